This design comes from an exercise in tuning for small area on the open sky130 flow, not from production work.
Where RTL was checked, it was by simulation tests only, not by an equivalence proof against the original.
The runs stand in the order in which they began. Some may have run side by side, so a run need not build on the results above it, and the first need not be the original design.
The series may have gaps, and a smaller design here may also do less where the tests do not look.
Only the layout flow was run in runs 1, 4 and 5; the RTL was not checked for function there.

### flow/design.v
module compare_and_exchange(
    input [31:0] i1,
    input [31:0] i2,
    input dir,
    input clk,
    input reset,
    input enable,
    output [31:0] o1,
    output  [31:0] o2
    );
    reg [31:0]r1;
    reg [31:0]r2;
   always @(posedge clk)
   begin
   if(reset==0)
   begin
           if(enable==1)
            begin
                 if(dir==1)
                     begin
                        if (i1<i2)
                            begin
                                 r1 <= i1;
                                 r2 <= i2;
                            end
                        else
                             begin
                                 r1 <= i2;
                                 r2 <= i1;
                             end
                       end
                 else if(dir==0)  
                     begin
                        if (i1>i2)
                            begin
                             r1 <= i1;
                             r2 <= i2;
                            end
                        else
                             begin
                                 r1 <= i2;
                                 r2 <= i1;
                              end
                      end
            end
    else if (reset==1)
    begin
    r1<=32'b0;
    r2<=32'b0;
    end
    end
    end
    assign o2=r2; 
  assign o1=r1;
endmodule
module BM4_CAE(
    input [31:0] i1,
    input [31:0] i2,
    input [31:0] i3,
    input [31:0] i4,
    input dir1,
    input dir2,
    input dir3,
    input clk,
    input reset,
    input enable,
    output [31:0] o1,
    output [31:0] o2,
    output [31:0] o3,
    output [31:0] o4
    );
    wire [31:0]r1,r2,r3,r4,r5,r6,r7,r8,r9,r10,r11,r12,r13,r14;
           compare_and_exchange cae1(i1[31:0],i2[31:0],dir1,clk,reset,enable,r1,r2);
           compare_and_exchange cae2(i3[31:0],i4[31:0],dir1,clk,reset,enable,r3,r4);
           compare_and_exchange cae3(r1[31:0],r4[31:0],dir2,clk,reset,enable,r5,r8);
           compare_and_exchange cae4(r2[31:0],r3[31:0],dir2,clk,reset,enable,r6,r7);
           compare_and_exchange cae5(r5[31:0],r6[31:0],dir3,clk,reset,enable,r11,r13);
           compare_and_exchange cae6(r7[31:0],r8[31:0],dir3,clk,reset,enable,r12,r14); 
           assign o1=r11;
           assign o2=r12;
           assign o3=r13;
           assign o4=r14;
    endmodule
module BM8_CAE(
        input [31:0] i1,
        input [31:0] i2,
        input [31:0] i3,
        input [31:0] i4,
        input [31:0] i5,
        input [31:0] i6,
        input [31:0] i7,
        input [31:0] i8,
        input dir1,
        input dir2,
        input dir3,
        input clk,
        input reset,
        input enable,
        output [31:0] o1,
        output [31:0] o2,
        output [31:0] o3,
        output [31:0] o4,
        output [31:0] o5,
        output [31:0] o6,
        output [31:0] o7,
        output [31:0] o8
        );
      wire [31:0] r1,r2 ,r3,r4,r5,r6,r7,r8,r9,r10,r11,r12,r13,r14,r15,r16,r17,r18,r19,r20,r21,r22,r23,r24;   
         compare_and_exchange cae1(i1[31:0],i8[31:0],dir1,clk,reset,enable,r1,r8);
         compare_and_exchange cae2(i2[31:0],i7[31:0],dir1,clk,reset,enable,r2,r7);
         compare_and_exchange cae3(i3[31:0],i6[31:0],dir1,clk,reset,enable,r3,r6);
         compare_and_exchange cae4(i4[31:0],i5[31:0],dir1,clk,reset,enable,r4,r5);
         compare_and_exchange cae6(r1[31:0],r2[31:0],dir2,clk,reset,enable,r9,r10); 
         compare_and_exchange cae7(r3[31:0],r4[31:0],dir2,clk,reset,enable,r11,r12); 
         compare_and_exchange cae8(r5[31:0],r6[31:0],dir2,clk,reset,enable,r13,r14);
         compare_and_exchange cae9(r7[31:0],r8[31:0],dir2,clk,reset,enable,r15,r16);
         compare_and_exchange cae10(r9[31:0],r11[31:0],dir3,clk,reset,enable,r17,r18); 
         compare_and_exchange cae11(r10[31:0],r12[31:0],dir3,clk,reset,enable,r19,r20);
         compare_and_exchange cae12(r13[31:0],r15[31:0],dir3,clk,reset,enable,r21,r22); 
         compare_and_exchange cae13(r14[31:0],r16[31:0],dir3,clk,reset,enable,r23,r24);  
        assign o1=r17;
        assign o2=r18;
        assign o3=r19;
        assign o4=r20;
        assign o5=r21;
        assign o6=r22;
        assign o7=r23;
        assign o8=r24;
      endmodule
module full_CAE(
input [31:0] i1,
input [31:0] i2,
input [31:0] i3,
input [31:0] i4,
input [31:0] i5,
input [31:0] i6,
input [31:0] i7,
input [31:0] i8,
input dir,
input clk,
input reset,
input enable,
output [31:0] o1,
output [31:0] o2,
output [31:0] o3,
output [31:0] o4,
output [31:0] o5,
output [31:0] o6,
output [31:0] o7,
output [31:0] o8
);
wire [31:0] r1,r2 ,r3,r4,r5,r6,r7,r8,r9,r10,r11,r12,r13,r14,r15,r16,r17,r18,r19,r20,r21,r22,r23,r24;
reg [6:1] dq;
always @(posedge clk)
begin
    if (reset==0 && enable==1)
        dq <= {dq[5:1], dir};
end
compare_and_exchange cae1(i1[31:0],i2[31:0],dir,clk,reset,enable,r1,r2);
compare_and_exchange cae2(i3[31:0],i4[31:0],dir,clk,reset,enable,r3,r4);
compare_and_exchange cae3(i5[31:0],i6[31:0],dir,clk,reset,enable,r5,r6);
compare_and_exchange cae4(i7[31:0],i8[31:0],dir,clk,reset,enable,r7,r8);
BM4_CAE a1(r1,r2,r3,r4,dq[1],dq[2],dq[3],clk,reset,enable,r9,r10,r11,r12);
BM4_CAE a2(r5,r6,r7,r8,dq[1],dq[2],dq[3],clk,reset,enable,r13,r14,r15,r16);
BM8_CAE a3(r9,r10,r11,r12,r13,r14,r15,r16,dq[4],dq[5],dq[6],clk,reset,enable,r17,r18,r19,r20,r21,r22,r23,r24);
assign o1=r17;
assign o2=r18;
assign o3=r19;
assign o4=r20;
assign o5=r21;
assign o6=r22;
assign o7=r23;
assign o8=r24;
endmodule
### flow/run.sh
#!/bin/bash
# synth_recipe.tcl (not shown) runs the flow's synth.tcl, then flattens the netlist and writes it again
# the make line also repeats each setting of config.mk as NAME=value (left out here)
make -C /OpenROAD-flow-scripts/flow DESIGN_CONFIG=/design/flow/config.mk WORK_HOME=/design/flow/orfs CLKGATE_MAP_FILE= SYNTH_SCRIPT=/design/flow/synth_recipe.tcl finish
### flow/config.mk
export PLATFORM = sky130hd
export DESIGN_NAME = full_CAE
export DESIGN_NICKNAME = full_CAE
export VERILOG_FILES = /design/flow/design.v
export SDC_FILE = /design/flow/constraint.sdc
export NUM_CORES = 4
export LEC_CHECK = 0
export CAP_MARGIN = 20
export CORE_MARGIN = 2
export CORE_UTILIZATION = 45
export SLEW_MARGIN = 20
### flow/constraint.sdc
create_clock -name core_clock -period 4.5 [get_ports {clk}]
set_input_delay 0.9000 -clock core_clock [delete_from_list [all_inputs] [get_ports {clk}]]
set_output_delay 0.9000 -clock core_clock [all_outputs]
set_load 0.01 [all_outputs]
==> results of run 1 <==
[per-stage QoR]
stage	TNS [ns]	setup WS [ns]	cells	cell area, µm²	util [%]
after detailed placement	-25.55	-0.270	10700	109000	49.7
after CTS	0	0.555	11000	116000	52.7
after global routing	0	0.305	11000	116000	52.7
final	0	0.498	11000	116000	52.7
after global placement	-20.79	-0.216	10700	109000	49.7
after floorplan	-	-23.64	7236	99800	-
[cells by family (layout without fill, tap and decap cells)]
group | Yosys count | after routing
compound gates | 1014 | 1014
xor+xnor | 2 | 2
simple gates | 736 | 736
buf+inv | 1133 | 1967
fa+ha+maj | 896 | 896
other cells | 0 | 5
flops | 1798 | 1798
mux | 1657 | 1657
[cells in the mapped netlist, drive strengths merged, types with 26 or more instances]
cell / number
o21ai: 180
a21o: 166
a211oi: 30
o211ai: 39
nand3: 48
a21oi: 296
inv: 907
mux2: 1635
edfxtp: 1798
a2111oi: 26
nor2b: 35
nor2: 132
nand4: 173
a221oi: 56
buf: 187
nand2: 238
nor4: 39
clkbuf: 38
a221o: 64
a22oi: 69
ha: 896
nor3: 29
[per-layer routing]
layer / GRT usage [%] / vias up
met1: 36.1 / 30600
met2: 36.6 / 1734
met3: 3.14 / 390
met4: 7.66 / 8
met5: 0 / -
li1: - / 28800
[final cells by class]
type	count	area, µm²	area share, %
well taps	2958	3700	3.19
flip-flops and latches	1798	54000	46.6
clock buffers	221	5080	4.38
repair buffers	696	7260	6.26
clock inverters	142	1590	1.37
multi-input cells	4305	40900	35.3
inverters	908	3410	2.94
diodes	5	12.5	0.0108
[worst max-delay path by stage]
stage,end,slack (ns)
finish,a2.cae5.r1[6]$_DFFE_PP_,0.50
floorplan,a1.cae1.r1[0]$_DFFE_PP_,-23.64
global placement,cae1.r1[6]$_DFFE_PP_,-0.22
detailed placement,cae1.r2[11]$_DFFE_PP_,-0.27
global route,a2.cae5.r2[6]$_DFFE_PP_,0.30
CTS,a2.cae3.r2[0]$_DFFE_PP_,0.56
[worst max-delay path: stages, from the launching register on]
cell and delay (ns):
edfxtp_1 0.48, ha_1 0.34, a21o_1 0.16, nand3_1 0.08
a21oi_1 0.06, a2111oi_0 0.60, o21ai_0 0.45, a211oi_2 0.41
mux2i_4 0.31, buf_12 0.35, mux2_2 0.44
==> notes.md, run 1 <==
R2R Path End a2.cae5.r1[6]$_DFFE_PP_; critical path required time between 5 and 6 ns; fin. max-slew vios 0; worst reg2reg path depth 10; Avg Cell Area, Syn 13.8 µm²; HPWL after detailed placement about 220000 µm; Num CTS Buffers 196; Initial Util 45.4%; post-cts sizing count 0; Final GP Congestion 0.951; Critical Path AT around 4.6 ns; syn nets approximately 8400; Remaining DRCs 0; period utilisation layout about nine tenths; layout cell share with drive strength beyond 1 26.5%; final setup fails 0; synthesis-stage register bit count around 1800; Metal-1 WL between 100000 and 150000 µm; worst hold stages 1; first-pass GRT wire length 403000 µm; xor-xnor portion of the synthesized cell area 0.0176%; warnings from Yosys 2; max_cap viols 0; Syn Inst Count just over 7000; largest family of logic cells by synthesized area multiplexers; Reg2Reg Setup Slack between 0.4 and 0.5 ns; min-delay src a2.cae6.r2[7]$_DFFE_PP_; crit path from a2.cae3.r1[5]$_DFFE_PP_; post-CTS setup buffer count 0; die width around 470 µm; post-synthesis compound-gate area fraction under 10%; synth unique cells 64; CP max FO 64; GRT Residual Overflow 0; synthesis-to-layout area growth 16.2%; Synth top area share between 50 and 60%; clk buf depth 3; die height 475 µm; Worst-Skew Late Latency approximately 0.86 ns; Num Clock Sinks around 1800; Worst-path clk slew roughly 0.06 ns; WL final 275000 µm; Simple-Gate Fraction of Synth Area under 10%; Most used DFF post-synth edfxtp_1; Post-DRT Antenna Nets 0; Filler cells approximately 18000; Post-Synth Adder-Cell Area roughly 11%; sequential-to-total area share from yosys stat 54.1%; crit path capture type flip-flop; slew margin rel. ~25%; slew at the pin closest to its max-slew limit 1.13 ns; # nets final around 9100; CTS tree built; status timing/DRC/antenna clean; uppermost layer routed met5; worst hold slack 0.598 ns; pin count of the biggest net entering global routing 84; Synth area leaders edfxtp_1, mux2_2, ha_1; worst r2r src a2.cae3.r1[5]$_DFFE_PP_; total core area ~220000 µm²; Core Rows 172; Worst Setup Start Kind flip-flop; first-pass detailed-route iteration total 6; Crit Path Class reg -> reg; Post-CTS Hold Buffers 0; initial antenna violation count 10; CTS root buf clkbuf_16; post-synth top area cell edfxtp_1; fin crit period around 4.0 ns; met3 WL ~13000 µm; commonest non-fill, non-tap cell in the layout edfxtp_1; H-tree level count 4; Via Count around 62000; worst hold path type reg -> reg; Total GRT Usage between 20% and 30%; Post-synth EDFFs roughly 1800; synthesized area between 90000 and 100000 µm²; asr flop ratio synth 0%; Worst Skew between 0.03 and 0.04 ns; fmax 250 MHz; I/O pins 516; met2 wire length about 120000 µm; vias in the first global route roughly 60000; commonest cells after routing, fill and taps aside edfxtp_1, mux2_2, inv_1; WL per Instance ~25 µm; RSZ-0062 raised after global routing false; Hold Fails Final Rpt 0; post-synthesis mux area share between 10% and 20%; vias per cell about 5.6; Initial DRC Count between 5000 and 6000; I/O Buffers just over 500; hold endpoint a3.cae1.r1[7]$_DFFE_PP_; Die ar. around 230000 µm²
Power of run 1 is not shown: the default activity estimate is doubtful for this run.
==> inputs of run 2 (changes only) <==
==> flow/design.v (replaced) <==
module cae_reg(
    input             clk,
    input             e,
    input             d,
    input      [31:0] x,
    input      [31:0] y,
    output reg [31:0] lo,
    output reg [31:0] hi
    );
    function lt32;
        input [31:0] a, b;
        integer i;
        reg c;
        begin
            c = 1'b0;
            for (i = 0; i < 32; i = i + 1)
                c = (~a[i] & b[i]) | (~a[i] & c) | (b[i] & c);
            lt32 = c;
        end
    endfunction
    wire sw = lt32(x, y) ^ d;
    wire ls = e & sw;
    wire lk = e & ~sw;
    wire h  = ~e;
    always @(posedge clk) begin
        lo <= ({32{ls}} & y) | ({32{lk}} & x) | ({32{h}} & lo);
        hi <= ({32{ls}} & x) | ({32{lk}} & y) | ({32{h}} & hi);
    end
endmodule
module pass_reg(
    input             clk,
    input             e,
    input      [31:0] x,
    output reg [31:0] q
    );
    always @(posedge clk)
        if (e)
            q <= x;
endmodule
module full_CAE(
input [31:0] i1,
input [31:0] i2,
input [31:0] i3,
input [31:0] i4,
input [31:0] i5,
input [31:0] i6,
input [31:0] i7,
input [31:0] i8,
input dir,
input clk,
input reset,
input enable,
output [31:0] o1,
output [31:0] o2,
output [31:0] o3,
output [31:0] o4,
output [31:0] o5,
output [31:0] o6,
output [31:0] o7,
output [31:0] o8
);
wire e = enable & ~reset;
reg [6:1] dq;
always @(posedge clk)
    if (e)
        dq <= {dq[5:1], dir};
wire [31:0] a0, a1, a2, a3, a4, a5, a6, a7;    
wire [31:0] b0, b1, b2, b3, b4, b5, b6, b7;    
wire [31:0] c0, c1, c2, c3, c4, c5, c6, c7;    
wire [31:0] f0, f1, f2, f3, f4, f5, f6, f7;    
wire [31:0] g0, g1, g2, g3, g4, g5, g6, g7;    
wire [31:0] k0, k1, k2, k3, k4, k5, k6, k7;    
wire [31:0] m0, m1, m2, m3, m4, m5, m6, m7;    
pass_reg p10(clk, e, i1, a0);
pass_reg p11(clk, e, i2, a1);
pass_reg p12(clk, e, i3, a2);
pass_reg p13(clk, e, i4, a3);
pass_reg p14(clk, e, i5, a4);
pass_reg p15(clk, e, i6, a5);
pass_reg p16(clk, e, i7, a6);
pass_reg p17(clk, e, i8, a7);
cae_reg x20(clk, e, dq[1], a0, a2, b0, b2);
cae_reg x21(clk, e, dq[1], a1, a3, b1, b3);
cae_reg x22(clk, e, dq[1], a4, a6, b4, b6);
cae_reg x23(clk, e, dq[1], a5, a7, b5, b7);
cae_reg x30(clk, e, dq[2], b0, b4, c0, c4);
cae_reg x31(clk, e, dq[2], b1, b5, c1, c5);
cae_reg x32(clk, e, dq[2], b2, b6, c2, c6);
cae_reg x33(clk, e, dq[2], b3, b7, c3, c7);
cae_reg x40(clk, e, dq[3], c0, c1, f0, f1);
cae_reg x41(clk, e, dq[3], c2, c3, f2, f3);
cae_reg x42(clk, e, dq[3], c4, c5, f4, f5);
cae_reg x43(clk, e, dq[3], c6, c7, f6, f7);
cae_reg x50(clk, e, dq[4], f2, f4, g2, g4);
cae_reg x51(clk, e, dq[4], f3, f5, g3, g5);
pass_reg p50(clk, e, f0, g0);
pass_reg p51(clk, e, f1, g1);
pass_reg p56(clk, e, f6, g6);
pass_reg p57(clk, e, f7, g7);
cae_reg x60(clk, e, dq[5], g1, g4, k1, k4);
cae_reg x61(clk, e, dq[5], g3, g6, k3, k6);
pass_reg p60(clk, e, g0, k0);
pass_reg p62(clk, e, g2, k2);
pass_reg p65(clk, e, g5, k5);
pass_reg p67(clk, e, g7, k7);
cae_reg x70(clk, e, dq[6], k1, k2, m1, m2);
cae_reg x71(clk, e, dq[6], k3, k4, m3, m4);
cae_reg x72(clk, e, dq[6], k5, k6, m5, m6);
pass_reg p70(clk, e, k0, m0);
pass_reg p77(clk, e, k7, m7);
assign o1 = m0;
assign o2 = m1;
assign o3 = m2;
assign o4 = m3;
assign o5 = m4;
assign o6 = m5;
assign o7 = m6;
assign o8 = m7;
endmodule
==> run 2 against run 1 <==
The layout now fails its checks (negative setup slack); global-route usage increased by 8.3 points; final cell count decreased by 0.27%; synthesized area decreased by 20%; fmax decreased by 12%; hold slack got worse by 0.19 ns; first-iteration DRC count increased by 10%; count of clock-buffer cells in the layout increased by 44; clock skew increased by 0.012 ns; sequential cell count unchanged; synthesized cell count increased by 11%; die area decreased by 20%; cell area decreased by 19%; critical endpoint is now x43.hi[20]$_DFF_P_; highest routed layer unchanged.
==> notes.md, run 2 <==
status complete, but fails checks (was timing/DRC/antenna clean); layout check failures negative setup slack; Slowest cell on crit path nor4_1 (was a2111oi_0); CTS tree built (unchanged); Synth top area share 30.6% (was 54.1%); Post-DRT Antenna Nets 0 (unchanged); first-pass GRT wire length 425000 µm (was 403000 µm); post-synth top area cell dfxtp_1 (was edfxtp_1); critical path required time 5.27 ns (was 5.07 ns); Post-synth EDFFs 582 (was 1798); Avg Cell Area, Syn 9.93 µm² (was 13.8 µm²); total core area 176000 µm² (was 220000 µm²); HPWL after detailed placement 235000 µm (was 220000 µm); final setup fails 1 (was 0); Initial Util 45.2% (was 45.4%); Synth area leaders dfxtp_1, edfxtp_1, mux2i_1 (was edfxtp_1, mux2_2, ha_1); vias in the first global route 59500 (was 60500); Initial DRC Count 6464 (was 5874); RSZ-0062 raised after global routing false (unchanged); max_cap viols 0 (unchanged); Hold Fails Final Rpt 0 (unchanged); Filler cells 16000 (was 18400); Die ar. 180000 µm² (was 225000 µm²); Num Clock Sinks 1798 (unchanged); Most used DFF post-synth dfxtp_1 (was edfxtp_1); slew at the pin closest to its max-slew limit 1.29 ns (was 1.13 ns); register area 41800 µm² (was 54000 µm²); Total GRT Usage 32.5% (was 24.2%); fin. max-slew vios 0 (unchanged); Remaining DRCs 0 (unchanged); fmax 220 MHz (was 250 MHz); Core Rows 154 (was 172); Design Area, Final 94400 µm² (was 116000 µm²); synthesized area 79700 µm² (was 99800 µm²); Post-DP Area 87900 µm² (was 109000 µm²); first-pass detailed-route iteration total 9 (was 6); GRT Residual Overflow 0 (unchanged); Worst-Skew Late Latency 0.91 ns (was 0.86 ns); Syn Inst Count 8024 (was 7236); final setup margin -0.0543 ns (was 0.498 ns); most used cell along the critical path buf_12; period utilisation layout 101% (was 88.9%); CTS root buf clkbuf_16 (unchanged); synthesis-stage register bit count 1798 (unchanged); synth unique cells 53 (was 64); Final GP Congestion 1.10 (was 0.951); die width 425 µm (was 475 µm); initial antenna violation count 20 (was 10); clk buf depth 3 (unchanged); Multi-input gate area 33700 µm² (was 40900 µm²); fin crit period 4.55 ns (was 4.00 ns); I/O pins 516 (unchanged); synthesis-to-layout area growth 18.5% (was 16.2%); I/O Buffers 515 (unchanged); most common cell in the netlist nand2_1 (was edfxtp_1); CP Cell Sequence o22ai_1 > or4_1 > nor4_1 > o221ai_1 > a2111oi_4 > buf_12 > buf_12 > mux2i_1 > o21ai_1 (was ha_1 > a21o_1 > nand3_1 > a21oi_1 > a2111oi_0 > o21ai_0 > a211oi_2 > mux2i_4 > buf_12 > mux2_2); sequential-to-total area share from yosys stat 52.5% (was 54.1%); H-tree level count 4 (unchanged); vias per cell 5.78 (was 5.58); syn nets 8284 (was 8392); commonest cells after routing, fill and taps aside nand2_1, dfxtp_1, mux2i_1 (was edfxtp_1, mux2_2, inv_1); asr flop ratio synth 0% (unchanged); crit path capture type flip-flop (unchanged); Crit Path Class reg -> reg (unchanged); WL final 301000 µm (was 275000 µm); commonest non-fill, non-tap cell in the layout nand2_1 (was edfxtp_1); Num CTS Buffers 188 (was 196); Critical Path AT 5.32 ns (was 4.58 ns); WL per Instance 27.3 µm (was 24.9 µm); pin count of the biggest net entering global routing 223 (was 84); # nets final 8752 (was 9061); warnings from Yosys 3 (was 2); worst hold path type reg -> reg (unchanged); Worst-path clk slew 0.06 ns (about the same); die height 425 µm (was 475 µm); Via Count 63600 (was 61500); CP max stage delay 0.99 ns (was 0.60 ns); Worst Setup Start Kind flip-flop (unchanged); slew margin rel. 13.0% (was 24.6%); CP max FO 40 (was 64); layout cell share with drive strength beyond 1 6.91% (was 26.5%); most instantiated cells after synthesis nand2_1, dfxtp_1, mux2i_1 (was edfxtp_1, mux2_2, inv_1); Worst Skew 0.0442 ns (was 0.0326 ns)
==> run 2: cell types whose count changed in the layout (fill, tap and decap cells not counted), sizes merged, moves of 361 or more <==
cell,previous run,this run
inv,916,456
o21ai,180,1012
ha,896,0
mux2,1635,0
nand2,238,1258
dfxtp,0,1216
o221ai,5,366
edfxtp,1798,582
mux2i,22,844
==> run 2: worst paths after layout <==
check | startpoint | to | slack, ns | depth (start not counted)
setup reg to reg | x33.hi[11]$_DFF_P_ | x43.hi[20]$_DFF_P_ | -0.05 | 9
hold reg to reg | p50.q[2]$_DFFE_PP_ | p60.q[2]$_DFFE_PP_ | 0.41 | 0
hold / removal | p50.q[2]$_DFFE_PP_ | p60.q[2]$_DFFE_PP_ | 0.41 | 0
setup / recovery | x33.hi[11]$_DFF_P_ | x43.hi[20]$_DFF_P_ | -0.05 | 9
==> run 2: critical path: cells and delay by family, from the launching register on <==
family / cells / cell delay (ns)
AO/OA/AOI/OAI: 4 / 1.15
buffers and inverters: 2 / 0.58
flip-flops: 1 / 0.48
multiplexers: 1 / 0.58
AND/OR/NAND/NOR: 2 / 1.60
==> run 2: cell type report <==
class                      count  share of cell area [%]
sequential                  1798                    44.3
multi-input combinational   5276                    35.7
timing repair buffer         777                    8.22
clock buffer                 265                    5.57
tap                         2340                    3.10
inverter                     451                    1.80
clock inverter                87                    1.32
antenna                        9                  0.0239
==> run 2: logic make-up (layout without fill, tap and decap cells) <==
family / after synthesis / in the layout / synth area share, %
adder cells (fa/ha/maj): 113 / 113 / 1.44
AND/OR/NAND/NOR: 2508 / 2508 / 15.0
multiplexers: 844 / 844 / 10.6
AO/OA/AOI/OAI: 1811 / 1811 / 15.0
flip-flops: 1798 / 1798 / 52.5
buffers and inverters: 950 / 1580 / 5.49
other: 0 / 9 / 0
==> run 2: metrics by stage <==
stage | setup WS, ns | utilization [%] | cells | TNS, ns | hold slack [ns]
floorplan | 0.470 | - | 8024 | 0 | 0.400
global placement | 0.161 | 49.9 | 10600 | 0 | 0.402
detailed placement | 0.133 | 49.9 | 10600 | 0 | 0.405
CTS | 0.159 | 53.6 | 11000 | 0 | 0.392
global route | 0.0771 | 53.6 | 11000 | 0 | 0.420
finish | -0.0543 | 53.6 | 11000 | -0.0543 | 0.408
==> run 2: timing repair <==
item,CTS,global route
hold endpoints to repair,0,0
hold buffers,0,0
endpoints found under the setup margin,0,1
resized for setup,0,1
setup buffers,0,0
==> run 2: per-layer routing <==
metal	global-route usage (%)	part of all wire [%]	up-vias
li1	-	-	29900
met1	41.7	41	30500
met2	50.5	44	2509
met3	6.04	7.0	632
met4	20.9	7.3	8
met5	0	0.015	-
Power of run 2 is not shown: the default activity estimate is doubtful for this run.
==> inputs of run 3 (changes only) <==
--- a/flow/design.v
+++ b/flow/design.v
@@ -8,16 +8,5 @@
     output reg [31:0] hi
     );
-    function lt32;
-        input [31:0] a, b;
-        integer i;
-        reg c;
-        begin
-            c = 1'b0;
-            for (i = 0; i < 32; i = i + 1)
-                c = (~a[i] & b[i]) | (~a[i] & c) | (b[i] & c);
-            lt32 = c;
-        end
-    endfunction
-    wire sw = lt32(x, y) ^ d;
+    wire sw = (x < y) ^ d;
     wire ls = e & sw;
     wire lk = e & ~sw;
==> flow/flow/run.sh (new file) <==
#!/bin/bash
# Own layout flow: the standard ORFS flow with these changes:
#  - synthesis is the standard flow's synthesis script, except that ABC maps the logic for
#    area (flow/amap.script) and Yosys does not extract half/full adders;
#    registers are inferred and mapped exactly as in the standard synthesis;
#  - ports get the smallest buffer, and CTS inserts no dummy loads.
# Every tool's output is kept: make.log here, ORFS's per-step logs in orfs/logs.
set -euo pipefail
W=$(pwd)
F=$W/flow

cat > $W/my_synth.tcl <<EOT
proc abc {args} {
  set i [lsearch -exact \$args -script]
  if { \$i >= 0 } {
    set args [lreplace \$args [expr {\$i + 1}] [expr {\$i + 1}] $F/amap.script]
  }
  puts "own flow: abc \$args"
  yosys abc {*}\$args
}
proc extract_fa {args} {
  puts "own flow: no extract_fa"
}
source $W/synth_recipe.tcl
EOT

make -C "$FLOW_HOME" DESIGN_CONFIG=$W/config.mk WORK_HOME=$W/orfs CLKGATE_MAP_FILE= \
  SYNTH_SCRIPT=$W/my_synth.tcl \
  BUFFER_PORTS_ARGS="-buffer_cell sky130_fd_sc_hd__buf_1" \
  CTS_ARGS="-sink_clustering_enable -repair_clock_nets -dont_use_dummy_load" \
  finish > $W/make.log 2>&1

R=$W/orfs/results/$FLOW_PLATFORM/full_CAE/base
: # left out here: write the final layout as DEF
==> flow/flow/amap.script (new file) <==
strash
dch
amap
topo
stime -c
==> flow/standard.sh (new file) <==
#!/bin/bash
# synth_recipe.tcl (not shown) runs the flow's synth.tcl, then flattens the netlist and writes it again
# the make line also repeats each setting of config.mk as NAME=value (left out here)
make -C /OpenROAD-flow-scripts/flow DESIGN_CONFIG=/design/flow/config.mk WORK_HOME=/design/flow/orfs CLKGATE_MAP_FILE= SYNTH_SCRIPT=/design/flow/synth_recipe.tcl "${@:-finish}"
removed: flow/run.sh
==> run 3 against run 2 <==
The run now finishes clean; fmax rose by 7.1%; register-to-register slack improved by 0.30 ns; sequential cell count did not move; worst setup slack improved by 0.30 ns; sequential share of layout area rose by 7.6 points; routed wire length fell by 21%; critical path depth rose by 4; synthesized area fell by 12%; critical path type unchanged.
==> notes.md, run 3 <==
critical path required time 5.17 ns (was 5.27 ns); Synth area leaders dfxtp_1, edfxtp_1, a22oi_1 (was dfxtp_1, edfxtp_1, mux2i_1); most instantiated cells after synthesis dfxtp_1, clkinv_1, a22oi_1 (was nand2_1, dfxtp_1, mux2i_1); Multi-input gate area 24900 µm² (was 33700 µm²); slew at the pin closest to its max-slew limit 1.00 ns (was 1.29 ns); CTS root buf clkbuf_16 (unchanged); fin crit period 4.25 ns (was 4.55 ns); final setup fails 0 (was 1); asr flop ratio synth 0% (unchanged); H-tree level count 4 (unchanged); sequential-to-total area share from yosys stat 59.9% (was 52.5%); I/O pins 516 (unchanged); GRT Residual Overflow 0 (unchanged); Remaining DRCs 0 (unchanged); Final GP Congestion 0.945 (was 1.10); layout cell share with drive strength beyond 1 4.99% (was 6.91%); synthesized area 69800 µm² (was 79700 µm²); first-pass GRT wire length 347000 µm (was 425000 µm); fin. max-slew vios 0 (unchanged); most common cell in the netlist dfxtp_1 (was nand2_1); Post-DRT Antenna Nets 0 (unchanged); Slowest cell on crit path clkinv_1 (was nor4_1); Die ar. 158000 µm² (was 180000 µm²); Worst Setup Start Kind flip-flop (unchanged); Synth top area share 34.9% (was 30.6%); Syn Inst Count 6718 (was 8024); Core Util, Final 52.3% (was 53.6%); clk buf depth 3 (unchanged); Post-Synth Adder-Cell Area 0% (was 1.44%); worst r2r src p13.q[30]$_DFFE_PP_ (was x33.hi[11]$_DFF_P_); register area 41800 µm² (unchanged); cell family with most CP delay simple AND/OR/NAND/NOR gates (unchanged); CP max stage delay 0.68 ns (was 0.99 ns); die height 398 µm (was 425 µm); post-synthesis mux area share 0% (was 10.6%); slew margin rel. 33.3% (was 13.0%); Initial DRC Count 6849 (was 6464); R2R Path End x21.hi[12]$_DFF_P_ (was x43.hi[20]$_DFF_P_); max_cap viols 0 (unchanged); Num CTS Buffers 188 (unchanged); Worst-path clk slew 0.06 ns (about the same); worst hold path type in -> reg (was reg -> reg); min-delay src i7[13] (was p50.q[2]$_DFFE_PP_); Most used DFF post-synth dfxtp_1 (unchanged); CP max FO 21 (was 40); I/O Buffers 515 (unchanged); vias per cell 6.15 (was 5.78); WL final 238000 µm (was 301000 µm); first-pass detailed-route iteration total 9 (unchanged); Hold Fails Final Rpt 0 (unchanged); period utilisation layout 94.5% (was 101%); initial antenna violation count 18 (was 20); total core area 154000 µm² (was 176000 µm²); Avg Cell Area, Syn 10.4 µm² (was 9.93 µm²); vias in the first global route 52800 (was 59500); crit path capture type flip-flop (unchanged); worst hold stages 1 (was 0); CP Cell Sequence clkinv_1 > nand2_1 > o21ai_0 > a2111oi_0 > nand2_1 > or4b_1 > or4_1 > o221a_1 > nand2_1 > o21ai_0 > nor2_4 > clkinv_1 > o221ai_1 (was o22ai_1 > or4_1 > nor4_1 > o221ai_1 > a2111oi_4 > buf_12 > buf_12 > mux2i_1 > o21ai_1); Critical Path AT 4.92 ns (was 5.32 ns); warnings from Yosys 3 (unchanged); worst reg2reg path depth 13 (was 9); Filler cells 13800 (was 16000); synth unique cells 44 (was 53); fmax 235 MHz (was 220 MHz); Reg2Reg Setup Slack 0.25 ns (was -0.05 ns); syn nets 6978 (was 8284); HPWL after detailed placement 179000 µm (was 235000 µm); post-synth top area cell dfxtp_1 (unchanged); Core Rows 144 (was 154); Worst-Skew Late Latency 0.82 ns (was 0.91 ns); Num Clock Sinks 1798 (unchanged); commonest cells after routing, fill and taps aside dfxtp_1, clkinv_1, a22oi_1 (was nand2_1, dfxtp_1, mux2i_1); commonest non-fill, non-tap cell in the layout dfxtp_1 (was nand2_1); WL per Instance 24.8 µm (was 27.3 µm); synthesis-to-layout area growth 15.4% (was 18.5%); Post-synth EDFFs 582 (unchanged); Worst Skew 0.0608 ns (was 0.0442 ns); post-synthesis compound-gate area fraction 27.2% (was 15.0%); xor-xnor portion of the synthesized cell area 0% (unchanged); Total GRT Usage 29.2% (was 32.5%); worst path bufs/invs 2 (unchanged); worst hold slack 0.255 ns (was 0.408 ns); CTS tree built (unchanged); largest family of logic cells by synthesized area compound AO/OA/AOI/OAI gates (was simple AND/OR/NAND/NOR gates); hold endpoint p16.q[13]$_DFFE_PP_ (was p60.q[2]$_DFFE_PP_); Via Count 59100 (was 63600); Initial Util 45.3% (was 45.2%); pin count of the biggest net entering global routing 182 (was 223); # nets final 7812 (was 8752); synthesis-stage register bit count 1798 (unchanged); status timing/DRC/antenna clean (was complete, but fails checks); Post-CTS Hold Buffers 0 (unchanged); Simple-Gate Fraction of Synth Area 7.96% (was 15.0%); most used cell along the critical path nand2_1 (was buf_12); Crit Path Class reg -> reg (unchanged); RSZ-0062 raised after global routing false (unchanged); die width 398 µm (was 425 µm)
==> run 3: changes by cell type in the layout (fill, tap and decap cells not counted), sizes merged, moves of 169 or more <==
cell / previous run / this run
inv: 456 / 1
buf: 262 / 644
clkinv: 58 / 915
nand2b: 172 / 3
nor2b: 339 / 32
mux2i: 844 / 0
clkdlybuf4s50: 515 / 0
a22oi: 37 / 789
nand2: 1258 / 560
nand3: 375 / 7
a221o: 0 / 180
o21ai: 1012 / 762
nor2: 72 / 622
==> run 3: layout make-up <==
type                       instances  share of cell area, %
timing repair buffer             644                   3.85
clock buffer                     188                   5.84
sequential                      1798                   51.9
antenna                            4                 0.0124
multi-input combinational       4003                   30.9
inverter                         917                   4.30
tap                             2044                   3.18
==> run 3: cells by family (layout without fill, tap and decap cells) <==
kind of cell	count (synthesis)	after routing
AO/OA/AOI/OAI	2655	2655
flip-flops	1798	1798
AND/OR/NAND/NOR	1348	1348
buffers and inverters	917	1749
other	0	4
==> run 3: worst max-delay path by stage <==
| stage | startpoint | endpoint | slack (ns) | depth (start not counted) |
|---|---|---|---|---|
| after floorplan | enable | x60.hi[29]$_DFF_P_ | -32.84 | 5 |
| after global placement | p12.q[30]$_DFFE_PP_ | x20.lo[28]$_DFF_P_ | -0.24 | 12 |
| after detailed placement | x23.lo[15]$_DFF_P_ | x31.hi[5]$_DFF_P_ | 0.34 | 15 |
| after CTS | p51.q[7]$_DFFE_PP_ | x60.lo[16]$_DFF_P_ | 0.33 | 15 |
| after global routing | x21.lo[15]$_DFF_P_ | x31.hi[5]$_DFF_P_ | 0.02 | 15 |
| final | p13.q[30]$_DFFE_PP_ | x21.hi[12]$_DFF_P_ | 0.25 | 13 |
==> run 3: per-stage QoR <==
stage	std cells	setup WS [ns]	setup TNS, ns	cell area [µm²]
after floorplan	6718	-32.84	-	70000
after global placement	9404	-0.236	-2.48	75700
after detailed placement	9405	0.345	0	75800
after CTS	9593	0.327	0	80500
after global routing	9594	0.0161	0	80500
final	9598	0.246	0	80500
==> run 3: repair_timing <==
action / in CTS / in global routing
hold endpoints to repair: 0 / 0
resized for setup: 0 / 1
setup endpoints to repair: 0 / 4
setup buffers: 0 / 0
==> run 3: routing by layer <==
metal / GRT usage [%] / routed length, µm / vias to the layer above
li1: - / - / 27500
met1: 44.3 / 109000 / 28600
met2: 42.2 / 101000 / 2655
met3: 4.82 / 19800 / 330
met4: 9.44 / 7810 / 0
met5: 0 / 0 / -
Power of run 3 is not shown: the default activity estimate is doubtful for this run.
==> inputs of run 4 (changes only) <==
--- a/flow/design.v
+++ b/flow/design.v
@@ -1,2 +1,44 @@
+module lt32(
+    input  [31:0] a,
+    input  [31:0] b,
+    output        lt
+    );
+    function f;
+        input [31:0] a, b;
+        integer i, j, n;
+        reg [1:0] l, p;
+        reg c, q;
+        begin
+            for (j = 0; j < 2; j = j + 1) begin
+                c = 1'b0;
+                q = 1'b1;
+                for (i = 16 * j; i < 16 * j + 16; i = i + 1) begin
+                    c = (~a[i] & b[i]) | (~a[i] & c) | (b[i] & c);
+                    q = q & (~a[i] | b[i]);
+                end
+                l[j] = c;
+                p[j] = q;
+            end
+            for (n = 1; n >= 1; n = n / 2)
+                for (i = 0; i < n; i = i + 1) begin
+                    l[i] = l[2*i+1] | (p[2*i+1] & l[2*i]);
+                    p[i] = p[2*i+1] & p[2*i];
+                end
+            f = l[0];
+        end
+    endfunction
+    assign lt = f(a, b);
+endmodule
+module sel3(
+    input  s1,
+    input  s0,
+    input  h,
+    input  v1,
+    input  v0,
+    input  q,
+    output d
+    );
+    assign d = (s1 & v1) | (s0 & v0) | (h & q);
+endmodule
 module cae_reg(
     input             clk,
@@ -8,11 +50,21 @@
     output reg [31:0] hi
     );
-    wire sw = (x < y) ^ d;
+    wire lt;
+    lt32 c(x, y, lt);
+    wire sw = lt ^ d;
     wire ls = e & sw;
     wire lk = e & ~sw;
     wire h  = ~e;
+    wire [31:0] dlo, dhi;
+    genvar i;
+    generate
+        for (i = 0; i < 32; i = i + 1) begin : b
+            sel3 slo(ls, lk, h, y[i], x[i], lo[i], dlo[i]);
+            sel3 shi(ls, lk, h, x[i], y[i], hi[i], dhi[i]);
+        end
+    endgenerate
     always @(posedge clk) begin
-        lo <= ({32{ls}} & y) | ({32{lk}} & x) | ({32{h}} & lo);
-        hi <= ({32{ls}} & x) | ({32{lk}} & y) | ({32{h}} & hi);
+        lo <= dlo;
+        hi <= dhi;
     end
 endmodule
==> flow/flow/run.sh (replaced) <==
#!/bin/bash
# Own layout flow: the standard ORFS flow with these changes:
#  - synthesis is the standard flow's synthesis script, except that Yosys does not extract
#    half/full adders, modules lt32 (comparator) and sel3 (one register input
#    bit) are mapped on their own before the design is flattened, and ABC maps
#    for area: lt32 with flow/mapa.script, the rest with flow/amap.script.
#    Registers are inferred and mapped exactly as in the standard synthesis.
#  - ports get the smallest buffer, and CTS inserts no dummy loads.
# Every tool's output is kept: make.log here, ORFS's per-step logs in orfs/logs.
set -euo pipefail
# clock tree: no dummy loads; the buffers CTS may use
CTS_ARGS="-sink_clustering_enable -repair_clock_nets -dont_use_dummy_load -buf_list sky130_fd_sc_hd__clkbuf_4"
W=$(pwd)
F=$W/flow

cat > $W/my_synth.tcl <<EOT
proc abc {args} {
  set i [lsearch -exact \$args -script]
  set a2 [lreplace \$args [expr {\$i + 1}] [expr {\$i + 1}] $F/mapa.script]
  puts "own flow: abc \$a2 lt32"
  yosys abc {*}\$a2 lt32
  set a1 [lreplace \$args [expr {\$i + 1}] [expr {\$i + 1}] $F/amap.script]
  puts "own flow: abc \$a1"
  yosys abc {*}\$a1
}
proc extract_fa {args} {
  puts "own flow: no extract_fa"
}
source $W/synth_recipe.tcl
EOT

make -C "$FLOW_HOME" DESIGN_CONFIG=$W/config.mk WORK_HOME=$W/orfs CLKGATE_MAP_FILE= \
  SYNTH_SCRIPT=$W/my_synth.tcl \
  SYNTH_KEEP_MODULES="lt32 sel3" \
  BUFFER_PORTS_ARGS="-buffer_cell sky130_fd_sc_hd__buf_1" \
  CTS_ARGS="$CTS_ARGS" \
  finish > $W/make.log 2>&1

R=$W/orfs/results/$FLOW_PLATFORM/full_CAE/base
: # left out here: write the final layout as DEF
==> flow/flow/mapa.script (new file) <==
strash
dch
map -a
topo
stime -c
==> run 4 against run 3 <==
Critical path type unchanged; count of clock-buffer cells in the layout up 283; register-to-register slack about the same; clock skew up 0.083 ns; fmax down 0.17%; sequential share of layout area up 0.50 points; synthesized area down 2.9%; global-route usage down 0.77 points; synthesized cell count down 11%; critical endpoint is now x43.lo[12]$_DFF_P_.
==> notes.md, run 4 <==
Core Rows 142 (was 144); Synth area leaders dfxtp_1, edfxtp_1, a222oi_1 (was dfxtp_1, edfxtp_1, a22oi_1); vias in the first global route 54100 (was 52800); H-tree level count 5 (was 4); largest family of logic cells by synthesized area compound AO/OA/AOI/OAI gates (unchanged); slew at the pin closest to its max-slew limit 1.24 ns (was 1.00 ns); Avg Cell Area, Syn 11.3 µm² (was 10.4 µm²); Hold Fails Final Rpt 0 (unchanged); initial antenna violation count 10 (was 18); vias per cell 6.18 (was 6.15); commonest cells after routing, fill and taps aside clkinv_1, a222oi_1, dfxtp_1 (was dfxtp_1, clkinv_1, a22oi_1); sequential-to-total area share from yosys stat 61.7% (was 59.9%); Via Count 57900 (was 59100); pre-CTS setup slack 0.171 ns (was 0.345 ns); Num CTS Buffers 471 (was 188); synthesis-to-layout area growth 17.6% (was 15.4%); pin count of the biggest net entering global routing 163 (was 182); Reg2Reg Setup Slack 0.24 ns (was 0.25 ns); I/O pins 516 (unchanged); HPWL after detailed placement 165000 µm (was 179000 µm); setup TNS 0 ns (unchanged); fmax 235 MHz (about the same); most used cell along the critical path o221ai_1 (was nand2_1); Syn Inst Count 5999 (was 6718); synth unique cells 22 (was 44); Worst-Skew Late Latency 1.41 ns (was 0.82 ns); fin crit period 4.26 ns (was 4.25 ns); max_cap viols 0 (unchanged); warnings from Yosys 4 (was 3); Filler cells 13300 (was 13800); die height 392 µm (was 398 µm); synthesized area 67800 µm² (was 69800 µm²); Worst Skew 0.144 ns (was 0.0608 ns); asr flop ratio synth 0% (unchanged); worst hold slack 0.212 ns (was 0.255 ns); Initial Util 45.3% (about the same); CTS root buf clkbuf_4 (was clkbuf_16); synthesis-stage register bit count 1798 (unchanged); Num Clock Sinks 1798 (unchanged); CP max stage delay 1.05 ns (was 0.68 ns); first-pass GRT wire length 331000 µm (was 347000 µm); # nets final 7614 (was 7812); post-synthesis mux area share 0% (unchanged); Final GP Congestion 0.919 (was 0.945); first-pass detailed-route iteration total 15 (was 9); Post-Synth Adder-Cell Area 0% (unchanged); most instantiated cells after synthesis clkinv_1, a222oi_1, dfxtp_1 (was dfxtp_1, clkinv_1, a22oi_1); Total GRT Usage 28.4% (was 29.2%); xor-xnor portion of the synthesized cell area 0% (unchanged); Simple-Gate Fraction of Synth Area 3.24% (was 7.96%); WL final 227000 µm (was 238000 µm); period utilisation layout 94.7% (was 94.5%); Synth top area share 35.9% (was 34.9%); Post-synth EDFFs 582 (unchanged); cell family with most CP delay compound AO/OA/AOI/OAI gates (was simple AND/OR/NAND/NOR gates); CP Cell Sequence clkinv_1 > nand2_1 > o21ai_0 > nand2_1 > o221ai_1 > nand3_1 > o221ai_1 > a31o_2 > nand3_1 > o221ai_1 > a31oi_1 > and2b_2 > o211ai_1 > o221ai_1 > a32o_1 > a21oi_1 > nor2b_2 > a222oi_1 > clkinv_1 (was clkinv_1 > nand2_1 > o21ai_0 > a2111oi_0 > nand2_1 > or4b_1 > or4_1 > o221a_1 > nand2_1 > o21ai_0 > nor2_4 > clkinv_1 > o221ai_1); CP max FO 22 (was 21); total core area 150000 µm² (was 154000 µm²); Critical Path AT 5.52 ns (was 4.92 ns); Initial DRC Count 10400 (was 6849); fin. max-slew vios 0 (unchanged); final setup fails 0 (unchanged); slew margin rel. 17.2% (was 33.3%); Slowest cell on crit path nor2b_2 (was clkinv_1); commonest non-fill, non-tap cell in the layout clkinv_1 (was dfxtp_1); worst hold path type in -> reg (unchanged); critical path required time 5.76 ns (was 5.17 ns); final setup margin 0.239 ns (was 0.246 ns); Post-DRT Antenna Nets 0 (unchanged); Remaining DRCs 0 (unchanged); die width 392 µm (was 398 µm); crit path capture type flip-flop (unchanged); Die ar. 154000 µm² (was 158000 µm²); worst path bufs/invs 2 (unchanged); WL per Instance 24.2 µm (was 24.8 µm); Crit Path Class reg -> reg (unchanged); most common cell in the netlist clkinv_1 (was dfxtp_1); Worst-path clk slew 0.08 ns (was 0.06 ns); post-synthesis compound-gate area fraction 25.0% (was 27.2%); status timing/DRC/antenna clean (unchanged); post-synth top area cell dfxtp_1 (unchanged); Most used DFF post-synth dfxtp_1 (unchanged); Worst Setup Start Kind flip-flop (unchanged); CTS tree built (unchanged); I/O Buffers 515 (unchanged); syn nets 6259 (was 6978); layout cell share with drive strength beyond 1 8.99% (was 4.99%); GRT Residual Overflow 0 (unchanged); clk buf depth 4 (was 3)
## run 4: cell families (layout without fill, tap and decap cells)
group | Yosys count | in the layout
buf+inv | 1825 | 3170
compound gates | 1881 | 1881
simple gates | 495 | 503
flops | 1798 | 1798
other cells | 0 | 9
## run 4: worst paths after layout
kind                  startpoint                  end  cells past startpoint
max           x32.hi[16]$_DFF_P_   x43.lo[12]$_DFF_P_                     19
min                       i4[31]  p13.q[31]$_DFFE_PP_                      2
max reg2reg   x32.hi[16]$_DFF_P_   x43.lo[12]$_DFF_P_                     19
min reg2reg  p67.q[11]$_DFFE_PP_  p77.q[11]$_DFFE_PP_                      0
## run 4: metal layers
metal  global-route usage [%]  share of wire (%)  vias to the layer above
li1                         -                  -                    26500
met5                        0             0.0053                        -
met1                     41.5                 44                    28000
met3                     5.69                 10                      334
met4                     10.6                3.1                        2
met2                     41.5                 43                     3098
## run 4: final cells by class
type	count	area [µm²]	share of cell area [%]
diodes	9	22.5	0.0282
clock buffers	471	3540	4.43
inverters	1825	6860	8.60
multi-input cells	2384	19500	24.4
flip-flops and latches	1798	41800	52.4
well taps	2016	2520	3.16
repair buffers	874	5500	6.90
## run 4: worst reg2reg max path, delay by kind of cell, from the launching register on
| kind | cells | cell delay, ns |
|---|---|---|
| DFF | 1 | 0.34 |
| buffers and inverters | 2 | 0.18 |
| AOI/OAI and AO/OA | 11 | 1.98 |
| and+or+nand+nor | 6 | 1.66 |
## run 4: modules after synthesis (local to each module, per instance)
module	flip-flops and latches	times used
lt32	0	19
full_CAE	1798	1
sel3	0	1216
## run 4: per-stage QoR
step | std cells | area [µm²] | util, %
6_report | 9377 | 79700 | 53.2
5_1_grt | 9372 | 79700 | 53.2
4_1_cts | 9357 | 79600 | 53.2
3_5_place_dp | 8629 | 73500 | 49.1
3_3_place_gp | 8628 | 73500 | 49.1
2_1_floorplan | 5999 | 67800 | -
## run 4: repair_timing
item                                   in CTS  in global routing
setup endpoints to repair                   0                117
hold buffers                              257                  0
resized for setup                           0                  4
endpoints found under the hold margin     257                  0
setup buffers                               0                  3
Power of run 4 is not shown: the default activity estimate is doubtful for this run.
==> inputs of run 5 (changes only) <==
--- a/flow/flow/run.sh
+++ b/flow/flow/run.sh
@@ -10,5 +10,5 @@
 set -euo pipefail
 # clock tree: no dummy loads; the buffers CTS may use
-CTS_ARGS="-sink_clustering_enable -repair_clock_nets -dont_use_dummy_load -buf_list sky130_fd_sc_hd__clkbuf_4"
+CTS_ARGS="-sink_clustering_enable -repair_clock_nets -dont_use_dummy_load"
 W=$(pwd)
 F=$W/flow
==> run 5 against run 4 <==
Critical path depth is 2 higher; final cell count is 5.8% lower; fmax hardly changed; first-iteration DRC count is 2.6% lower; register-to-register slack hardly changed.
==> notes.md, run 5 <==
status timing/DRC/antenna clean (unchanged); worst path bufs/invs 3 (was 2); slew at the pin closest to its max-slew limit 1.23 ns (was 1.24 ns); Hold Fails Final Rpt 0 (unchanged); min-delay src i4[27] (was i4[31]); pin count of the biggest net entering global routing 163 (unchanged); asr flop ratio synth 0% (unchanged); CTS tree built (unchanged); clk buf depth 3 (was 4); die height 392 µm (unchanged); post-synth top area cell dfxtp_1 (unchanged); Crit Path Class reg -> reg (unchanged); vias per cell 6.29 (was 6.18); Remaining DRCs 0 (unchanged); Via Count 55500 (was 57900); Initial DRC Count 10100 (was 10400); final setup fails 0 (unchanged); # nets final 7074 (was 7614); cell family with most CP delay compound AO/OA/AOI/OAI gates (unchanged); Worst Setup Start Kind flip-flop (unchanged); crit path capture type flip-flop (unchanged); WL final 221000 µm (was 227000 µm); warnings from Yosys 4 (unchanged); I/O pins 516 (unchanged); Core Rows 142 (unchanged); most used cell along the critical path o221ai_1 (unchanged); synthesis-to-layout area growth 15.5% (was 17.6%); synthesized area 67800 µm² (unchanged); Post-DRT Antenna Nets 0 (unchanged); RSZ-0062 raised after global routing false; CP Cell Sequence clkinv_1 > nand2_1 > o21ai_0 > nand2_1 > o221ai_1 > nand3_1 > o221ai_1 > a31o_2 > nand3_1 > o221ai_1 > a31oi_1 > and2b_2 > o211ai_1 > o221ai_1 > a32o_1 > nor2_1 > a21oi_1 > nor2_4 > buf_4 > a222oi_1 > clkinv_1 (was clkinv_1 > nand2_1 > o21ai_0 > nand2_1 > o221ai_1 > nand3_1 > o221ai_1 > a31o_2 > nand3_1 > o221ai_1 > a31oi_1 > and2b_2 > o211ai_1 > o221ai_1 > a32o_1 > a21oi_1 > nor2b_2 > a222oi_1 > clkinv_1); Synth top area share 35.9% (unchanged); commonest non-fill, non-tap cell in the layout clkinv_1 (unchanged); max_cap viols 0 (unchanged); CP max stage delay 0.80 ns (was 1.05 ns); DP Cell Count 8629 (unchanged); Reg2Reg Setup Slack 0.24 ns (about the same); worst hold path type in -> reg (unchanged); setup TNS 0 ns (unchanged); most common cell in the netlist clkinv_1 (unchanged); first-pass detailed-route iteration total 12 (was 15); CTS root buf clkbuf_16 (was clkbuf_4); fmax 235 MHz (about the same); GRT Residual Overflow 0 (unchanged); Critical Path AT 5.01 ns (was 5.52 ns); Num Clock Sinks 1798 (unchanged); first-pass GRT wire length 319000 µm (was 331000 µm); Worst Skew 0.0726 ns (was 0.144 ns); Total GRT Usage 27.6% (was 28.4%); initial antenna violation count 6 (was 10); Post-synth EDFFs 582 (unchanged); Post-Layout Cell Count 8829 (was 9377); Worst-Skew Late Latency 0.82 ns (was 1.41 ns); Num CTS Buffers 187 (was 471); synthesis-stage register bit count 1798 (unchanged); Die ar. 154000 µm² (unchanged); Avg Cell Area, Syn 11.3 µm² (unchanged); Syn Inst Count 5999 (unchanged); commonest cells after routing, fill and taps aside clkinv_1, a222oi_1, dfxtp_1 (unchanged); sequential-to-total area share from yosys stat 61.7% (unchanged); fin crit period 4.26 ns (about the same); worst reg2reg path depth 21 (was 19); most instantiated cells after synthesis clkinv_1, a222oi_1, dfxtp_1 (unchanged); vias in the first global route 50400 (was 54100); worst r2r src x21.hi[16]$_DFF_P_ (was x32.hi[16]$_DFF_P_); Final GP Congestion 0.919 (unchanged); WL per Instance 25.0 µm (was 24.2 µm); Most used DFF post-synth dfxtp_1 (unchanged); Synth area leaders dfxtp_1, edfxtp_1, a222oi_1 (unchanged); die width 392 µm (unchanged); worst hold stages 1 (was 2); period utilisation layout 94.8% (was 94.7%); synth unique cells 22 (unchanged); I/O Buffers 515 (unchanged); critical path required time 5.25 ns (was 5.76 ns); H-tree level count 4 (was 5); syn nets 6259 (unchanged); Worst-path clk slew 0.06 ns (was 0.08 ns); fin. max-slew vios 0 (unchanged); hold endpoint p13.q[27]$_DFFE_PP_ (was p13.q[31]$_DFFE_PP_); Post-CTS Hold Buffers 0 (was 257); slew margin rel. 17.9% (was 17.2%); CP max FO 37 (was 22); Initial Util 45.3% (unchanged); total core area 150000 µm² (unchanged); HPWL after detailed placement 165000 µm (unchanged); Slowest cell on crit path nor2_4 (was nor2b_2); layout cell share with drive strength beyond 1 5.56% (was 8.99%); R2R Path End x33.lo[1]$_DFF_P_ (was x43.lo[12]$_DFF_P_)
[run 5: per-module statistics from Yosys (local to each module, per instance)]
module | flip-flops and latches | cells inside | area (µm²) | times used
full_CAE | 1798 | 1876 | 42200 | 1
lt32 | 0 | 89 | 467 | 19
sel3 | 0 | 2 | 13.8 | 1216
[run 5: worst max-delay path by stage]
stage	from	to	slack, ns	cells past startpoint
final	x21.hi[16]$_DFF_P_	x33.lo[1]$_DFF_P_	0.24	21
after global routing	x23.hi[2]$_DFF_P_	x33.lo[9]$_DFF_P_	0.004	19
after detailed placement	p17.q[2]$_DFFE_PP_	x23.lo[27]$_DFF_P_	0.17	19
after floorplan	enable	x21.lo[3]$_DFF_P_	-33.09	5
after CTS	p17.q[2]$_DFFE_PP_	x23.lo[27]$_DFF_P_	0.13	19
after global placement	p65.q[16]$_DFFE_PP_	x72.hi[19]$_DFF_P_	0.16	21
[run 5: cell families (layout without fill, tap and decap cells)]
kind of cell	after synthesis	count (layout)	share of synthesized area [%]
AO/OA/AOI/OAI	1881	1881	25.0
AND/OR/NAND/NOR	495	502	3.24
flip-flops	1798	1798	61.7
other	0	1	0
buffers and inverters	1825	2631	10.1
[run 5: cell type report]
cell class              instances  area [µm²]
repair buffers                619        2940
multi-input cells            2383       19500
well taps                    2016        2520
clock buffers                 187        4680
fillers                     13300       71500
flip-flops and latches       1798       41800
diodes                          1        2.50
inverters                    1825        6860
[run 5: repair_timing]
action | CTS | global route
setup buffers | 0 | 5
endpoints found under the setup margin | 0 | 114
endpoints found under the hold margin | 0 | 0
gates resized for setup | 0 | 4
[run 5: metrics by stage]
stage               cell area, µm²  setup slack (ns)  hold WS [ns]  util [%]
global placement             73500             0.164         0.403      49.1
global route                 78300           0.00445         0.206      52.3
detailed placement           73500             0.171         0.405      49.1
CTS                          78200             0.133         0.184      52.2
finish                       78300             0.236         0.239      52.3
floorplan                    67800            -33.09         0.400         -
[run 5: metal layers]
metal	wire (µm)	global-route usage [%]	vias to the layer above
met4	7590	9.69	2
met1	97700	41.5	27100
met2	93600	39.8	2790
met3	21700	4.59	353
li1	-	-	25300
met5	13	0	-
Power of run 5 is not shown: the default activity estimate is doubtful for this run.
==> inputs of run 6 (changes only) <==
==> flow/design.v (replaced) <==
module lt32(
    input  [31:0] xn,
    input  [31:0] y,
    output        lt
    );
    function f;
        input [31:0] xn, y;
        integer i, j, n;
        reg [1:0] l, p;
        reg c, q;
        begin
            for (j = 0; j < 2; j = j + 1) begin
                c = 1'b0;
                q = 1'b1;
                for (i = 16 * j; i < 16 * j + 16; i = i + 1) begin
                    c = (xn[i] & y[i]) | (xn[i] & c) | (y[i] & c);
                    q = q & (xn[i] | y[i]);
                end
                l[j] = c;
                p[j] = q;
            end
            for (n = 1; n >= 1; n = n / 2)
                for (i = 0; i < n; i = i + 1) begin
                    l[i] = l[2*i+1] | (p[2*i+1] & l[2*i]);
                    p[i] = p[2*i+1] & p[2*i];
                end
            f = l[0];
        end
    endfunction
    assign lt = f(xn, y);
endmodule
module sel3n(
    input  s1,
    input  s0,
    input  h,
    input  v1,
    input  v0,
    input  q,
    output d
    );
    assign d = ~((s1 & v1) | (s0 & v0) | (h & q));
endmodule
module cae_reg(
    input             clk,
    input             e,
    input             d,
    input             ltv,
    input      [31:0] x,
    input      [31:0] y,
    output reg [31:0] lo,
    output reg [31:0] hi,
    output     [31:0] loc,
    output     [31:0] hic
    );
    wire sw = ltv ^ d;
    wire ls = e & sw;
    wire lk = e & ~sw;
    wire h  = ~e;
    wire [31:0] dlo, dhi;
    assign loc = ~lo;
    assign hic = ~hi;
    genvar i;
    generate
        for (i = 0; i < 32; i = i + 1) begin : b
            sel3n slo(ls, lk, h, y[i], x[i], loc[i], dlo[i]);
            sel3n shi(ls, lk, h, x[i], y[i], hic[i], dhi[i]);
        end
    endgenerate
    always @(posedge clk) begin
        lo <= dlo;
        hi <= dhi;
    end
endmodule
module pass_reg(
    input             clk,
    input             e,
    input      [31:0] x,
    output reg [31:0] q
    );
    always @(posedge clk)
        if (e)
            q <= x;
endmodule
module full_CAE(
input [31:0] i1,
input [31:0] i2,
input [31:0] i3,
input [31:0] i4,
input [31:0] i5,
input [31:0] i6,
input [31:0] i7,
input [31:0] i8,
input dir,
input clk,
input reset,
input enable,
output [31:0] o1,
output [31:0] o2,
output [31:0] o3,
output [31:0] o4,
output [31:0] o5,
output [31:0] o6,
output [31:0] o7,
output [31:0] o8
);
wire e = enable & ~reset;
reg [6:1] dq;
always @(posedge clk)
    if (e)
        dq <= {dq[5:1], dir};
wire [31:0] a0, a1, a2, a3, a4, a5, a6, a7;    
wire [31:0] b0_n, b0_c, b1_n, b1_c, b2_n, b2_c, b3_n, b3_c, b4_n, b4_c, b5_n, b5_c, b6_n, b6_c, b7_n, b7_c;    
wire [31:0] c0_n, c0_c, c1_n, c1_c, c2_n, c2_c, c3_n, c3_c, c4_n, c4_c, c5_n, c5_c, c6_n, c6_c, c7_n, c7_c;    
wire [31:0] f0_n, f0_c, f1_n, f1_c, f2_n, f2_c, f3_n, f3_c, f4_n, f4_c, f5_n, f5_c, f6_n, f6_c, f7_n, f7_c;    
wire [31:0] g0, g1, g2_n, g2_c, g3_n, g3_c, g4_n, g4_c, g5_n, g5_c, g6, g7;    
wire [31:0] k0, k1_n, k1_c, k2, k3_n, k3_c, k4_n, k4_c, k5, k6_n, k6_c, k7;    
wire [31:0] m0, m1_n, m1_c, m2_n, m2_c, m3_n, m3_c, m4_n, m4_c, m5_n, m5_c, m6_n, m6_c, m7;    
pass_reg p10(clk, e, i1, a0);
pass_reg p11(clk, e, i2, a1);
pass_reg p12(clk, e, i3, a2);
pass_reg p13(clk, e, i4, a3);
pass_reg p14(clk, e, i5, a4);
pass_reg p15(clk, e, i6, a5);
pass_reg p16(clk, e, i7, a6);
pass_reg p17(clk, e, i8, a7);
wire lt_20;
lt32 c20((~a0), a2, lt_20);
cae_reg x20(clk, e, dq[1], lt_20, a0, a2, b0_n, b2_n, b0_c, b2_c);
wire lt_21;
lt32 c21((~a1), a3, lt_21);
cae_reg x21(clk, e, dq[1], lt_21, a1, a3, b1_n, b3_n, b1_c, b3_c);
wire lt_22;
lt32 c22((~a4), a6, lt_22);
cae_reg x22(clk, e, dq[1], lt_22, a4, a6, b4_n, b6_n, b4_c, b6_c);
wire lt_23;
lt32 c23((~a5), a7, lt_23);
cae_reg x23(clk, e, dq[1], lt_23, a5, a7, b5_n, b7_n, b5_c, b7_c);
wire lt_30;
lt32 c30(b0_n, b4_c, lt_30);
cae_reg x30(clk, e, dq[2], lt_30, b0_c, b4_c, c0_n, c4_n, c0_c, c4_c);
wire lt_31;
lt32 c31(b1_n, b5_c, lt_31);
cae_reg x31(clk, e, dq[2], lt_31, b1_c, b5_c, c1_n, c5_n, c1_c, c5_c);
wire lt_32;
lt32 c32(b2_n, b6_c, lt_32);
cae_reg x32(clk, e, dq[2], lt_32, b2_c, b6_c, c2_n, c6_n, c2_c, c6_c);
wire lt_33;
lt32 c33(b3_n, b7_c, lt_33);
cae_reg x33(clk, e, dq[2], lt_33, b3_c, b7_c, c3_n, c7_n, c3_c, c7_c);
wire lt_40;
lt32 c40(c0_n, c1_c, lt_40);
cae_reg x40(clk, e, dq[3], lt_40, c0_c, c1_c, f0_n, f1_n, f0_c, f1_c);
wire lt_41;
lt32 c41(c2_n, c3_c, lt_41);
cae_reg x41(clk, e, dq[3], lt_41, c2_c, c3_c, f2_n, f3_n, f2_c, f3_c);
wire lt_42;
lt32 c42(c4_n, c5_c, lt_42);
cae_reg x42(clk, e, dq[3], lt_42, c4_c, c5_c, f4_n, f5_n, f4_c, f5_c);
wire lt_43;
lt32 c43(c6_n, c7_c, lt_43);
cae_reg x43(clk, e, dq[3], lt_43, c6_c, c7_c, f6_n, f7_n, f6_c, f7_c);
wire lt_50;
lt32 c50(f2_n, f4_c, lt_50);
cae_reg x50(clk, e, dq[4], lt_50, f2_c, f4_c, g2_n, g4_n, g2_c, g4_c);
wire lt_51;
lt32 c51(f3_n, f5_c, lt_51);
cae_reg x51(clk, e, dq[4], lt_51, f3_c, f5_c, g3_n, g5_n, g3_c, g5_c);
pass_reg p50(clk, e, f0_c, g0);
pass_reg p51(clk, e, f1_c, g1);
pass_reg p56(clk, e, f6_c, g6);
pass_reg p57(clk, e, f7_c, g7);
wire gt_60;
wire lt_60 = ~gt_60;
lt32 c60(g4_n, g1, gt_60);
cae_reg x60(clk, e, dq[5], lt_60, g1, g4_c, k1_n, k4_n, k1_c, k4_c);
wire lt_61;
lt32 c61(g3_n, g6, lt_61);
cae_reg x61(clk, e, dq[5], lt_61, g3_c, g6, k3_n, k6_n, k3_c, k6_c);
pass_reg p60(clk, e, g0, k0);
pass_reg p62(clk, e, g2_c, k2);
pass_reg p65(clk, e, g5_c, k5);
pass_reg p67(clk, e, g7, k7);
wire lt_70;
lt32 c70(k1_n, k2, lt_70);
cae_reg x70(clk, e, dq[6], lt_70, k1_c, k2, m1_n, m2_n, m1_c, m2_c);
wire lt_71;
lt32 c71(k3_n, k4_c, lt_71);
cae_reg x71(clk, e, dq[6], lt_71, k3_c, k4_c, m3_n, m4_n, m3_c, m4_c);
wire gt_72;
wire lt_72 = ~gt_72;
lt32 c72(k6_n, k5, gt_72);
cae_reg x72(clk, e, dq[6], lt_72, k5, k6_c, m5_n, m6_n, m5_c, m6_c);
pass_reg p70(clk, e, k0, m0);
pass_reg p77(clk, e, k7, m7);
assign o1 = m0;
assign o2 = m1_c;
assign o3 = m2_c;
assign o4 = m3_c;
assign o5 = m4_c;
assign o6 = m5_c;
assign o7 = m6_c;
assign o8 = m7;
endmodule
--- a/flow/flow/run.sh
+++ b/flow/flow/run.sh
@@ -2,5 +2,5 @@
 # Own layout flow: the standard ORFS flow with these changes:
 #  - synthesis is the standard flow's synthesis script, except that Yosys does not extract
-#    half/full adders, modules lt32 (comparator) and sel3 (one register input
+#    half/full adders, modules lt32 (comparator) and sel3n (one register input
 #    bit) are mapped on their own before the design is flattened, and ABC maps
 #    for area: lt32 with flow/mapa.script, the rest with flow/amap.script.
@@ -10,5 +10,5 @@
 set -euo pipefail
 # clock tree: no dummy loads; the buffers CTS may use
-CTS_ARGS="-sink_clustering_enable -repair_clock_nets -dont_use_dummy_load"
+CTS_ARGS="-sink_clustering_enable -repair_clock_nets -dont_use_dummy_load -sink_clustering_size 24 -sink_clustering_max_diameter 60"
 W=$(pwd)
 F=$W/flow
@@ -32,5 +32,5 @@
 make -C "$FLOW_HOME" DESIGN_CONFIG=$W/config.mk WORK_HOME=$W/orfs CLKGATE_MAP_FILE= \
   SYNTH_SCRIPT=$W/my_synth.tcl \
-  SYNTH_KEEP_MODULES="lt32 sel3" \
+  SYNTH_KEEP_MODULES="lt32 sel3n" \
   BUFFER_PORTS_ARGS="-buffer_cell sky130_fd_sc_hd__buf_1" \
   CTS_ARGS="$CTS_ARGS" \
==> run 6 against run 5 <==
Still clean; non-clock buffer count is 3 higher; first-iteration DRC count is 13% higher; die area is 3.3% lower; critical path depth is 2 lower; worst setup slack better by 0.012 ns; register-to-register slack hardly changed; synthesized area is 3.3% lower; count of clock-buffer cells in the layout is 49 lower; hold slack better by 0.033 ns; sequential share of layout area is 2.3 points higher; routed wire length is 1.8% higher; critical path type unchanged.
==> notes.md, run 6 <==
vias in the first global route 48100 (was 50400); pin count of the biggest net entering global routing 214 (was 163); slew at the pin closest to its max-slew limit 1.24 ns (was 1.23 ns); Worst-Skew Late Latency 0.80 ns (was 0.82 ns); syn nets 5646 (was 6259); worst path bufs/invs 1 (was 3); Hold Fails Final Rpt 0 (unchanged); met1 Use GR 37.1% (was 41.5%); final setup fails 0 (unchanged); Post-Layout Cell Count 8069 (was 8829); xor-xnor portion of the synthesized cell area 0% (unchanged); Final GP Congestion 0.982 (was 0.919); CTS tree built (unchanged); fin crit period 4.25 ns (was 4.26 ns); Via Count 53500 (was 55500); global routing's busiest layer met2 (was met1); commonest cells after routing, fill and taps aside clkinv_1, a222oi_1, dfxtp_1 (unchanged); worst reg2reg path depth 19 (was 21); period utilisation layout 94.5% (was 94.8%); GRT Residual Overflow 0 (unchanged); Avg Cell Area, Syn 12.2 µm² (was 11.3 µm²); fin. max-slew vios 0 (unchanged); Initial DRC Count 11500 (was 10100); slew margin rel. 17.4% (was 17.9%); most used cell along the critical path nor2_1 (was o221ai_1); # nets final 6414 (was 7074); vias per cell 6.63 (was 6.29); worst hold slack 0.272 ns (was 0.239 ns); Synth area leaders dfxtp_1, edfxtp_1, a222oi_1 (unchanged); end point of the critical path x20.lo[8]$_DFF_P_ (was x33.lo[1]$_DFF_P_); Remaining DRCs 0 (unchanged); clk buf depth 3 (unchanged); CP Cell Sequence o22ai_1 > nor2_1 > a221oi_1 > o21ai_0 > o221ai_1 > a21oi_1 > a221oi_1 > nor2_1 > a221oi_1 > nor2_1 > a221oi_1 > nor2_1 > a221oi_2 > o32ai_1 > nor2_1 > a21oi_2 > nor2_4 > buf_12 > a222oi_1 (was clkinv_1 > nand2_1 > o21ai_0 > nand2_1 > o221ai_1 > nand3_1 > o221ai_1 > a31o_2 > nand3_1 > o221ai_1 > a31oi_1 > and2b_2 > o211ai_1 > o221ai_1 > a32o_1 > nor2_1 > a21oi_1 > nor2_4 > buf_4 > a222oi_1 > clkinv_1); first-pass GRT wire length 320000 µm (was 319000 µm); worst hold path type in -> reg (unchanged); Worst Setup Start Kind flip-flop (unchanged); post-synthesis mux area share 0% (unchanged); met3 Use GR 4.06% (was 4.59%); RSZ-0062 raised after global routing true (was false); CP max stage delay 0.53 ns (was 0.80 ns); synthesis-to-layout area growth 14.5% (was 15.5%); fmax 235 MHz (about the same); R2R Path End x20.lo[8]$_DFF_P_ (was x33.lo[1]$_DFF_P_); synthesis-stage register bit count 1798 (unchanged); WL per Instance 27.8 µm (was 25.0 µm); Core Util, Final 51.8% (was 52.3%); largest family of logic cells by synthesized area compound AO/OA/AOI/OAI gates (unchanged); crit path from p12.q[17]$_DFFE_PP_ (was x21.hi[16]$_DFF_P_); sequential-to-total area share from yosys stat 63.8% (was 61.7%); max_cap viols 0 (unchanged); Most used DFF post-synth dfxtp_1 (unchanged); Post-Synth Adder-Cell Area 0% (unchanged); Syn Inst Count 5386 (was 5999); Simple-Gate Fraction of Synth Area 1.75% (was 3.24%); WP depth 19 (was 21); Post-synth EDFFs 582 (unchanged); critical path required time 5.09 ns (was 5.25 ns); Critical Path AT 4.84 ns (was 5.01 ns); HPWL after detailed placement 162000 µm (was 165000 µm); layout cell share with drive strength beyond 1 4.88% (was 5.56%); I/O pins 516 (unchanged); Slowest cell on crit path nor2_4 (unchanged); Num Clock Sinks 1798 (unchanged); post-synthesis compound-gate area fraction 26.7% (was 25.0%); Worst-path clk slew 0.08 ns (was 0.06 ns); Post-CTS Hold Buffers 0 (unchanged); synth unique cells 18 (was 22); Synth top area share 37.1% (was 35.9%); most instantiated cells after synthesis clkinv_1, a222oi_1, dfxtp_1 (unchanged); Total GRT Usage 28.8% (was 27.6%); initial antenna violation count 4 (was 6); synthesized area 65500 µm² (was 67800 µm²); die height 386 µm (was 392 µm); I/O Buffers 515 (unchanged); Inserted Diodes 0 (was 1); cell family with most CP delay compound AO/OA/AOI/OAI gates (unchanged); status timing/DRC/antenna clean (unchanged); commonest non-fill, non-tap cell in the layout clkinv_1 (unchanged); setup TNS 0 ns (unchanged); Crit Path Class reg -> reg (unchanged); warnings from Yosys 4 (unchanged); Post-DRT Antenna Nets 0 (unchanged); DP Cell Count 7921 (was 8629); Num CTS Buffers 138 (was 187); Initial Util 45.2% (was 45.3%); WL final 225000 µm (was 221000 µm); Die ar. 149000 µm² (was 154000 µm²); Reg2Reg Setup Slack 0.25 ns (was 0.24 ns); CTS root buf clkbuf_16 (unchanged); post-synth top area cell dfxtp_1 (unchanged); worst r2r src p12.q[17]$_DFFE_PP_ (was x21.hi[16]$_DFF_P_); asr flop ratio synth 0% (unchanged); total core area 145000 µm² (was 150000 µm²); CP max FO 32 (was 37); routing usage on met2 46.9% (was 39.8%); Core Rows 140 (was 142); H-tree level count 4 (unchanged); crit path capture type flip-flop (unchanged); most common cell in the netlist clkinv_1 (unchanged); first-pass detailed-route iteration total 15 (was 12); Worst Skew 0.0665 ns (was 0.0726 ns); die width 386 µm (was 392 µm)
## run 6: cell type report
| type | instances | area [µm²] |
|---|---|---|
| fill | 13000 | 70000 |
| sequential | 1798 | 41800 |
| multi-input combinational | 2249 | 19000 |
| inverter | 1345 | 5060 |
| clock buffer | 138 | 3450 |
| timing repair buffer | 622 | 3280 |
| tap | 1917 | 2400 |
## run 6: layer usage
layer	vias up	wire length, µm
met4	0	12500
met5	-	0
met1	26100	86900
met2	3057	106000
met3	371	19000
li1	23900	-
## run 6: worst min path at each step
| stage | slack [ns] | depth (start not counted) | from | end |
|---|---|---|---|---|
| after floorplan | 0.40 | 0 | p50.q[0]$_DFFE_PP_ | p60.q[0]$_DFFE_PP_ |
| after global placement | 0.40 | 0 | p67.q[26]$_DFFE_PP_ | p77.q[26]$_DFFE_PP_ |
| after detailed placement | 0.40 | 0 | p50.q[17]$_DFFE_PP_ | p60.q[17]$_DFFE_PP_ |
| after CTS | 0.23 | 1 | i7[0] | p16.q[0]$_DFFE_PP_ |
| after global routing | 0.25 | 1 | i7[0] | p16.q[0]$_DFFE_PP_ |
| final | 0.27 | 1 | i7[0] | p16.q[0]$_DFFE_PP_ |
## run 6: modules after synthesis, one instance, submodules excluded
module / cell area, µm² / times used / cells inside / flip-flops and latches
lt32: 323 / 19 / 50 / 0
full_CAE: 47200 / 1 / 3220 / 1798
sel3n: 10.0 / 1216 / 1 / 0
## run 6: repair_timing
item	in CTS	in global routing
endpoints found under the setup margin	0	331
buffers inserted	0	3
resized for setup	0	15
## run 6: logic make-up (layout without fill, tap and decap cells)
| group | after synthesis | after routing |
|---|---|---|
| flops | 1798 | 1798 |
| simple gates | 267 | 273 |
| buf+inv | 1345 | 2105 |
| compound gates | 1976 | 1976 |
## run 6: worst register-to-register path: cells and delay by family (launching register included)
| kind | cells | cell delay, ns |
|---|---|---|
| buffers and inverters | 1 | 0.27 |
| AOI/OAI and AO/OA | 12 | 2.36 |
| DFF | 1 | 0.45 |
| and+or+nand+nor | 6 | 0.99 |
## run 6: stage by stage
| stage | setup slack (ns) | instance area [µm²] |
|---|---|---|
| 6_report | 0.248 | 75100 |
| 5_1_grt | -0.0416 | 75100 |
| 4_1_cts | 0.0394 | 74900 |
| 3_5_place_dp | 0.0683 | 71400 |
| 3_3_place_gp | 0.0423 | 71400 |
| 2_1_floorplan | -33.08 | 65500 |
Power of run 6 is not shown: the default activity estimate is doubtful for this run.
==> inputs of run 7 (changes only) <==
--- a/flow/flow/run.sh
+++ b/flow/flow/run.sh
@@ -10,5 +10,5 @@
 set -euo pipefail
 # clock tree: no dummy loads; the buffers CTS may use
-CTS_ARGS="-sink_clustering_enable -repair_clock_nets -dont_use_dummy_load -sink_clustering_size 24 -sink_clustering_max_diameter 60"
+CTS_ARGS="-sink_clustering_enable -repair_clock_nets -dont_use_dummy_load -sink_clustering_size 14 -sink_clustering_max_diameter 60 -buf_list sky130_fd_sc_hd__clkbuf_8"
 W=$(pwd)
 F=$W/flow
==> run 7 against run 6 <==
Die area stayed put; critical path depth is 1 higher; largest cell class unchanged; routed wire length is 0.14% higher; cell area is 1.7% lower; non-clock buffer count stayed put; global-route usage hardly changed; fmax is 0.75% higher; sequential share of layout area is 0.96 points higher; synthesized cell count stayed put; hold slack worse by 0.14 ns; via count hardly changed.
==> notes.md, run 7 <==
slew margin rel. 22.7% (was 17.4%); synthesis-to-layout area growth 12.6% (was 14.5%); Hold Fails Final Rpt 0 (unchanged); Worst Setup Start Kind flip-flop (unchanged); vias per cell 6.60 (was 6.63); worst hold path type in -> reg (unchanged); status timing/DRC/antenna clean (unchanged); HPWL after detailed placement 162000 µm (unchanged); fin crit period 4.22 ns (was 4.25 ns); most common cell in the netlist clkinv_1 (unchanged); GRT Residual Overflow 0 (unchanged); Post-Layout Cell Count 8096 (was 8069); met3 Use GR 4.07% (was 4.06%); period utilisation layout 93.8% (was 94.5%); WL per Instance 27.8 µm (about the same); first-pass GRT wire length 320000 µm (about the same); Synth top area share 37.1% (unchanged); Syn Inst Count 5386 (unchanged); Core Rows 140 (unchanged); slew at the pin closest to its max-slew limit 1.16 ns (was 1.24 ns); Num CTS Buffers 158 (was 138); asr flop ratio synth 0% (unchanged); setup TNS 0 ns (unchanged); total core area 145000 µm² (unchanged); CP max FO 32 (unchanged); WL final 225000 µm (about the same); Via Count 53500 (about the same); initial antenna violation count 7 (was 4); Initial Util 45.2% (unchanged); Post-DRT Antenna Nets 0 (unchanged); crit path capture type flip-flop (unchanged); hold endpoint p17.q[14]$_DFFE_PP_ (was p16.q[0]$_DFFE_PP_); CTS root buf clkbuf_8 (was clkbuf_16); H-tree level count 4 (unchanged); Most used DFF post-synth dfxtp_1 (unchanged); first-pass detailed-route iteration total 17 (was 15); # nets final 6434 (was 6414); commonest cells after routing, fill and taps aside clkinv_1, a222oi_1, dfxtp_1 (unchanged); worst reg2reg path depth 20 (was 19); Worst Skew 0.0759 ns (was 0.0665 ns); Die ar. 149000 µm² (unchanged); final setup fails 0 (unchanged); warnings from Yosys 4 (unchanged); syn nets 5646 (unchanged); Final GP Congestion 0.982 (unchanged); R2R Path End x20.lo[11]$_DFF_P_ (was x20.lo[8]$_DFF_P_); Initial DRC Count 11400 (was 11500); fmax 237 MHz (was 235 MHz); Worst-Skew Late Latency 0.93 ns (was 0.80 ns); max_cap viols 0 (unchanged); vias in the first global route 48500 (was 48100); synthesized area 65500 µm² (unchanged); I/O pins 516 (unchanged); most instantiated cells after synthesis clkinv_1, a222oi_1, dfxtp_1 (unchanged); Avg Cell Area, Syn 12.2 µm² (unchanged); Total GRT Usage 28.8% (about the same); routing usage on met2 46.8% (was 46.9%); clk buf depth 3 (unchanged); Post-CTS Hold Buffers 0 (unchanged); critical path required time 5.22 ns (was 5.09 ns); Crit Path Class reg -> reg (unchanged); min-delay src i8[14] (was i7[0]); pin count of the biggest net entering global routing 214 (unchanged); sequential-to-total area share from yosys stat 63.8% (unchanged); Remaining DRCs 0 (unchanged); Synth area leaders dfxtp_1, edfxtp_1, a222oi_1 (unchanged); die height 386 µm (unchanged); Critical Path AT 4.94 ns (was 4.84 ns); Worst-path clk slew 0.09 ns (was 0.08 ns); synthesis-stage register bit count 1798 (unchanged); global routing's busiest layer met2 (unchanged); met1 Use GR 36.9% (was 37.1%); commonest non-fill, non-tap cell in the layout clkinv_1 (unchanged); synth unique cells 18 (unchanged); die width 386 µm (unchanged); Post-synth EDFFs 582 (unchanged); worst r2r src p10.q[17]$_DFFE_PP_ (was p12.q[17]$_DFFE_PP_); Num Clock Sinks 1798 (unchanged); post-synth top area cell dfxtp_1 (unchanged); worst hold stages 1 (unchanged); Core Util, Final 50.9% (was 51.8%); CTS tree built (unchanged); DP Cell Count 7921 (unchanged); Reg2Reg Setup Slack 0.28 ns (was 0.25 ns); layout cell share with drive strength beyond 1 5.15% (was 4.88%); I/O Buffers 515 (unchanged); fin. max-slew vios 0 (unchanged)
run 7: logic make-up after synthesis:
kind of cell	share of synthesized area, %
buffers and inverters	7.70
and+or+nand+nor	1.75
DFF	63.8
AOI/OAI and AO/OA	26.7
run 7: area by class of cell:
cell class | count | area [µm²]
Sequential cell | 1798 | 41800
Inverter | 1345 | 5060
Fill cell | 13200 | 71300
Clock buffer | 158 | 2170
Antenna cell | 7 | 17.5
Tap cell | 1917 | 2400
Multi-Input combinational cell | 2249 | 19000
Timing Repair Buffer | 622 | 3290
run 7: Yosys stat by module (local to each module, per instance):
module	copies in the design	cells
lt32	19	50
sel3n	1216	1
full_CAE	1	3220
run 7: timing repair:
item	4_1_cts	5_1_grt
setup endpoints to repair	0	311
buffers inserted	0	3
gates resized for setup	0	13
run 7: worst max path at each step:
| stage | slack (ns) | cells after the start | to | from |
|---|---|---|---|---|
| after floorplan | -33.08 | 4 | x21.lo[6]$_DFF_P_ | enable |
| after global placement | 0.04 | 20 | x20.lo[0]$_DFF_P_ | p10.q[17]$_DFFE_PP_ |
| after detailed placement | 0.07 | 20 | x20.lo[7]$_DFF_P_ | p10.q[17]$_DFFE_PP_ |
| after CTS | 0.01 | 20 | x20.lo[11]$_DFF_P_ | p10.q[17]$_DFFE_PP_ |
| after global routing | -0.02 | 19 | x31.lo[16]$_DFF_P_ | x23.lo[17]$_DFF_P_ |
| final | 0.28 | 20 | x20.lo[11]$_DFF_P_ | p10.q[17]$_DFFE_PP_ |
run 7: through the flow:
| stage | area, µm² | hold slack, ns | worst slack [ns] |
|---|---|---|---|
| floorplan | 65500 | 0.400 | -33.08 |
| CTS | 73600 | 0.0588 | 0.0117 |
| detailed placement | 71400 | 0.405 | 0.0683 |
| finish | 73800 | 0.134 | 0.280 |
| global route | 73800 | 0.0905 | -0.0246 |
| global placement | 71400 | 0.402 | 0.0423 |
run 7: worst max-delay path, stage by stage, from the launching register on:
cell	delay, ns
edfxtp_1	0.39
clkinv_1	0.10
a22oi_1	0.19
nor2_1	0.06
a221oi_1	0.19
o21ai_0	0.11
o221ai_1	0.08
a21oi_1	0.09
a221oi_1	0.23
nor2_1	0.07
a221oi_1	0.21
nor2_1	0.07
a221oi_1	0.29
nor2_1	0.09
a221oi_2	0.48
o32ai_1	0.21
nor2_1	0.16
a21oi_2	0.10
nor2_4	0.52
buf_12	0.27
a222oi_1	0.12
run 7: per-layer routing:
layer | part of all wire, % | up-vias
met5 | 0.0062 | -
met4 | 6.0 | 2
met3 | 8.3 | 423
met2 | 47 | 3069
met1 | 39 | 26100
li1 | - | 23900
Power of run 7 is not shown: the default activity estimate is doubtful for this run.
==> inputs of run 8 (changes only) <==
--- a/flow/config.mk
+++ b/flow/config.mk
@@ -8,4 +8,5 @@
 export CAP_MARGIN = 20
 export CORE_MARGIN = 2
-export CORE_UTILIZATION = 45
+export CORE_UTILIZATION = 60
+export PLACE_DENSITY = 0.72
 export SLEW_MARGIN = 20
==> run 8 against run 7 <==
Non-clock buffer count up 4; critical path type unchanged; synthesized cell count unchanged; first-iteration DRC count up 11%; largest cell class unchanged; still clean; routed wire length down 6.8%.
==> notes.md, run 8 <==
status timing/DRC/antenna clean (unchanged); post-synthesis compound-gate area fraction 26.7% (unchanged); most common cell in the netlist clkinv_1 (unchanged); Post-synth EDFFs 582 (unchanged); fin crit period 4.26 ns (was 4.22 ns); worst r2r src p10.q[18]$_DFFE_PP_ (was p10.q[17]$_DFFE_PP_); Slowest cell on crit path a222oi_1 (was nor2_4); Hold Fails Final Rpt 0 (unchanged); CP max FO 32 (unchanged); R2R Path End x20.lo[17]$_DFF_P_ (was x20.lo[11]$_DFF_P_); I/O pins 516 (unchanged); layout cell share with drive strength beyond 1 5.23% (was 5.15%); Worst Setup Start Kind flip-flop (unchanged); fmax 235 MHz (was 237 MHz); Reg2Reg Setup Slack 0.24 ns (was 0.28 ns); Total GRT Usage 35.5% (was 28.8%); DP Cell Count 7417 (was 7921); end point of the critical path x20.lo[17]$_DFF_P_ (was x20.lo[11]$_DFF_P_); Initial DRC Count 12600 (was 11400); largest family of logic cells by synthesized area compound AO/OA/AOI/OAI gates (unchanged); CTS root buf clkbuf_8 (unchanged); worst hold path type in -> reg (unchanged); Worst-Skew Late Latency 0.89 ns (was 0.93 ns); Remaining DRCs 0 (unchanged); GRT Residual Overflow 0 (unchanged); xor-xnor portion of the synthesized cell area 0% (unchanged); Synth area leaders dfxtp_1, edfxtp_1, a222oi_1 (unchanged); synthesized area 65500 µm² (unchanged); Post-Layout Cell Count 7591 (was 8096); Post-Synth Adder-Cell Area 0% (unchanged); CP max stage delay 0.52 ns (about the same); crit path from p10.q[18]$_DFFE_PP_ (was p10.q[17]$_DFFE_PP_); fin. max-slew vios 0 (unchanged); first-pass detailed-route iteration total 17 (unchanged); pin count of the biggest net entering global routing 190 (was 214); I/O Buffers 515 (unchanged); CTS tree built (unchanged); Simple-Gate Fraction of Synth Area 1.75% (unchanged); total core area 109000 µm² (was 145000 µm²); synthesis-to-layout area growth 11.4% (was 12.6%); period utilisation layout 94.6% (was 93.8%); Worst Skew 0.0593 ns (was 0.0759 ns); Num CTS Buffers 151 (was 158); clk buf depth 3 (unchanged); max_cap viols 0 (unchanged); final setup margin 0.242 ns (was 0.280 ns); post-synthesis mux area share 0% (unchanged); pre-CTS setup slack 0.272 ns (was 0.0683 ns); Core Rows 121 (was 140); Critical Path AT 4.98 ns (was 4.94 ns); final setup fails 0 (unchanged); RSZ-0062 raised after global routing false; warnings from Yosys 4 (unchanged); post-synth top area cell dfxtp_1 (unchanged); cell family with most CP delay compound AO/OA/AOI/OAI gates (unchanged); WL per Instance 27.6 µm (was 27.8 µm); Worst-path clk slew 0.09 ns (about the same); setup TNS 0 ns (unchanged); Die ar. 112000 µm² (was 149000 µm²); sequential-to-total area share from yosys stat 63.8% (unchanged); vias in the first global route 48700 (was 48500); slew margin rel. 14.0% (was 22.7%); crit path capture type flip-flop (unchanged); vias per cell 7.11 (was 6.60); CP Cell Sequence clkinv_1 > o22ai_1 > nor2_1 > a221oi_1 > o21ai_0 > o221ai_1 > a21oi_1 > a221oi_1 > nor2_1 > a221oi_1 > nor2_1 > a221oi_1 > nor2_1 > a221oi_1 > o32ai_1 > nor2_1 > a21oi_2 > nor2b_4 > buf_4 > a222oi_1 (was clkinv_1 > a22oi_1 > nor2_1 > a221oi_1 > o21ai_0 > o221ai_1 > a21oi_1 > a221oi_1 > nor2_1 > a221oi_1 > nor2_1 > a221oi_1 > nor2_1 > a221oi_2 > o32ai_1 > nor2_1 > a21oi_2 > nor2_4 > buf_12 > a222oi_1); worst hold slack 0.193 ns (was 0.134 ns); # nets final 6435 (was 6434); slew at the pin closest to its max-slew limit 1.29 ns (was 1.16 ns); Most used DFF post-synth dfxtp_1 (unchanged); HPWL after detailed placement 148000 µm (was 162000 µm); commonest cells after routing, fill and taps aside clkinv_1, a222oi_1, dfxtp_1 (unchanged); first-pass GRT wire length 303000 µm (was 320000 µm); commonest non-fill, non-tap cell in the layout clkinv_1 (unchanged); Avg Cell Area, Syn 12.2 µm² (unchanged); worst path bufs/invs 2 (unchanged); die height 334 µm (was 386 µm); Post-DRT Antenna Nets 0 (unchanged); initial antenna violation count 3 (was 7); Syn Inst Count 5386 (unchanged); Initial Util 60.4% (was 45.2%); asr flop ratio synth 0% (unchanged); worst reg2reg path depth 20 (unchanged); WP depth 20 (unchanged); synthesis-stage register bit count 1798 (unchanged); WL final 210000 µm (was 225000 µm); Synth top area share 37.1% (unchanged); Via Count 54000 (was 53500); Crit Path Class reg -> reg (unchanged); syn nets 5646 (unchanged); most instantiated cells after synthesis clkinv_1, a222oi_1, dfxtp_1 (unchanged); critical path required time 5.22 ns (about the same); Final GP Congestion 1.03 (was 0.982); synth unique cells 18 (unchanged); Num Clock Sinks 1798 (unchanged); H-tree level count 4 (unchanged); die width 334 µm (was 386 µm)
## run 8: cell counts after synthesis
No cell type changed its count.
## run 8: cell families after synthesis
group | after synthesis
DFF | 1798
AOI/OAI and AO/OA | 1976
buffers and inverters | 1345
and+or+nand+nor | 267
## run 8: metrics by stage
stage	utilization, %	instance area (µm²)
final	67.3	73000
after global routing	67.3	73000
after CTS	67.0	72800
after detailed placement	65.1	70700
after global placement	65.1	70700
after floorplan	-	65500
## run 8: worst min-delay path by stage
stage / startpoint / to / slack, ns / cells past startpoint
after floorplan: p50.q[0]$_DFFE_PP_ / p60.q[0]$_DFFE_PP_ / 0.40 / 0
final: i1[0] / p10.q[0]$_DFFE_PP_ / 0.19 / 1
after CTS: i1[0] / p10.q[0]$_DFFE_PP_ / 0.12 / 1
after detailed placement: p50.q[11]$_DFFE_PP_ / p60.q[11]$_DFFE_PP_ / 0.40 / 0
after global routing: i7[3] / p16.q[3]$_DFFE_PP_ / 0.16 / 1
after global placement: p57.q[16]$_DFFE_PP_ / p67.q[16]$_DFFE_PP_ / 0.40 / 0
## run 8: modules after synthesis (local to each module, per instance)
| module | area [µm²] | cells inside |
|---|---|---|
| full_CAE | 47200 | 3220 |
| lt32 | 323 | 50 |
| sel3n | 10.0 | 1 |
## run 8: worst register-to-register path, delay by kind of cell, from the launching register on
family | cells | cell delay [ns]
DFF | 1 | 0.43
buffers and inverters | 2 | 0.41
AOI/OAI and AO/OA | 12 | 2.64
and+or+nand+nor | 6 | 0.65
## run 8: timing repair
item | CTS | global route
endpoints found under the hold margin | 0 | 0
endpoints found under the setup margin | 0 | 346
hold buffers | 0 | 0
resized for setup | 0 | 16
setup buffers | 0 | 8
## run 8: cell type report
| class | count | area, µm² |
|---|---|---|
| sequential | 1798 | 41800 |
| fill | 8365 | 35500 |
| multi-input combinational | 2253 | 19100 |
| inverter | 1345 | 5060 |
| timing repair buffer | 626 | 3200 |
| clock buffer | 151 | 2080 |
| tap | 1414 | 1770 |
| antenna | 4 | 10.0 |
## run 8: layer usage
metal,track usage [%],wire (µm),vias up
li1,-,-,23900
met1,45.5,78100,26100
met2,57.2,97600,3483
met3,5.07,20000,495
met4,21.8,13900,0
met5,0,0,-
Power of run 8 is not shown: the default activity estimate is doubtful for this run.
==> inputs of run 9 (changes only) <==
--- a/flow/flow/run.sh
+++ b/flow/flow/run.sh
@@ -10,5 +10,5 @@
 set -euo pipefail
 # clock tree: no dummy loads; the buffers CTS may use
-CTS_ARGS="-sink_clustering_enable -repair_clock_nets -dont_use_dummy_load -sink_clustering_size 14 -sink_clustering_max_diameter 60 -buf_list sky130_fd_sc_hd__clkbuf_8"
+CTS_ARGS="-sink_clustering_enable -repair_clock_nets -dont_use_dummy_load -sink_clustering_size 16 -sink_clustering_max_diameter 60 -buf_list sky130_fd_sc_hd__clkbuf_8"
 W=$(pwd)
 F=$W/flow
--- a/flow/config.mk
+++ b/flow/config.mk
@@ -8,5 +8,4 @@
 export CAP_MARGIN = 20
 export CORE_MARGIN = 2
-export CORE_UTILIZATION = 60
-export PLACE_DENSITY = 0.72
+export CORE_UTILIZATION = 45
 export SLEW_MARGIN = 20
==> run 9 against run 8 <==
Cell area increased by 0.89%; critical endpoint is now x20.lo[4]$_DFF_P_; largest cell class unchanged; worst setup slack worse by 0.020 ns; via count decreased by 0.93%.
==> notes.md, run 9 <==
HPWL after detailed placement 162000 µm (was 148000 µm); post-synth top area cell dfxtp_1 (unchanged); worst r2r src p10.q[17]$_DFFE_PP_ (was p10.q[18]$_DFFE_PP_); syn nets 5646 (unchanged); slew at the pin closest to its max-slew limit 1.23 ns (was 1.29 ns); Syn Inst Count 5386 (unchanged); asr flop ratio synth 0% (unchanged); fin. max-slew vios 0 (unchanged); final setup fails 0 (unchanged); Reg2Reg Setup Slack 0.22 ns (was 0.24 ns); met3 WL 18600 µm (was 20000 µm); synth unique cells 18 (unchanged); Core Rows 140 (was 121); Post-DRT Antenna Nets 0 (unchanged); crit path capture type flip-flop (unchanged); warnings from Yosys 4 (unchanged); CP max FO 32 (unchanged); initial antenna violation count 5 (was 3); Synth top area share 37.1% (unchanged); Multi-input gate area 19000 µm² (was 19100 µm²); Synth area leaders dfxtp_1, edfxtp_1, a222oi_1 (unchanged); uppermost layer routed met4 (unchanged); worst hold slack 0.122 ns (was 0.193 ns); met2 wire length 105000 µm (was 97600 µm); Via Count 53500 (was 54000); I/O Buffers 515 (unchanged); crit path from p10.q[17]$_DFFE_PP_ (was p10.q[18]$_DFFE_PP_); first-pass GRT wire length 320000 µm (was 303000 µm); commonest non-fill, non-tap cell in the layout clkinv_1 (unchanged); fin crit period 4.28 ns (was 4.26 ns); status timing/DRC/antenna clean (unchanged); setup TNS 0 ns (unchanged); WL final 224000 µm (was 210000 µm); period utilisation layout 95.1% (was 94.6%); Post-synth EDFFs 582 (unchanged); max_cap viols 0 (unchanged); Initial Util 45.2% (was 60.4%); fmax 234 MHz (was 235 MHz); die height 386 µm (was 334 µm); die width 386 µm (was 334 µm); Hold Fails Final Rpt 0 (unchanged); vias per cell 6.61 (was 7.11); Avg Cell Area, Syn 12.2 µm² (unchanged); Initial DRC Count 11600 (was 12600); first-pass detailed-route iteration total 15 (was 17); vias in the first global route 48200 (was 48700); H-tree level count 4 (unchanged); Critical Path AT 5.03 ns (was 4.98 ns); Filler cells 13200 (was 8365); Worst Setup Start Kind flip-flop (unchanged); layout cell share with drive strength beyond 1 5.06% (was 5.23%); # nets final 6426 (was 6435); critical path required time 5.26 ns (was 5.22 ns); Remaining DRCs 0 (unchanged); most common cell in the netlist clkinv_1 (unchanged); slew margin rel. 18.3% (was 14.0%); sequential-to-total area share from yosys stat 63.8% (unchanged); I/O pins 516 (unchanged); GRT Residual Overflow 0 (unchanged); min-delay src i1[27] (was i1[0]); RSZ-0062 raised after global routing true (was false); Crit Path Class reg -> reg (unchanged); Num Clock Sinks 1798 (unchanged); Num CTS Buffers 149 (was 151); synthesis-to-layout area growth 12.4% (was 11.4%); synthesized area 65500 µm² (unchanged); Post-CTS Hold Buffers 0 (unchanged); Metal-1 WL 87700 µm (was 78100 µm); CTS tree built (unchanged); Design Area, Final 73700 µm² (was 73000 µm²); register area 41800 µm² (unchanged); commonest cells after routing, fill and taps aside clkinv_1, a222oi_1, dfxtp_1 (unchanged); Total GRT Usage 28.7% (was 35.5%); clk buf depth 3 (unchanged); pin count of the biggest net entering global routing 214 (was 190); synthesis-stage register bit count 1798 (unchanged); most instantiated cells after synthesis clkinv_1, a222oi_1, dfxtp_1 (unchanged); Post-DP Area 71400 µm² (was 70700 µm²); WL per Instance 27.8 µm (was 27.6 µm); Most used DFF post-synth dfxtp_1 (unchanged); Final GP Congestion 0.982 (was 1.03); Worst-path clk slew 0.10 ns (was 0.09 ns); Die ar. 149000 µm² (was 112000 µm²); Worst-Skew Late Latency 0.94 ns (was 0.89 ns); CTS root buf clkbuf_8 (unchanged); worst hold path type in -> reg (unchanged); total core area 145000 µm² (was 109000 µm²); Worst Skew 0.0969 ns (was 0.0593 ns)
## run 9: cells by family after synthesis
logic type,synth area share (%)
buffers and inverters,7.70
and+or+nand+nor,1.75
DFF,63.8
AOI/OAI and AO/OA,26.7
## run 9: Yosys stat by module, one instance, submodules excluded
module	cells inside	times used	flops+latches
lt32	50	19	0
sel3n	1	1216	0
full_CAE	3220	1	1798
## run 9: worst paths after layout
kind / to / cells past startpoint
hold reg to reg: p67.q[7]$_DFFE_PP_ / 0
hold / removal: p10.q[27]$_DFFE_PP_ / 1
setup reg to reg: x20.lo[4]$_DFF_P_ / 20
setup / recovery: x20.lo[4]$_DFF_P_ / 20
## run 9: what timing repair did
| item | in CTS | in global routing |
|---|---|---|
| setup endpoints to repair | 0 | 310 |
| resized for setup | 0 | 15 |
| buffers inserted | 0 | 4 |
## run 9: layer usage
metal | up-vias | global-route usage, %
li1 | 23900 | -
met2 | 3001 | 46.5
met4 | 0 | 16.0
met5 | - | 0
met3 | 398 | 3.95
met1 | 26200 | 37.2
## run 9: through the flow
stage / util (%) / instances / setup slack [ns]
final: 50.8 / 8084 / 0.222
after global routing: 50.8 / 8083 / -0.0662
after CTS: 50.7 / 8070 / 0.0181
after detailed placement: 49.3 / 7921 / 0.0683
after global placement: 49.3 / 7921 / 0.0423
after floorplan: - / 5386 / -33.08
## run 9: final cells by class
class,instances,share of cell area (%)
Sequential cell,1798,56.8
Multi-Input combinational cell,2249,25.9
Inverter,1345,6.86
Timing Repair Buffer,623,4.47
Tap cell,1917,3.26
Clock buffer,149,2.78
Antenna cell,3,0.0102
## run 9: worst max-delay path: stages (launching register included)
cell and delay, ns:
edfxtp_1 0.39, clkinv_1 0.10, a22oi_1 0.19, nor2_1 0.06, a221oi_1 0.19, o21ai_0 0.11, o221ai_1 0.08, a21oi_1 0.09
a221oi_1 0.21, nor2_1 0.07, a221oi_1 0.22, nor2_1 0.07, a221oi_1 0.29, nor2_1 0.10, a221oi_2 0.50, o32ai_1 0.22
nor2_1 0.17, a21oi_2 0.10, nor2_4 0.54, buf_12 0.27, a222oi_1 0.12
Power of run 9 is not shown: the default activity estimate is doubtful for this run.

## re-timing with driven ports
How much do the figures lean on ideal ports? The routed layouts below were timed once more, with nothing changed but the port constraints. Step 1: set_driving_cell puts a clkbuf_16 on clk and a buf_2 on each other input, an assumption about the parent block. Step 2 moves the port delays by t, midway between the first and last clock arrival at a register: inputs arrive t later, outputs are due t later. That takes back most of the time a late clock gives input paths. Three values: no drivers, after step 1, after step 2; two values: the first two.
run | t, ns | setup WS [ns] | worst hold slack (ns) | worst slew at a driven data input, ns
run 1 | 0.928 | 0.498 / 0.498 / -0.222 | 0.598 / 0.598 / 0.598 | 0.09
run 2 | 0.964 | -0.054 / -0.054 / -0.054 | 0.408 / 0.408 / 0.408 | 0.07
run 3 | 0.879 | 0.246 / 0.246 / 0.246 | 0.255 / 0.193 / 0.400 | 0.06
run 4 | 1.409 | 0.239 / 0.239 / 0.239 | 0.212 / 0.164 / 0.383 | 0.08
run 5 | 0.867 | 0.236 / 0.236 / 0.236 | 0.239 / 0.183 / 0.402 | 0.15
run 6 | 0.844 | 0.248 / 0.248 / 0.248 | 0.272 / 0.224 / 0.396 | 0.05
run 7 | 0.975 | 0.280 / 0.280 / 0.280 | 0.134 / 0.078 / 0.410 | 0.05
run 8 | 0.940 | 0.242 / 0.242 / 0.242 | 0.193 / 0.137 / 0.398 | 0.06
run 9 | 0.976 | 0.222 / 0.222 / 0.222 | 0.122 / 0.069 / 0.399 | 0.06
With both steps, setup timing fails in run 1, where it was met with ideal ports. The setup slack of run 1, which loses most, moves by 0.000 ns with the drivers and by -0.720 ns with both steps.
